From an optimization exercise on the open Yosys and OpenROAD flow, aimed at small area, a short achievable clock period and few clock cycles; shortcuts taken in it are not production practice. Where RTL was checked, it was by simulation tests only, not by an equivalence proof against the original. Order is by start time. A run may have started before the one above it ended, and the first run may already hold edits. Some runs may be left out. An edit can pass the tests and still lose a function that they never use. The RTL of runs 2 and 3 was laid out without a check of its function. Power figures rest on the tool's default switching activity, not on a simulated workload.

==> flow/design.v <==
`timescale 1ns / 1ps
`timescale 1ns / 1ps
 `timescale 1ns / 1ps
module InstrSet(
    input [31:0] Instr,
    output Ical,
    output Rcal,
    output jal,
    output lw,
    output sw,
    output jr,
    output beq
    );
    assign Ical = (Instr[31:26] == 6'b001101) || (Instr[31:26] == 6'b001111);    
    assign Rcal = (Instr[31:26] == 6'b000000 && Instr[5:0] == 6'b100000) ||
                  (Instr[31:26] == 6'b000000 && Instr[5:0] == 6'b100010);       
    assign jal = (Instr[31:26] == 6'b000011);
    assign lw = (Instr[31:26] == 6'b100011);
    assign sw = (Instr[31:26] == 6'b101011);
    assign jr = (Instr[31:26] == 6'b000000 && Instr[5:0] == 6'b001000);
    assign beq = (Instr[31:26] == 6'b000100);
endmodule
`timescale 1ns / 1ps
 `timescale 1ns / 1ps
module control(
    input [5:0] opcode,
    input [5:0] funct,
	 input Zero,
    output [2:0] NPCOp,
    output [2:0] ALUOp,
    output [1:0] A3WRSel,
    output [1:0] WDSel,
    output EXTOp,
    output RFWr,
    output ALUBSel,
    output DMWr
    );
    wire add = (opcode == 6'b000000 && funct == 6'b100000);
    wire sub = (opcode == 6'b000000 && funct == 6'b100010);
    wire ori = (opcode == 6'b001101);
    wire lw = (opcode == 6'b100011);
    wire sw = (opcode == 6'b101011);
    wire beq = (opcode == 6'b000100);
    wire lui = (opcode == 6'b001111);
    wire nop = (opcode == 6'b000000 && funct == 6'b000000);
	 wire jal = (opcode == 6'b000011);
	 wire jr = (opcode == 6'b000000 && funct == 6'b001000);
    assign NPCOp = (beq && Zero) ? (3'b001) : 
						 (jal) ? 3'b010 :
						 (jr) ? 3'b011 :
						 2'b00;
    assign ALUOp = (sub || beq) ? 3'b001 :
                    (ori) ? 3'b010 :
                    (lui) ? 3'b011 :
                    3'b000;
    assign A3WRSel = (add || sub) ? 2'b01 : 
							(jal) ? 2'b10 :
							2'b00;
    assign WDSel = (lw) ? 2'b01 : 
						 (jal) ? 2'b10 :
						 2'b00;
    assign EXTOp = (lw || sw) ? 1'b1 : 1'b0;
    assign RFWr = (add || sub || ori || lw || lui || jal) ? 1'b1 : 1'b0;
    assign ALUBSel = (ori || lw || sw || lui) ? 1'b1 : 1'b0;
	 assign DMWr = (sw) ? 1'b1 : 1'b0;
endmodule
`timescale 1ns / 1ps
 `timescale 1ns / 1ps
module hazardUnit(
    input [31:0] D_Instr,
    input [31:0] E_Instr,
    input [31:0] M_Instr,
    input [31:0] W_Instr,
    input [4:0] E_for_GRFWriteAddr,
    input [4:0] M_for_GRFWriteAddr,
    input [4:0] W_GRFWriteAddr,
    output F_Stall,
    output D_Stall,
    output E_Flush,
    output [2:0] D_Sel_rs,
    output [2:0] D_Sel_rt,
    output [2:0] E_Sel_rs,
    output [2:0] E_Sel_rt,
    output [2:0] M_Sel_rt
    );
    wire D_Ical, D_Rcal, D_jal, D_lw, D_sw, D_jr, D_beq;
    wire [4:0] D_rs, D_rt;
    InstrSet D_InstrSet (.Instr(D_Instr), .Ical(D_Ical), .Rcal(D_Rcal), .jal(D_jal), .lw(D_lw), .sw(D_sw), .jr(D_jr), .beq(D_beq));
    assign D_rs = D_Instr[25:21];
    assign D_rt = D_Instr[20:16];
    wire E_Ical, E_Rcal, E_jal, E_lw, E_sw, E_jr, E_beq;
    wire [4:0] E_rs, E_rt, E_rd;
    InstrSet E_InstrSet (.Instr(E_Instr), .Ical(E_Ical), .Rcal(E_Rcal), .jal(E_jal), .lw(E_lw), .sw(E_sw), .jr(E_jr), .beq(E_beq));
    assign E_rs = E_Instr[25:21];
    assign E_rt = E_Instr[20:16];
    assign E_rd = E_Instr[15:11];
    wire M_Ical, M_Rcal, M_jal, M_lw, M_sw, M_jr, M_beq;
    wire [4:0] M_rs, M_rt, M_rd;
    InstrSet M_InstrSet (.Instr(M_Instr), .Ical(M_Ical), .Rcal(M_Rcal), .jal(M_jal), .lw(M_lw), .sw(M_sw), .jr(M_jr), .beq(M_beq));
    assign M_rs = M_Instr[25:21];
    assign M_rt = M_Instr[20:16];
    assign M_rd = M_Instr[15:11];
    wire W_Ical, W_Rcal, W_jal, W_lw, W_sw, W_jr, W_beq;
    wire [4:0] W_rs, W_rt, W_rd;
    InstrSet W_InstrSet (.Instr(W_Instr), .Ical(W_Ical), .Rcal(W_Rcal), .jal(W_jal), .lw(W_lw), .sw(W_sw), .jr(W_jr), .beq(W_beq));
    wire [1:0] D_Tuse_rs, D_Tuse_rt;
    assign D_Tuse_rs = (D_beq || D_jr) ? 0 :
                       (D_Rcal || D_Ical || D_lw || D_sw) ? 1 :
                                                            2;
    assign D_Tuse_rt = D_beq ? 0 :
                       D_Rcal ? 1 :
                       D_sw ? 2 :
                              3;  
    wire [1:0] E_Tnew = (E_Rcal || E_Ical) ?  1 :
                        (E_lw) ? 2 :
                                 0;
    wire [1:0] M_Tnew = (M_lw) ? 1 : 0;                                                                                            
    wire rs_Stall, rt_Stall;
    wire stallYes;
    assign stallYes = rs_Stall || rt_Stall;
    assign F_Stall = stallYes;
    assign D_Stall = stallYes;
    assign E_Flush = stallYes;
    assign rs_Stall = ((D_rs == E_for_GRFWriteAddr) && D_rs && (D_Tuse_rs < E_Tnew)) ||              
                      ((D_rs == M_for_GRFWriteAddr) && D_rs && (D_Tuse_rs < M_Tnew));                
    assign rt_Stall = ((D_rt == E_for_GRFWriteAddr) && D_rt && (D_Tuse_rt < E_Tnew)) ||              
                      ((D_rt == M_for_GRFWriteAddr) && D_rt && (D_Tuse_rt < M_Tnew));                
    assign D_Sel_rs = (E_jal && (D_rs == E_for_GRFWriteAddr)) ? 1 :                                  
                      (M_jal && (D_rs == M_for_GRFWriteAddr)) ? 2 :                                  
                      ((M_Rcal || M_Ical) && (D_rs == M_for_GRFWriteAddr) && D_rs) ? 3 :             
                                                                                     0;
    assign D_Sel_rt = (E_jal && (D_rt == E_for_GRFWriteAddr)) ? 1 :                                  
                      (M_jal && (D_rt == M_for_GRFWriteAddr)) ? 2 :                                  
                      ((M_Rcal || M_Ical) && (D_rt == M_for_GRFWriteAddr) && D_rt) ? 3 :             
                                                                                     0;
    assign E_Sel_rs = (M_jal && (E_rs == M_for_GRFWriteAddr)) ? 1 :                                  
                      ((M_Ical || M_Rcal) && (E_rs == M_for_GRFWriteAddr) && E_rs) ? 2 :             
                      (W_jal && (E_rs == W_GRFWriteAddr)) ? 3 :                                      
                      ((W_lw || W_Ical || W_Rcal) && (E_rs == W_GRFWriteAddr) && E_rs) ? 4 :         
                                                                                         0;
    assign E_Sel_rt = (M_jal && (E_rt == M_for_GRFWriteAddr)) ? 1 :                                  
                      ((M_Ical || M_Rcal) && (E_rt == M_for_GRFWriteAddr) && E_rt) ? 2 :             
                      (W_jal && (E_rt == W_GRFWriteAddr)) ? 3 :                                      
                      ((W_lw || W_Ical || W_Rcal) && (E_rt == W_GRFWriteAddr) && E_rt) ? 4 :         
                                                                                         0;
    assign M_Sel_rt = (W_jal && (M_rt == W_GRFWriteAddr)) ? 1 :                                      
                      ((W_lw || W_Ical || W_Rcal) && (M_rt == W_GRFWriteAddr) && M_rt) ? 2 :         
                                                                                         0;
endmodule
`timescale 1ns / 1ps
 `timescale 1ns / 1ps
module pc(
    input [31:0] NPC,
    input clk,
    input reset,
	 input F_Stall,
    output reg [31:0] PC
    );
    always @(posedge clk) begin
        if (reset) begin
            PC <= 32'h00003000;
        end
        else if (!F_Stall) begin
            PC <= NPC;
        end
    end
endmodule
`timescale 1ns / 1ps
 `timescale 1ns / 1ps
module npc(
    input [31:0] PC,
	 input [31:0] RA,
    input [25:0] Imm,
    input [2:0] NPCOp,	 
    output [31:0] NPC
    );
    assign NPC = (NPCOp == 3'b001) ? PC + {{14{Imm[15]}}, Imm[15:0], 2'b0} :   
                 (NPCOp == 3'b010) ? {PC[31:28], Imm, 2'b0} :                     
                 (NPCOp == 3'b011) ? RA :
                 PC + 4;                               	    						   
endmodule
`timescale 1ns / 1ps
 `timescale 1ns / 1ps
module FD_reg(
    input clk,
    input reset,
    input D_Stall,
    input [31:0] F_Instr,
    input [31:0] F_PC,
    output reg [31:0] D_Instr,
    output reg [31:0] D_PC
    );
    always @(posedge clk) begin
        if (reset) begin				 
            D_PC <= 32'h00003000;
            D_Instr <= 0;
        end
        else if (!D_Stall) begin						 
            D_PC <= F_PC;
            D_Instr <= F_Instr;
        end
    end
endmodule
`timescale 1ns / 1ps
 `timescale 1ns / 1ps
module grf(
    input clk,
    input reset,	 
    input W_RFWr,
    input [4:0] A1,
    input [4:0] A2,
    input [4:0] A3,
    input [31:0] WD,
	 input [31:0] W_PC,			  
    output [31:0] RD1,
    output [31:0] RD2
    );
    reg [31 : 0] rf [0 : 31];  
    integer i;
    always @(posedge clk) begin
        if (reset) begin
            for (i = 0; i < 32; i = i + 1) begin
                rf[i] <= 32'b0;
            end
        end
        else if (W_RFWr && A3 != 0) begin			 
            rf[A3] <= WD;
        end
    end
    assign RD1 = (W_RFWr && A1 == A3 && A3 != 0) ? WD : rf[A1];
    assign RD2 = (W_RFWr && A2 == A3 && A3 != 0) ? WD : rf[A2];
endmodule
`timescale 1ns / 1ps
 `timescale 1ns / 1ps
module ext(
    input [15:0] in,
    input D_EXTOp,
    output [31:0] out
    );
	 assign out = (D_EXTOp == 1'b1) ? {{16{in[15]}}, in} : {16'b0, in};
endmodule
`timescale 1ns / 1ps
 `timescale 1ns / 1ps
module DE_reg(
    input [31:0] D_PC,
    input [31:0] D_Imm32,
    input [31:0] D_Instr,
    input [31:0] D_RD1,
    input [31:0] D_RD2,
    input clk,
    input reset,
    output reg [31:0] E_PC,
    output reg [31:0] E_Imm32,
    output reg [31:0] E_Instr,
    output reg [31:0] E_RD1,
    output reg [31:0] E_RD2
    );
    always @(posedge clk) begin
        if (reset) begin
            E_PC <= 32'h00003000;
            E_Imm32 <= 0;
            E_Instr <= 0;
            E_RD1 <= 0;
            E_RD2 <= 0;
        end
        else begin
            E_PC <= D_PC;
            E_Imm32 <= D_Imm32;
            E_Instr <= D_Instr;
            E_RD1 <= D_RD1;
            E_RD2 <= D_RD2;
        end
    end
endmodule
`timescale 1ns / 1ps
 `timescale 1ns / 1ps
module alu(
    input [31:0] Op1,
    input [31:0] Op2,
    input [2:0] ALUOp,
    output [31:0] result
    );
    assign result = (ALUOp == 3'b000) ? Op1 + Op2 :      
                    (ALUOp == 3'b001) ? Op1 - Op2 :      
                    (ALUOp == 3'b010) ? Op1 | Op2 :      
                    (ALUOp == 3'b011) ? Op2 << 16 :  	   
                                        32'b0;
endmodule
`timescale 1ns / 1ps
 `timescale 1ns / 1ps
module EM_reg(
    input clk,
    input reset,
    input [31:0] E_PC,
    input [31:0] E_ALUResult,
    input [31:0] E_Instr,
    input [4:0] E_for_GRFWriteAddr,
    input [31:0] E_for_rt,
    output reg [31:0] M_PC,
    output reg [31:0] M_ALUResult,
    output reg [31:0] M_Instr,
    output reg [4:0] M_for_GRFWriteAddr,
    output reg [31:0] M_for_rt
    );
    always @(posedge clk) begin
        if (reset) begin
            M_PC <= 32'h00003000;
            M_ALUResult <= 0;
            M_Instr <= 0;
            M_for_GRFWriteAddr <= 0;
            M_for_rt <= 0;
        end
        else begin
            M_PC <= E_PC;
            M_ALUResult <= E_ALUResult;
            M_Instr <= E_Instr;
            M_for_GRFWriteAddr <= E_for_GRFWriteAddr;
            M_for_rt <= E_for_rt;
        end
    end
endmodule
`timescale 1ns / 1ps
 `timescale 1ns / 1ps
module MW_reg(
    input clk,
    input reset,
    input [31:0] M_PC,
    input [31:0] M_Instr,
    input [4:0] M_for_GRFWriteAddr,
    input [31:0] M_ALUResult,
    input [31:0] M_RD,
    output reg [31:0] W_PC,
    output reg [31:0] W_Instr,
    output reg [4:0] W_for_GRFWriteAddr,
    output reg [31:0] W_ALUResult,
    output reg [31:0] W_RD
    );
    always @(posedge clk) begin
        if (reset) begin
            W_PC <= 32'h00003000;
            W_Instr <= 0;   
            W_for_GRFWriteAddr <= 0;     
            W_ALUResult <= 0;
            W_RD <= 0;    
        end
        else begin
            W_PC <= M_PC;
            W_Instr <= M_Instr;
            W_for_GRFWriteAddr <= M_for_GRFWriteAddr;
            W_ALUResult <= M_ALUResult;
            W_RD <= M_RD;
        end
    end
endmodule
`timescale 1ns / 1ps
 `timescale 1ns / 1ps
module mips(
    input clk,
    input reset,
    output [31:0] i_addr,
    input  [31:0] i_data,
    output [31:0] d_addr,
    output [31:0] d_wdata,
    output        d_we,
    output [31:0] d_pc,
    input  [31:0] d_rdata,
    output        reg_we,
    output [4:0]  reg_addr,
    output [31:0] reg_wdata,
    output [31:0] reg_pc
    );
    wire [31:0] D_Instr, E_Instr, M_Instr, W_Instr;
    wire [4:0] E_for_GRFWriteAddr, M_for_GRFWriteAddr, W_GRFWriteAddr;
    wire [2:0] D_Sel_rs, D_Sel_rt, E_Sel_rs, E_Sel_rt, M_Sel_rt;
    wire F_Stall, D_Stall, E_Flush;
    hazardUnit _hazardUnit (.D_Instr(D_Instr), .E_Instr(E_Instr), .M_Instr(M_Instr), .W_Instr(W_Instr), .E_for_GRFWriteAddr(E_for_GRFWriteAddr), .M_for_GRFWriteAddr(M_for_GRFWriteAddr), .W_GRFWriteAddr(W_GRFWriteAddr), .F_Stall(F_Stall), .D_Stall(D_Stall), .E_Flush(E_Flush), .D_Sel_rs(D_Sel_rs), .D_Sel_rt(D_Sel_rt), .E_Sel_rs(E_Sel_rs), .E_Sel_rt(E_Sel_rt), .M_Sel_rt(M_Sel_rt));
    wire [31:0] F_PC, F_NPC, F_Instr, 
                D_for_rs;
    wire [2:0] F_NPCOp;
    pc _pc (.NPC(F_NPC), .clk(clk), .reset(reset), .F_Stall(F_Stall), .PC(F_PC));
    npc _npc (.PC(F_PC), .RA(D_for_rs), .Imm(D_Instr[25:0]), .NPCOp(F_NPCOp), .NPC(F_NPC));
    assign i_addr = F_PC;
    assign F_Instr = i_data;
    wire [31:0] D_PC, D_RD1, D_RD2, D_EXTResult, D_for_rt,
                E_PC, 
                M_ALUResult, M_PC, 
                W_GRFWriteData, W_PC;
    wire D_EXTOp, D_Zero,
         W_RFWr;
    assign D_for_rs = (D_Sel_rs == 1) ? E_PC + 8 :
                      (D_Sel_rs == 2) ? M_PC + 8 :
                      (D_Sel_rs == 3) ? M_ALUResult : 
                                        D_RD1;
    assign D_for_rt = (D_Sel_rt == 1) ? E_PC + 8 :
                      (D_Sel_rt == 2) ? M_PC + 8 :
                      (D_Sel_rt == 3) ? M_ALUResult : 
                                        D_RD2;
    assign D_Zero = (D_for_rs == D_for_rt) ? 1'b1 : 1'b0;
    FD_reg _fd_reg (.clk(clk), .reset(reset), .D_Stall(D_Stall), .F_Instr(F_Instr), .F_PC(F_PC), .D_Instr(D_Instr), .D_PC(D_PC));
    grf _grf (.clk(clk), .reset(reset), .W_RFWr(W_RFWr), .A1(D_Instr[25:21]), .A2(D_Instr[20:16]), .A3(W_GRFWriteAddr), .WD(W_GRFWriteData), .W_PC(W_PC), .RD1(D_RD1), .RD2(D_RD2));
    ext _ext (.in(D_Instr[15:0]), .D_EXTOp(D_EXTOp), .out(D_EXTResult));
    control D_CTRL (.opcode(D_Instr[31:26]), .funct(D_Instr[5:0]), .Zero(D_Zero), .NPCOp(F_NPCOp), .EXTOp(D_EXTOp));
    wire [31:0] E_for_rs, E_for_rt, E_EXTResult, E_RD1, E_RD2, E_ALUResult, E_ALUB;
    wire [2:0] E_ALUOp;
    wire [1:0] E_A3WRSel;
    wire E_ALUBSel;
    assign E_for_rs = (E_Sel_rs == 1) ? M_PC + 8 :
                      (E_Sel_rs == 2) ? M_ALUResult :
                      (E_Sel_rs == 3) ? W_PC + 8 :
                      (E_Sel_rs == 4) ? W_GRFWriteData :
                                        E_RD1;
    assign E_for_rt = (E_Sel_rt == 1) ? M_PC + 8 :
                      (E_Sel_rt == 2) ? M_ALUResult :
                      (E_Sel_rt == 3) ? W_PC + 8 :
                      (E_Sel_rt == 4) ? W_GRFWriteData :
                                        E_RD2;                                        
    assign E_ALUB = (E_ALUBSel == 1) ? E_EXTResult : E_for_rt;
    assign E_for_GRFWriteAddr = (E_A3WRSel == 2'b00) ? E_Instr[20:16] :
                                (E_A3WRSel == 2'b01) ? E_Instr[15:11] :
                                (E_A3WRSel == 2'b10) ? 5'd31 :
                                5'b0;
    DE_reg _de_reg (.D_PC(D_PC), .D_Imm32(D_EXTResult), .D_Instr(D_Instr), .D_RD1(D_for_rs), .D_RD2(D_for_rt), .clk(clk), .reset(reset || E_Flush), .E_PC(E_PC), .E_Imm32(E_EXTResult), .E_Instr(E_Instr), .E_RD1(E_RD1), .E_RD2(E_RD2));
    alu _alu (.Op1(E_for_rs), .Op2(E_ALUB), .ALUOp(E_ALUOp), .result(E_ALUResult));
    control E_CTRL (.opcode(E_Instr[31:26]), .funct(E_Instr[5:0]), .ALUOp(E_ALUOp), .A3WRSel(E_A3WRSel), .ALUBSel(E_ALUBSel));
    wire [31:0] M_for_rt, M_RD, M_DMWD;
    wire M_DMWr;
    assign M_DMWD = (M_Sel_rt == 1) ? W_PC + 8 :
                    (M_Sel_rt == 2) ? W_GRFWriteData : 
                                      M_for_rt; 
    EM_reg _em_reg (.clk(clk), .reset(reset), .E_PC(E_PC), .E_ALUResult(E_ALUResult), .E_Instr(E_Instr), .E_for_GRFWriteAddr(E_for_GRFWriteAddr), .E_for_rt(E_for_rt), .M_PC(M_PC), .M_ALUResult(M_ALUResult), .M_Instr(M_Instr), .M_for_GRFWriteAddr(M_for_GRFWriteAddr), .M_for_rt(M_for_rt));
    assign d_addr = M_ALUResult;
    assign d_wdata = M_DMWD;
    assign d_we = M_DMWr;
    assign d_pc = M_PC;
    assign M_RD = d_rdata;
    control M_CTRL (.opcode(M_Instr[31:26]), .funct(M_Instr[5:0]), .DMWr(M_DMWr));
    wire [31:0] W_ALUResult, W_RD;
    wire [1:0] W_WDSel;
    assign W_GRFWriteData = (W_WDSel == 2'b00) ? W_ALUResult :
                            (W_WDSel == 2'b01) ? W_RD :
                            (W_WDSel == 2'b10) ? W_PC + 8 :
                            32'b0;
    MW_reg _mw_reg (.clk(clk), .reset(reset), .M_PC(M_PC), .M_Instr(M_Instr), .M_for_GRFWriteAddr(M_for_GRFWriteAddr), .M_ALUResult(M_ALUResult), .M_RD(M_RD), .W_PC(W_PC), .W_Instr(W_Instr), .W_for_GRFWriteAddr(W_GRFWriteAddr), .W_ALUResult(W_ALUResult), .W_RD(W_RD)); 
    control W_CTRL (.opcode(W_Instr[31:26]), .funct(W_Instr[5:0]), .WDSel(W_WDSel), .RFWr(W_RFWr));
    assign reg_we = W_RFWr && (W_GRFWriteAddr != 5'd0);
    assign reg_addr = W_GRFWriteAddr;
    assign reg_wdata = W_GRFWriteData;
    assign reg_pc = W_PC;
endmodule
==> flow/run.sh <==
#!/bin/bash
# synth_recipe.tcl (not shown) runs the flow's synth.tcl, then flattens the netlist and writes it again
# the make line also repeats each setting of config.mk as NAME=value (left out here)
make -C /OpenROAD-flow-scripts/flow DESIGN_CONFIG=/design/flow/config.mk WORK_HOME=/design/flow/orfs CLKGATE_MAP_FILE= SYNTH_SCRIPT=/design/flow/synth_recipe.tcl finish
==> flow/config.mk <==
export PLATFORM = sky130hd
export DESIGN_NAME = mips
export DESIGN_NICKNAME = mips
export VERILOG_FILES = /design/flow/design.v
export SDC_FILE = /design/flow/constraint.sdc
export NUM_CORES = 4
export LEC_CHECK = 0
export CAP_MARGIN = 20
export CORE_MARGIN = 2
export CORE_UTILIZATION = 40
export SLEW_MARGIN = 20
==> flow/constraint.sdc <==
create_clock -name core_clock -period 9.0 [get_ports {clk}]
set_input_delay 1.8000 -clock core_clock [delete_from_list [all_inputs] [get_ports {clk}]]
set_output_delay 1.8000 -clock core_clock [all_outputs]
set_load 0.01 [all_outputs]
==> results of run 1 <==
-- layer usage --
layer	vias up	part of all wire [%]	global-route usage [%]
li1	27051	-	-
met1	33848	38	48.9
met2	5141	43	54.0
met3	1132	13	10.8
met4	19	7.1	21.9
met5	-	0.048	0.276
-- worst min-delay path by stage --
stage,startpoint,slack [ps],to,depth (start not counted)
2_1_floorplan,_fd_reg.D_PC[12],420,_de_reg.E_PC[12],1
3_3_place_gp,_fd_reg.D_PC[13],430,_de_reg.E_PC[13],1
3_5_place_dp,_fd_reg.D_PC[13],440,_de_reg.E_PC[13],1
4_1_cts,_fd_reg.D_PC[13],450,_de_reg.E_PC[13],1
5_1_grt,_fd_reg.D_PC[21],460,_fd_reg.D_PC[21],2
6_report,_fd_reg.D_PC[13],440,_de_reg.E_PC[13],1
-- placed cells by master, fill, tap and decap left out, types with 99 or more instances in the layout --
| cell type | count |
|---|---|
| nor2_1 | 1407 |
| edfxtp_1 | 1024 |
| mux4_2 | 576 |
| nand2_1 | 484 |
| dfxtp_1 | 453 |
| a21oi_1 | 309 |
| clkdlybuf4s50_1 | 263 |
| buf_4 | 248 |
| nor2b_1 | 182 |
| clkbuf_16 | 177 |
| inv_1 | 174 |
| o21ai_0 | 173 |
| mux2i_1 | 139 |
| xnor2_1 | 135 |
| and3_1 | 131 |
| ha_1 | 129 |
| o211ai_1 | 119 |
| xor2_1 | 110 |
| nand3_1 | 99 |
-- cell families after synthesis --
| kind of cell | share of synthesized area, % |
|---|---|
| AOI/OAI and AO/OA | 9.45 |
| xor gates and xnor gates | 2.61 |
| adders and majority gates | 2.04 |
| buffers and inverters | 4.30 |
| DFF | 48.7 |
| muxes | 18.1 |
| other | 0.00456 |
| and+or+nand+nor | 14.8 |
-- synthesized netlist by cell type (16+ instances only) --
library cell and instances:
nand2b_1 25, clkbuf_1 484, and2_1 29, mux2_2 34, o21ai_0 174, a221oi_1 34, a211oi_1 93, a21o_1 37
o31ai_1 16, a211o_1 20, mux2i_1 146, a21oi_1 312, inv_1 174, o22ai_1 48, xnor2_1 135, buf_6 30
o211ai_1 119, dfxtp_1 464, a22oi_1 32, a31oi_1 29, nor3b_1 17, buf_4 24, buf_2 62, or2_2 23
and3_1 131, or3_1 33, o21bai_1 16, nor2b_1 182, nand3_1 100, mux4_2 576, nand2_1 547, nor3_1 82
xor2_1 110, nor2_1 1413, nor4_1 20, buf_1 58, nand4_1 38, a221o_1 19, ha_1 129, edfxtp_1 1024
o21a_1 40
-- metrics by stage --
step	instances	utilization (%)
floorplan	7358	-
global placement	9910	43.1
detailed placement	9911	43.1
CTS	10219	46.0
global route	10222	46.0
finish	10243	46.1
-- area by class of cell --
cell class	count	area (sq um)	share of cell area, %
sequential	1488	40100	42.6
clock inverter	89	1230	1.31
clock buffer	219	4710	5.00
tap	2688	3360	3.57
inverter	178	673	0.715
antenna	23	57.6	0.0611
multi-input combinational	5034	39300	41.7
timing repair buffer	524	4740	5.04
-- power by group --
part	switching (mW)	internal (mW)	total (mW)
Combinational	2.39	1.27	3.66
Sequential	0.294	7.60	7.89
Clock	3.15	4.26	7.41
Total	5.83	13.1	19.0
-- critical path, cell delays in order (launching register included) --
cell       delay [ps]
dfxtp_1           360
nor3_1            240
nand4b_1          220
a211o_1           490
o311ai_1          950
buf_4             330
or2_1             280
buf_4             260
o211ai_1          100
a31oi_1           510
mux2_2            300
inv_1             110
ha_1              330
a21oi_1           230
o21bai_1          150
a2111oi_0         780
o31ai_1           260
a21oi_1           220
o21bai_1          130
a21oi_1           260
o31ai_1           130
a41oi_1           320
o31a_1            230
a21oi_1           160
a2111oi_0         480
o211ai_1          140
o311ai_0          150
==> metrics.md, run 1 <==
| Metric | Value |
|---|---|
| Hold violation count in the final report | `0` |
| Total CTS buffers | `170` |
| Post-synth top area share | `37.4%` |
| Worst rel slew slack | `18.4%` |
| Dpl hpwl | `264000 um` |
| Worst hold path type | `flop to flop` |
| RSZ-0062 raised after global routing | `no` |
| Post-CTS Hold Buffers | `0` |
| Synth area leader | `edfxtp_1` |
| CP Max Fanout | `14` |
| Predominant post-synthesis flop cell | `edfxtp_1` |
| Power Density | `201 nW/um^2` |
| Clk Latency, worst-skew pair | `900 ps` |
| Tot Pwr | `19.0 mW` |
| Post-synth EDFFs | `1024` |
| Post-Place Setup Slack | `925 ps` |
| Root Driver | `clkbuf_16` |
| Max reg flops | `1024` |
| Ranking of synthesized cells by area | `edfxtp_1 37%, mux4_2 16%, dfxtp_1 11%` |
| Via-per-instance ratio | `6.56` |
| WL/cell | `38.6 um` |
| DR iter-0 viols | `10.9k` |
| Cell Area, Synth | `82200 sq um` |
| Yosys cell types | `110` |
| Final setup violation count | `0` |
| # DRC | `0` |
| Area growth syn-to-layout | `14.6%` |
| Total wire length | `395000 um` |
| H-tree depth | `4` |
| Setup TNS | `0 ps` |
| CTS max path bufs | `3` |
| Worst reg2reg setup slack | `750 ps` |
| Sequential area share after synthesis | `48.7%` |
| Global-route wire length before repair | `537000 um` |
| #FFs+latches synth | `1488` |
| Most flop-heavy register | `_grf.rf` |
| Post-cts repair resize count | `0` |
| Critical path origin | `_em_reg.M_Instr[29]` |
| Final ANT Viol Nets | `0` |
| Required @ worst endpoint | `9740 ps` |
| Outcome | `timing/DRC/antenna clean` |
| Clock Sinks | `1488` |
| Fin crit period | `8250 ps` |
| Starting Density | `40.2%` |
| Max IR drop VDD | `212 uV` |
| Startpoint types | `flop` |
| R2R depth | `26` |
| DRT Pass-1 Iters | `7` |
| Final worst slack | `751 ps` |
| Clock Skew | `79.4 ps` |
| Clk slew on worst S/H paths | `60 ps` |
| Final Cell Area | `94200 sq um` |
| Chip Width | `457 um` |
| Post-Syn Instances | `7327` |
| LEAKAGE | `33.2 nW` |
| Syn. warnings | `6` |
| Max-cap violations | `0` |
| Via count | `67.2k` |
| Fill count | `18.7k` |
| GRT overflow | `0` |
| Aggregate global-route resource usage | `37.1%` |
| Layout cells sized above 1 | `17.6%` |
| Avg Inst Size Synth | `11.2 sq um` |
| Chip Height | `457 um` |
| Final #Nets | `7594` |
| Vias in the first global route | `64.3k` |
| Port Buffers | `264` |
| Post-DP Area | `88100 sq um` |
| Critical path class | `flop to flop` |
| Routability Congestion | `1.05` |
| FMAX | `0.121 GHz` |
| CP endpoint kind | `flop` |
| Pin count of the biggest net entering global routing | `168` |
| Worst reg2reg path endpoint | `_em_reg.M_ALUResult[31]` |
| Period utilisation layout | `91.7%` |
| Initial antenna violation count | `26` |
| Num ports | `265` |
| Worst setup endpoint | `_em_reg.M_ALUResult[31]` |
| Async S/R FF share, synth | `0%` |
| CTS tree | `done` |
| Area of the die | `209000 sq um` |
| Worst-Margin Slew | `1210 ps` |
| Slew Viols, Final | `0` |
| Post-CTS setup buffer count | `0` |
| WHS | `443 ps` |
| Row count | `166` |
| CP Data Arrival Time | `8990 ps` |
| Core ar. | `204000 sq um` |
| Worst R2R Start | `_em_reg.M_Instr[29]` |
Testbench counts, summed over its fixed seeds: cycles 29,882.
==> run 2, diff against run 1 <==
==> flow/design.v (replaced) <==
`timescale 1ns / 1ps
`timescale 1ns / 1ps
module mips(
    input clk,
    input reset,
    output [31:0] i_addr,
    input  [31:0] i_data,
    output [31:0] d_addr,
    output [31:0] d_wdata,
    output        d_we,
    output [31:0] d_pc,
    input  [31:0] d_rdata,
    output        reg_we,
    output [4:0]  reg_addr,
    output [31:0] reg_wdata,
    output [31:0] reg_pc
    );
    reg [31:0] pc;
    assign i_addr = pc;
    reg        d_v;
    reg [31:0] d_ir, dpc;
    reg [31:0] e_a, e_b, e_x, e_pc;
    reg        e_sub, e_or, e_lw, e_sw, e_beq, e_wr;
    reg [4:0]  e_dst;
    reg        e_fa, e_fb, e_fsm, e_fsl;
    reg [31:0] m_res, m_sd, m_pc;
    reg        m_lw, m_sw, m_wr;
    reg [4:0]  m_dst;
    reg [31:0] w_res, w_pc;
    reg        w_wr;
    reg [4:0]  w_dst;
    reg [31:0] rf [1:31];
    reg [31:1] rf_v;             
    always @(posedge clk) begin
        if (w_wr) rf[w_dst] <= w_res;
    end
    always @(posedge clk) begin
        if (reset) rf_v <= 31'b0;
        else if (w_wr) rf_v[w_dst] <= 1'b1;
    end
    wire [5:0] op = d_ir[31:26];
    wire [5:0] fn = d_ir[5:0];
    wire [4:0] rs = d_ir[25:21];
    wire [4:0] rt = d_ir[20:16];
    wire [4:0] rd = d_ir[15:11];
    wire [15:0] imm = d_ir[15:0];
    wire [31:0] simm = {{16{imm[15]}}, imm};
    wire rtype = (op == 6'h00);
    wire i_add = d_v & rtype & (fn == 6'h20);
    wire i_sub = d_v & rtype & (fn == 6'h22);
    wire i_jr  = d_v & rtype & (fn == 6'h08);
    wire i_ori = d_v & (op == 6'h0d);
    wire i_lui = d_v & (op == 6'h0f);
    wire i_lw  = d_v & (op == 6'h23);
    wire i_sw  = d_v & (op == 6'h2b);
    wire i_beq = d_v & (op == 6'h04);
    wire i_jal = d_v & (op == 6'h03);
    wire beq_always = i_beq & (rs == rt);      
    wire beq_cond   = i_beq & (rs != rt);
    wire [4:0] dst = (i_add | i_sub) ? rd : i_jal ? 5'd31 : rt;
    wire wr = (i_add | i_sub | i_ori | i_lui | i_lw | i_jal) & (dst != 5'd0);
    wire use_a = i_add | i_sub | i_ori | i_lw | i_sw | beq_cond;    
    wire use_b = i_add | i_sub | beq_cond;                          
    function [31:0] rdval;
        input [4:0] r;
        begin
            if (m_wr && m_dst == r) rdval = m_lw ? d_rdata : m_res;
            else if (w_wr && w_dst == r) rdval = w_res;
            else if (r != 5'd0 && rf_v[r]) rdval = rf[r];
            else rdval = 32'b0;
        end
    endfunction
    wire [31:0] rs_val = rdval(rs);
    wire [31:0] rt_val = rdval(rt);
    wire e_hit_rs = e_wr & (e_dst == rs);
    wire e_hit_rt = e_wr & (e_dst == rt);
    wire stall = (e_lw & ((use_a & e_hit_rs) | (use_b & e_hit_rt))) | (i_jr & e_hit_rs);
    wire [31:0] br_tgt = pc + {simm[29:0], 2'b00};
    wire [31:0] a = e_fa ? m_res : e_a;
    wire [31:0] b = e_fb ? m_res : e_b;
    wire [31:0] sum = a + (e_sub ? ~b : b) + {31'b0, e_sub};
    wire [31:0] res = e_or ? (a | b) : sum;
    wire taken = e_beq & (a == b);
    wire [31:0] sd = e_fsm ? m_res : e_fsl ? d_rdata : e_x;
    reg [31:0] npc;
    always @(*) begin
        if (taken) npc = e_x;
        else if (stall) npc = pc;
        else if (i_jal) npc = {pc[31:28], d_ir[25:0], 2'b00};
        else if (beq_always) npc = br_tgt;
        else if (i_jr) npc = rs_val;
        else npc = pc + 32'd4;
    end
    always @(posedge clk) begin
        if (reset) pc <= 32'h00003000;
        else pc <= npc;
    end
    always @(posedge clk) begin
        if (reset) d_v <= 1'b0;
        else if (taken) d_v <= 1'b0;
        else if (!stall) d_v <= 1'b1;
    end
    always @(posedge clk) begin
        if (!stall) begin
            d_ir <= i_data;
            dpc <= pc;
        end
    end
    wire bubble = stall;
    always @(posedge clk) begin
        if (reset | bubble) begin
            e_lw <= 1'b0; e_sw <= 1'b0; e_beq <= 1'b0; e_wr <= 1'b0;
        end else begin
            e_lw <= i_lw; e_sw <= i_sw; e_beq <= beq_cond; e_wr <= wr;
        end
    end
    always @(posedge clk) begin
        e_sub <= i_sub | beq_cond;
        e_or  <= i_ori | i_lui;
        e_dst <= dst;
        e_fa  <= use_a & e_hit_rs;
        e_fb  <= use_b & e_hit_rt;
        e_fsm <= e_hit_rt & ~e_lw;
        e_fsl <= e_hit_rt & e_lw;
        e_pc  <= dpc;
        e_a   <= i_jal ? dpc : i_lui ? 32'b0 : rs_val;
        e_b   <= (i_add | i_sub | i_beq) ? rt_val :
                 i_jal ? 32'd8 :
                 i_lui ? {imm, 16'b0} :
                 i_ori ? {16'b0, imm} : simm;
        e_x   <= i_sw ? rt_val : br_tgt;
    end
    always @(posedge clk) begin
        if (reset) begin
            m_lw <= 1'b0; m_sw <= 1'b0; m_wr <= 1'b0;
        end else begin
            m_lw <= e_lw; m_sw <= e_sw; m_wr <= e_wr;
        end
    end
    always @(posedge clk) begin
        m_res <= res;
        m_sd  <= sd;
        m_pc  <= e_pc;
        m_dst <= e_dst;
    end
    assign d_addr  = m_res;
    assign d_wdata = m_sd;
    assign d_we    = m_sw;
    assign d_pc    = m_pc;
    always @(posedge clk) begin
        if (reset) w_wr <= 1'b0;
        else w_wr <= m_wr;
    end
    always @(posedge clk) begin
        w_res <= m_lw ? d_rdata : m_res;
        w_pc  <= m_pc;
        w_dst <= m_dst;
    end
    assign reg_we    = w_wr;
    assign reg_addr  = w_dst;
    assign reg_wdata = w_res;
    assign reg_pc    = w_pc;
endmodule
==> run 2 against run 1 <==
Against the previous run: clock skew decreased by 55 ps; total power decreased by 15%; sequential power fell by 1%; maximum frequency grew 65%; combinational power fell by 48%; synthesized cell count shrank 40%; clock power shrank 14%; hold slack got worse by 120 ps; critical path depth fell by 15; critical path type unchanged; highest routed layer unchanged; count of clock-buffer cells in the layout decreased by 14.
==> metrics.md, run 2 <==
| Metric | Value |
|---|---|
| Post-synth top area share | `46.5%` |
| Final #Nets | `4853` |
| Crit-path cells | `inv_1 > ha_1 > mux4_2 > mux2_2 > a2111oi_4 > nor4_2 > a31oi_4 > nor3_2 > buf_4 > a222oi_1 > o21ai_0` |
| Placed cells | `6738` |
| Post-CTS setup buffer count | `0` |
| Clock Skew | `24.1 ps` |
| Predominant post-synthesis flop cell | `edfxtp_1` |
| Aggregate global-route resource usage | `25.8%` |
| Vias in the first global route | `42.9k` |
| Async S/R FF share, synth | `0%` |
| Most flop-heavy register | `rf` |
| Starting Density | `40.3%` |
| Worst-Margin Slew | `1180 ps` |
| Slew Viols, Final | `0` |
| Power Density | `204 nW/um^2` |
| Critical-path top delay cell | `edfxtp_1` |
| CP Max Fanout | `15` |
| FMAX | `0.200 GHz` |
| Clock Sinks | `1447` |
| Post-Syn Instances | `4432` |
| Via-per-instance ratio | `6.24` |
| Max-cap violations | `0` |
| Critical path class | `flop to flop` |
| Fin util | `46.5%` |
| Dpl hpwl | `145000 um` |
| Period utilisation layout | `55.6%` |
| Port Buffers | `264` |
| Outcome | `timing/DRC/antenna clean` |
| Max IR drop VDD | `129 uV` |
| DRT Pass-1 Iters | `8` |
| WHS | `325 ps` |
| Most common cell in the netlist | `edfxtp_1` |
| Startpoint types | `flop` |
| Post-cts repair resize count | `0` |
| Global-route wire length before repair | `321000 um` |
| Final setup violation count | `0` |
| Syn. warnings | `1` |
| Max reg flops | `992` |
| Area of the die | `174000 sq um` |
| LEAKAGE | `26.4 nW` |
| Core ar. | `169000 sq um` |
| Synth area leader | `edfxtp_1` |
| Hold violation count in the final report | `0` |
| CTS tree | `done` |
| H-tree depth | `4` |
| Critical Path Max Stage Delay | `930 ps` |
| Post-DP Area | `73700 sq um` |
| Worst hold path type | `flop to flop` |
| Final worst slack | `4000 ps` |
| CP endpoint kind | `flop` |
| Required @ worst endpoint | `9620 ps` |
| Sequential area share after synthesis | `58.0%` |
| Total CTS buffers | `157` |
| Ranking of synthesized cells by area | `edfxtp_1 47%, mux4_2 19%, dfxtp_1 11%` |
| Post-synth EDFFs | `1056` |
| Avg Inst Size Synth | `15.4 sq um` |
| Setup TNS | `0 ps` |
| Yosys cell types | `91` |
| Cell Area, Synth | `68200 sq um` |
| WL/cell | `32.3 um` |
| Worst path bufs/invs | `2` |
| Post-CTS Hold Buffers | `0` |
| Tot Pwr | `16.1 mW` |
| DR iter-0 viols | `5514` |
| Routability Congestion | `0.969` |
| Via count | `43.8k` |
| Worst reg2reg setup slack | `4000 ps` |
| Num ports | `265` |
| Most frequent cells in the layout | `1056 x edfxtp_1, 590 x mux4_2, 374 x dfxtp_1` |
| CP delay by family, top | `compound AO/OA/AOI/OAI gates` |
| Row count | `151` |
| Layout cells sized above 1 | `22.5%` |
| Total wire length | `227000 um` |
| Final cell count without fillers | `7030` |
| Root Driver | `clkbuf_16` |
| Area growth syn-to-layout | `15.5%` |
| Chip Width | `417 um` |
| Post-Place Setup Slack | `4080 ps` |
| Initial antenna violation count | `7` |
| RSZ-0062 raised after global routing | `no` |
| CTS max path bufs | `3` |
| Most common cell after layout, fill and taps aside | `edfxtp_1` |
| #FFs+latches synth | `1447` |
| Clk Latency, worst-skew pair | `800 ps` |
| Final ANT Viol Nets | `0` |
| GRT overflow | `0` |
| Chip Height | `417 um` |
| Fin crit period | `5000 ps` |
| Final Cell Area | `78700 sq um` |
| Worst rel slew slack | `20.9%` |
| # DRC | `0` |
| CP Data Arrival Time | `5630 ps` |
| Clk slew on worst S/H paths | `60 ps` |
| Pin count of the biggest net entering global routing | `99` |
| Top cells by count, synth | `1056 x edfxtp_1, 590 x mux4_2, 391 x dfxtp_1` |
run 2: metal layers:
layer  vias up  wire (um)  global-route usage [%]
met5         -         41                       0
met4         6       9840                    10.4
met3       446      18700                    4.80
met2      2249     107000                    41.1
met1     22818      91400                    35.0
li1      18320          -                       -
run 2: worst paths after layout:
check	start	end	cells past startpoint
min	e_pc[30]	m_pc[30]	0
max	d_ir[21]	e_a[14]	11
min reg2reg	e_pc[30]	m_pc[30]	0
max reg2reg	d_ir[21]	e_a[14]	11
run 2: kinds of logic (layout without fill, tap and decap cells):
| group | count (synthesis) | count (layout) | share of synthesized area (%) |
|---|---|---|---|
| and+or+nand+nor | 740 | 740 | 5.03 |
| AOI/OAI and AO/OA | 718 | 718 | 6.76 |
| DFF | 1447 | 1447 | 58.0 |
| adders and majority gates | 108 | 108 | 2.00 |
| other | 0 | 2 | 0 |
| xor gates and xnor gates | 157 | 157 | 2.03 |
| buffers and inverters | 383 | 761 | 2.35 |
| muxes | 879 | 879 | 23.8 |
run 2: power breakdown:
part           switching [mW]  leakage [nW]  total [mW]  internal (mW)
clock network            2.72          2.46        6.37           3.65
logic                    1.18          11.1        1.91          0.738
registers               0.227          12.9        7.78           7.56
run 2: area by class of cell:
cell class                      instances  area (sq um)
Fill cell                           14583         90600
Antenna cell                            2          5.00
Sequential cell                      1447         39600
Inverter                               73           275
Clock inverter                         85           807
Tap cell                             2218          2780
Multi-Input combinational cell       2602         27300
Timing Repair Buffer                  398          3730
Clock buffer                          205          4230
==> run 3, diff against run 2 <==
--- a/flow/config.mk
+++ b/flow/config.mk
@@ -5,7 +5,9 @@
 export SDC_FILE = /design/flow/constraint.sdc
 export NUM_CORES = 4
 export LEC_CHECK = 0
+export ABC_CLOCK_PERIOD_IN_PS = 3500
 export CAP_MARGIN = 20
 export CORE_MARGIN = 2
-export CORE_UTILIZATION = 40
+export CORE_UTILIZATION = 60
+export SETUP_SLACK_MARGIN = 5
 export SLEW_MARGIN = 20
==> run 3 against run 2 <==
Against the previous run: final cell count fell by 10%; hold slack improved by 0.62 ps; maximum frequency rose by 23%; count of clock-buffer cells in the layout fell by 1; cell area fell by 0.87%; clock power fell by 3.6%; worst setup slack improved by 940 ps; routed wire length rose by 0.37%; highest routed layer unchanged.
==> metrics.md, run 3 <==
| Metric | Value |
|---|---|
| Crit-path cells | `ha_1 > o21a_1 > o21ai_0 > o21ba_2 > o2111a_1 > nor4b_2 > o21ba_2 > nor3_1 > a2111oi_0 > a32o_1` |
| Max reg flops | `992` |
| DR iter-0 viols | `6825` |
| Port Buffers | `264` |
| Max-cap violations | `0` |
| Int Pwr | `11.8 mW` |
| Cell Area, Synth | `68200 sq um` |
| Layout cells sized above 1 | `23.4%` |
| Setup TNS | `0 ps` |
| Post-Syn Instances | `4432` |
| Final ANT Viol Nets | `0` |
| Worst hold path type | `flop to flop` |
| Startpoint types | `flop` |
| CTS max path bufs | `3` |
| Most flop-heavy register | `rf` |
| Post-DP Area | `72700 sq um` |
| Syn. warnings | `1` |
| RSZ-0062 raised after global routing | `yes` |
| Outcome | `timing/DRC/antenna clean` |
| Clock Skew | `23.8 ps` |
| Ranking of synthesized cells by area | `edfxtp_1 47%, mux4_2 19%, dfxtp_1 11%` |
| Dpl hpwl | `140000 um` |
| Critical-path top delay cell | `a2111oi_0` |
| Starting Density | `60.5%` |
| Psw | `4.12 mW` |
| Post-synth top area share | `46.5%` |
| Clock Sinks | `1447` |
| Final setup violation count | `0` |
| Fill count | `7541` |
| H-tree depth | `4` |
| WL/cell | `36.1 um` |
| Post-synth EDFFs | `1056` |
| FMAX | `0.246 GHz` |
| Fin crit period | `4070 ps` |
| Final #Nets | `4858` |
| Area of the multi-input gates | `27500 sq um` |
| Period utilisation layout | `45.2%` |
| CP delay by family, top | `compound AO/OA/AOI/OAI gates` |
| Root Driver | `clkbuf_16` |
| Post-Place Setup Slack | `4220 ps` |
| DRT Pass-1 Iters | `6` |
| Aggregate global-route resource usage | `39.3%` |
| Avg Inst Size Synth | `15.4 sq um` |
| Via count | `45.3k` |
| Total CTS buffers | `153` |
| Post-CTS Hold Buffers | `0` |
| Hold violation count in the final report | `0` |
| Sw Ratio | `25.9%` |
| Final Cell Area | `78000 sq um` |
| Hold depth | `0` |
| Vias in the first global route | `43.9k` |
| Synth area leader | `edfxtp_1` |
| Pin count of the biggest net entering global routing | `98` |
| Yosys cell types | `91` |
| Worst rel slew slack | `21.1%` |
| Chip Height | `341 um` |
| CP Data Arrival Time | `4780 ps` |
| # DRC | `0` |
| CTS tree | `done` |
| Num ports | `265` |
| GRT overflow | `0` |
| Final worst slack | `4930 ps` |
| Routability Congestion | `1.04` |
| Async S/R FF share, synth | `0%` |
| Via-per-instance ratio | `7.17` |
| Top cells by count, synth | `1056 x edfxtp_1, 590 x mux4_2, 391 x dfxtp_1` |
| CP Max Fanout | `6` |
| #FFs+latches synth | `1447` |
| Global-route wire length before repair | `323000 um` |
| CP endpoint kind | `flop` |
| Sequential area share after synthesis | `58.0%` |
| Worst path most repeated cell | `o21ba_2` |
| Critical path class | `flop to flop` |
| Initial antenna violation count | `10` |
| Combinational share of power | `12.3%` |
| Predominant post-synthesis flop cell | `edfxtp_1` |
| WHS | `325 ps` |
| Area growth syn-to-layout | `14.5%` |
| Most frequent cells in the layout | `1056 x edfxtp_1, 590 x mux4_2, 370 x dfxtp_1` |
| Core ar. | `113000 sq um` |
| R2R depth | `10` |
| Area of the die | `116000 sq um` |
| Most common cell in the netlist | `edfxtp_1` |
| Clk slew on worst S/H paths | `60 ps` |
| Register share of total power | `49.1%` |
| FF/Latch Area | `39600 sq um` |
| Worst path bufs/invs | `0` |
| Worst-Margin Slew | `1180 ps` |
| Chip Width | `341 um` |
| Total wire length | `228000 um` |
| Slew Viols, Final | `0` |
| Critical Path Stages | `10` |
| Row count | `123` |
| Most common cell after layout, fill and taps aside | `edfxtp_1` |
| LEAKAGE | `26.5 nW` |
| Critical Path Max Stage Delay | `860 ps` |
| Clock share of power | `38.6%` |
| Required @ worst endpoint | `9720 ps` |
| Clk Latency, worst-skew pair | `790 ps` |
| Max IR drop VDD | `203 uV` |
| Power Density | `204 nW/um^2` |
==> run 3: cell families after synthesis <==
logic type      share of synthesized area, %
simple gates                            5.03
fa+ha+maj                               2.00
flops                                   58.0
xor+xnor                                2.03
mux                                     23.8
buf+inv                                 2.35
compound gates                          6.76
==> run 3: worst register-to-register path: stages, from the launching register on <==
cell	delay (ps)
edfxtp_1	570
ha_1	400
o21a_1	200
o21ai_0	330
o21ba_2	310
o2111a_1	320
nor4b_2	480
o21ba_2	260
nor3_1	60
a2111oi_0	860
a32o_1	230
==> run 3: final cells by class <==
type | count | share of cell area [%]
Sequential cell | 1447 | 50.7
Multi-Input combinational cell | 2602 | 35.2
Clock buffer | 204 | 5.31
Timing Repair Buffer | 407 | 5.06
Tap cell | 1500 | 2.41
Clock inverter | 75 | 0.875
Inverter | 73 | 0.361
Antenna cell | 1 | 0.00321
==> run 3: repair_timing <==
action	4_1_cts	5_1_grt
endpoints found under the hold margin	0	0
pin swaps	2	0
setup endpoints to repair	184	141
gates cloned	1	1
setup buffers	13	0
gates resized for setup	39	38
==> run 3: worst paths after layout <==
check / start / to / slack (ps)
setup / recovery: d_ir[5] / pc[29] / 4930
hold / removal: e_pc[0] / m_pc[0] / 330
setup reg to reg: d_ir[5] / pc[29] / 4930
hold reg to reg: e_pc[0] / m_pc[0] / 330
==> run 3: through the flow <==
step / power, mW / utilization [%] / instances
2_1_floorplan: 8.87 / - / 4432
3_3_place_gp: 9.79 / 64.6 / 6014
3_5_place_dp: 9.80 / 64.6 / 6014
4_1_cts: 15.9 / 69.1 / 6307
5_1_grt: 16.3 / 69.3 / 6309
6_report: 15.9 / 69.3 / 6309
==> run 3: power groups by stage <==
stage | clock [mW] | combinational (mW) | sequential (mW)
3_3_place_gp | 0 | 1.85 | 7.94
3_5_place_dp | 0 | 1.87 | 7.93
4_1_cts | 6.17 | 1.90 | 7.79
6_report | 6.14 | 1.96 | 7.80
2_1_floorplan | 0 | 0.879 | 7.99
5_1_grt | 6.43 | 2.05 | 7.80
==> run 3: routing by layer <==
layer / GRT usage (%) / wire length [um] / vias up
li1: - / - / 18297
met1: 53.6 / 82600 / 22920
met2: 60.0 / 104000 / 3352
met3: 9.27 / 27500 / 676
met4: 20.1 / 13900 / 8
met5: 0 / 57 / -
==> run 4, diff against run 3 <==
--- a/flow/design.v
+++ b/flow/design.v
@@ -22,7 +22,7 @@
     reg [31:0] e_a, e_b, e_x, e_pc;
     reg        e_sub, e_or, e_lw, e_sw, e_beq, e_wr;
     reg [4:0]  e_dst;
-    reg        e_fa, e_fb, e_fsm, e_fsl;
+    reg        e_fsl;
     reg [31:0] m_res, m_sd, m_pc;
     reg        m_lw, m_sw, m_wr;
     reg [4:0]  m_dst;
@@ -31,12 +31,13 @@
     reg [4:0]  w_dst;
     reg [31:0] rf [1:31];
     reg [31:1] rf_v;             
+    wire [31:0] m_val = m_lw ? d_rdata : m_res;
     always @(posedge clk) begin
-        if (w_wr) rf[w_dst] <= w_res;
+        if (m_wr) rf[m_dst] <= m_val;
     end
     always @(posedge clk) begin
         if (reset) rf_v <= 31'b0;
-        else if (w_wr) rf_v[w_dst] <= 1'b1;
+        else if (m_wr) rf_v[m_dst] <= 1'b1;
     end
     wire [5:0] op = d_ir[31:26];
     wire [5:0] fn = d_ir[5:0];
@@ -61,27 +62,38 @@
     wire wr = (i_add | i_sub | i_ori | i_lui | i_lw | i_jal) & (dst != 5'd0);
     wire use_a = i_add | i_sub | i_ori | i_lw | i_sw | beq_cond;    
     wire use_b = i_add | i_sub | beq_cond;                          
-    function [31:0] rdval;
-        input [4:0] r;
-        begin
-            if (m_wr && m_dst == r) rdval = m_lw ? d_rdata : m_res;
-            else if (w_wr && w_dst == r) rdval = w_res;
-            else if (r != 5'd0 && rf_v[r]) rdval = rf[r];
-            else rdval = 32'b0;
-        end
-    endfunction
-    wire [31:0] rs_val = rdval(rs);
-    wire [31:0] rt_val = rdval(rt);
     wire e_hit_rs = e_wr & (e_dst == rs);
     wire e_hit_rt = e_wr & (e_dst == rt);
     wire stall = (e_lw & ((use_a & e_hit_rs) | (use_b & e_hit_rt))) | (i_jr & e_hit_rs);
+    wire [4:0] n_rs = stall ? rs : i_data[25:21];
+    wire [4:0] n_rt = stall ? rt : i_data[20:16];
+    reg  [31:1] oh_s, oh_t;
+    integer di;
+    always @(posedge clk) begin
+        for (di = 1; di < 32; di = di + 1) begin
+            oh_s[di] <= (n_rs == di);
+            oh_t[di] <= (n_rt == di);
+        end
+    end
+    wire [31:1] sel_s = oh_s & rf_v;
+    wire [31:1] sel_t = oh_t & rf_v;
+    reg  [31:0] rf_s, rf_t;
+    integer ri;
+    always @(*) begin
+        rf_s = 32'b0;
+        rf_t = 32'b0;
+        for (ri = 1; ri < 32; ri = ri + 1) begin
+            rf_s = rf_s | ({32{sel_s[ri]}} & rf[ri]);
+            rf_t = rf_t | ({32{sel_t[ri]}} & rf[ri]);
+        end
+    end
+    wire [31:0] rs_val = (m_wr && m_dst == rs) ? m_val : rf_s;
+    wire [31:0] rt_val = (m_wr && m_dst == rt) ? m_val : rf_t;
     wire [31:0] br_tgt = pc + {simm[29:0], 2'b00};
-    wire [31:0] a = e_fa ? m_res : e_a;
-    wire [31:0] b = e_fb ? m_res : e_b;
-    wire [31:0] sum = a + (e_sub ? ~b : b) + {31'b0, e_sub};
-    wire [31:0] res = e_or ? (a | b) : sum;
-    wire taken = e_beq & (a == b);
-    wire [31:0] sd = e_fsm ? m_res : e_fsl ? d_rdata : e_x;
+    wire [31:0] sum = e_a + e_b + {31'b0, e_sub};
+    wire [31:0] res = e_or ? (e_a | e_b) : sum;
+    wire taken = e_beq & (e_a == e_b);
+    wire [31:0] sd = e_fsl ? d_rdata : e_x;
     reg [31:0] npc;
     always @(*) begin
         if (taken) npc = e_x;
@@ -106,6 +118,8 @@
             dpc <= pc;
         end
     end
+    wire fwd_s = e_hit_rs & ~e_lw;
+    wire fwd_t = e_hit_rt & ~e_lw;
     wire bubble = stall;
     always @(posedge clk) begin
         if (reset | bubble) begin
@@ -115,20 +129,18 @@
         end
     end
     always @(posedge clk) begin
-        e_sub <= i_sub | beq_cond;
+        e_sub <= i_sub;
         e_or  <= i_ori | i_lui;
         e_dst <= dst;
-        e_fa  <= use_a & e_hit_rs;
-        e_fb  <= use_b & e_hit_rt;
-        e_fsm <= e_hit_rt & ~e_lw;
         e_fsl <= e_hit_rt & e_lw;
         e_pc  <= dpc;
-        e_a   <= i_jal ? dpc : i_lui ? 32'b0 : rs_val;
-        e_b   <= (i_add | i_sub | i_beq) ? rt_val :
+        e_a   <= i_jal ? dpc : i_lui ? 32'b0 : fwd_s ? res : rs_val;
+        e_b   <= (i_add | i_beq) ? (fwd_t ? res : rt_val) :
+                 i_sub ? ~(fwd_t ? res : rt_val) :
                  i_jal ? 32'd8 :
                  i_lui ? {imm, 16'b0} :
                  i_ori ? {16'b0, imm} : simm;
-        e_x   <= i_sw ? rt_val : br_tgt;
+        e_x   <= i_sw ? (fwd_t ? res : rt_val) : br_tgt;
     end
     always @(posedge clk) begin
         if (reset) begin
@@ -152,7 +164,7 @@
         else w_wr <= m_wr;
     end
     always @(posedge clk) begin
-        w_res <= m_lw ? d_rdata : m_res;
+        w_res <= m_val;
         w_pc  <= m_pc;
         w_dst <= m_dst;
     end
==> flow/flow/run.sh (new file) <==
#!/bin/bash
# The standard layout, with timing repair aiming for more setup slack
# than the clock period needs (the SDC and clock period are unchanged).
bash standard.sh SETUP_SLACK_MARGIN=6 finish > standard.log 2>&1
==> flow/standard.sh (new file) <==
#!/bin/bash
# synth_recipe.tcl (not shown) runs the flow's synth.tcl, then flattens the netlist and writes it again
# the make line also repeats each setting of config.mk as NAME=value (left out here)
make -C /OpenROAD-flow-scripts/flow DESIGN_CONFIG=/design/flow/config.mk WORK_HOME=/design/flow/orfs CLKGATE_MAP_FILE= SYNTH_SCRIPT=/design/flow/synth_recipe.tcl "${@:-finish}"
==> flow/config.mk (replaced) <==
export PLATFORM = sky130hd
export DESIGN_NAME = mips
export DESIGN_NICKNAME = mips
export VERILOG_FILES = /design/flow/design.v
export SDC_FILE = /design/flow/constraint.sdc
export NUM_CORES = 4
export LEC_CHECK = 0
export CAP_MARGIN = 20
export CORE_MARGIN = 2
export CORE_UTILIZATION = 50
export CTS_CLUSTER_DIAMETER = 80
export CTS_CLUSTER_SIZE = 24
export SLEW_MARGIN = 20
removed: flow/run.sh
==> run 4 against run 3 <==
Against the previous run: largest cell class unchanged; combinational power shrank 52%; still clean on timing, DRC and antenna; critical path depth is the same; highest routed layer unchanged; critical path type unchanged; largest power group unchanged; worst setup slack gained 520 ps; final cell count grew 19%; global-route usage grew 11 points; synthesized cell count grew 16%.
==> metrics.md, run 4 <==
| Metric | Value |
|---|---|
| Outcome | `timing/DRC/antenna clean` |
| Total wire length | `361000 um` |
| Top Usage Layer GRT | `met2` |
| CP Max Fanout | `23` |
| Fin crit period | `3550 ps` |
| Initial antenna violation count | `28` |
| Synth area leader | `edfxtp_1` |
| Top cells by count, synth | `1056 x edfxtp_1, 459 x a22oi_1, 440 x dfxtp_1` |
| Int Pwr | `9.77 mW` |
| Routability Congestion | `1.02` |
| Cell Area, Synth | `64200 sq um` |
| Hold violation count in the final report | `0` |
| Most flop-heavy register | `rf` |
| Root Driver | `clkbuf_16` |
| Predominant post-synthesis flop cell | `edfxtp_1` |
| Worst R2R Start | `rf_v[15]` |
| Routing usage on met2 | `71.9%` |
| # DRC | `0` |
| Post-Syn Instances | `5134` |
| CP endpoint kind | `flop` |
| Post-synth EDFFs | `1056` |
| Clock Sinks | `1496` |
| Required @ worst endpoint | `9690 ps` |
| Max reg flops | `992` |
| Worst-Margin Slew | `1320 ps` |
| Dpl hpwl | `194000 um` |
| Via count | `59.5k` |
| Pin count of the biggest net entering global routing | `52` |
| Clk Latency, worst-skew pair | `790 ps` |
| Total CTS buffers | `83` |
| Num ports | `265` |
| Sw Ratio | `24.8%` |
| Fill count | `9839` |
| Core ar. | `128000 sq um` |
| Final setup violation count | `0` |
| Combinational share of power | `7.2%` |
| Row count | `131` |
| DRT Pass-1 Iters | `9` |
| Slew Viols, Final | `0` |
| Post-synth top area share | `49.4%` |
| Period utilisation layout | `39.4%` |
| Critical path class | `flop to flop` |
| Ranking of synthesized cells by area | `edfxtp_1 49%, dfxtp_1 14%, a22oi_1 5.4%` |
| Async S/R FF share, synth | `0%` |
| Aggregate global-route resource usage | `50.6%` |
| Setup TNS | `0 ps` |
| CTS max path bufs | `3` |
| Starting Density | `50.3%` |
| Layout cells sized above 1 | `30.8%` |
| Port Buffers | `264` |
| Worst rel slew slack | `11.0%` |
| H-tree depth | `3` |
| WL/cell | `48.1 um` |
| Avg Inst Size Synth | `12.5 sq um` |
| CTS tree | `done` |
| Clock Skew | `41.2 ps` |
| GRT overflow | `0` |
| Max IR drop VDD | `154 uV` |
| Via-per-instance ratio | `7.92` |
| Most common cell after layout, fill and taps aside | `edfxtp_1` |
| Chip Height | `362 um` |
| CP Data Arrival Time | `4240 ps` |
| Critical path origin | `rf_v[15]` |
| Chip Width | `362 um` |
| Max-cap violations | `0` |
| WHS | `329 ps` |
| FMAX | `0.282 GHz` |
| DR iter-0 viols | `13.4k` |
| Global-route wire length before repair | `449000 um` |
| #FFs+latches synth | `1496` |
| Worst hold path type | `flop to flop` |
| Sequential area share after synthesis | `63.1%` |
| Met3 Usage GRT | `21.9%` |
| Placed cells | `6858` |
| Final cell count without fillers | `7519` |
| Clock share of power | `34.7%` |
| Vias in the first global route | `52.2k` |
| Worst hold start | `e_pc[12]` |
| Final #Nets | `5933` |
| Startpoint types | `flop` |
| Yosys cell types | `99` |
| Most frequent cells in the layout | `1056 x edfxtp_1, 455 x a22oi_1, 423 x buf_4` |
| Syn. warnings | `1` |
| Met1 usage | `60.3%` |
| Most common cell in the netlist | `edfxtp_1` |
| Area of the die | `131000 sq um` |
| Area growth syn-to-layout | `25.7%` |
| Final ANT Viol Nets | `0` |
| RSZ-0062 raised after global routing | `yes` |
| Clk slew on worst S/H paths | `100 ps` |
| Psw | `3.22 mW` |
| Register share of total power | `58.1%` |
| Power Density | `161 nW/um^2` |
| LEAKAGE | `28.8 nW` |
==> run 4: cell types whose count changed after synthesis, moves of 114 or more <==
cell	delta
mux4_2	-590
nand4_1	+114
a221oi_1	+200
nand2_1	+129
a22o_1	+200
a22oi_1	+436
mux2i_1	-180
==> run 4: path summary, 6_finish.rpt <==
path	endpoint	slack [ps]	cells past startpoint
max	e_b[28]	5450	10
min	m_pc[12]	330	0
max reg2reg	e_b[28]	5450	10
min reg2reg	m_pc[12]	330	0
==> run 4: power groups by stage <==
stage,logic (mW),clock network [mW],registers (mW)
floorplan,0.290,0,7.69
global placement,0.610,0,7.72
detailed placement,0.613,0,7.72
CTS,0.734,4.45,7.55
global route,0.950,4.70,7.55
finish,0.933,4.51,7.55
==> run 4: kinds of logic (layout without fill, tap and decap cells) <==
group,count (synthesis),count (layout),synth area share [%]
other cells,0,33,0
compound gates,1572,1572,18.5
flops,1496,1496,63.1
fa+ha+maj,107,107,2.12
buf+inv,488,1155,3.03
simple gates,1250,1257,9.80
mux,121,137,2.02
xor+xnor,100,100,1.36
==> run 4: per-stage QoR <==
step                cell area (sq um)  total power, mW  setup slack [ps]  util (%)
floorplan                       64400             7.98              5460         -
global placement                69100             8.33              4670      54.2
detailed placement              69100             8.33              4670      54.2
CTS                             76100             12.7              5740      59.7
global route                    80600             13.2              5650      63.2
finish                          80700             13.0              5450      63.3
==> run 4: cell type report <==
type                            instances  area [sq um]  area share, %
Sequential cell                      1496         40900           50.7
Multi-Input combinational cell       3173         25500           31.6
Timing Repair Buffer                  864          8750           10.8
Clock buffer                          107          2210           2.74
Tap cell                             1662          2080           2.58
Clock inverter                         42           547          0.677
Inverter                              135           543          0.673
Antenna cell                           33          82.6          0.102
Timing Repair inverter                  7          52.6         0.0651
==> run 4: repair_timing <==
action,4_1_cts,5_1_grt
cloned,14,35
pin swaps,97,179
setup endpoints to repair,678,569
hold endpoints to repair,0,0
hold buffers,0,0
resized for setup,1662,517
buffers inserted,207,219
==> run 4: metal layers <==
| layer | vias to the layer above | part of all wire (%) |
|---|---|---|
| met5 | - | 0.27 |
| li1 | 21617 | - |
| met1 | 28645 | 31 |
| met4 | 36 | 11 |
| met3 | 2274 | 18 |
| met2 | 6958 | 40 |
==> run 4: critical path: stages (launching register included) <==
cell and delay [ps]:
dfxtp_1 480, and2_4 400, buf_4 690, a22o_1 250, a221oi_1 50, nand4_1 160
nor3_2 120, a21oi_1 640, nor2_1 140, or3_1 400, nand3_1 90
Testbench counts for the RTL of run 4, summed over its fixed seeds: cycles 28,575.
==> run 5, diff against run 4 <==
--- a/flow/design.v
+++ b/flow/design.v
@@ -31,13 +31,18 @@
     reg [4:0]  w_dst;
     reg [31:0] rf [1:31];
     reg [31:1] rf_v;             
+    reg [31:1] rf_v_n;
+    integer vi;
+    always @(*) begin
+        for (vi = 1; vi < 32; vi = vi + 1)
+            rf_v_n[vi] = ~reset & (rf_v[vi] | (m_wr & (m_dst == vi)));
+    end
     wire [31:0] m_val = m_lw ? d_rdata : m_res;
     always @(posedge clk) begin
         if (m_wr) rf[m_dst] <= m_val;
     end
     always @(posedge clk) begin
-        if (reset) rf_v <= 31'b0;
-        else if (m_wr) rf_v[m_dst] <= 1'b1;
+        rf_v <= rf_v_n;
     end
     wire [5:0] op = d_ir[31:26];
     wire [5:0] fn = d_ir[5:0];
@@ -71,12 +76,12 @@
     integer di;
     always @(posedge clk) begin
         for (di = 1; di < 32; di = di + 1) begin
-            oh_s[di] <= (n_rs == di);
-            oh_t[di] <= (n_rt == di);
+            oh_s[di] <= (n_rs == di) & rf_v_n[di];
+            oh_t[di] <= (n_rt == di) & rf_v_n[di];
         end
     end
-    wire [31:1] sel_s = oh_s & rf_v;
-    wire [31:1] sel_t = oh_t & rf_v;
+    wire [31:1] sel_s = oh_s;
+    wire [31:1] sel_t = oh_t;
     reg  [31:0] rf_s, rf_t;
     integer ri;
     always @(*) begin
==> run 5 against run 4 <==
Against the previous run: flip-flop and latch count did not move; register-to-register slack improved by 270 ps; die area fell by 2.1%; synthesized area fell by 2.1%; final cell count fell by 5.2%; worst setup slack improved by 270 ps; hold slack got worse by 3.4 ps.
==> metrics.md, run 5 <==
| Metric | Value |
|---|---|
| Outcome | `timing/DRC/antenna clean` |
| Hold violation count in the final report | `0` |
| Initial antenna violation count | `28` |
| Required @ worst endpoint | `9600 ps` |
| Worst-Margin Slew | `1270 ps` |
| Setup TNS | `0 ps` |
| Top cells by count, synth | `1056 x edfxtp_1, 440 x dfxtp_1, 361 x a22oi_1` |
| Dpl hpwl | `190000 um` |
| LEAKAGE | `27.5 nW` |
| Clock Sinks | `1496` |
| Final setup violation count | `0` |
| Slew Viols, Final | `0` |
| Clk Latency, worst-skew pair | `770 ps` |
| RSZ-0062 raised after global routing | `yes` |
| Final ANT Viol Nets | `0` |
| Most common cell in the netlist | `edfxtp_1` |
| Clk slew on worst S/H paths | `100 ps` |
| Area of the multi-input gates | `23900 sq um` |
| #FFs+latches synth | `1496` |
| Max-cap violations | `0` |
| Most frequent cells in the layout | `1056 x edfxtp_1, 361 x a22oi_1, 335 x buf_4` |
| DRT Pass-1 Iters | `21` |
| CTS tree | `done` |
| Final worst slack | `5720 ps` |
| Sequential area share after synthesis | `64.5%` |
| Synth area leader | `edfxtp_1` |
| # DRC | `0` |
| Chip Width | `358 um` |
| Total CTS buffers | `79` |
| Routability Congestion | `1.02` |
| Ranking of synthesized cells by area | `edfxtp_1 50%, dfxtp_1 14%, a22oi_1 4.3%` |
| Critical path class | `flop to flop` |
| Clock Skew | `51.0 ps` |
| Pin count of the biggest net entering global routing | `55` |
| Area growth syn-to-layout | `23.4%` |
| Root Driver | `clkbuf_16` |
| Aggregate global-route resource usage | `50.0%` |
| Core ar. | `125000 sq um` |
| WL/cell | `48.3 um` |
| CP endpoint kind | `flop` |
| Vias in the first global route | `50.7k` |
| Post-Syn Instances | `4862` |
| Global-route wire length before repair | `434000 um` |
| Worst rel slew slack | `15.4%` |
| Period utilisation layout | `36.4%` |
| FF/Latch Area | `41000 sq um` |
| Startpoint types | `flop` |
| Num ports | `265` |
| Async S/R FF share, synth | `0%` |
| Layout cells sized above 1 | `28.6%` |
| Fill count | `9527` |
| Max reg flops | `992` |
| Port Buffers | `264` |
| GRT overflow | `0` |
| Final #Nets | `5544` |
| CP Max Fanout | `23` |
| Worst hold path type | `flop to flop` |
| Most common cell after layout, fill and taps aside | `edfxtp_1` |
| Post-synth top area share | `50.5%` |
| Avg Inst Size Synth | `12.9 sq um` |
| Predominant post-synthesis flop cell | `edfxtp_1` |
| Via-per-instance ratio | `8.03` |
| Syn. warnings | `1` |
| Yosys cell types | `91` |
| Post-Place Setup Slack | `4470 ps` |
| DR iter-0 viols | `15.3k` |
| Chip Height | `358 um` |
| Row count | `130` |
| CP Data Arrival Time | `3870 ps` |
| FMAX | `0.305 GHz` |
| Area of the die | `128000 sq um` |
| H-tree depth | `3` |
| Via count | `57.3k` |
| Power Density | `164 nW/um^2` |
| Cell Area, Synth | `62800 sq um` |
| Total wire length | `344000 um` |
| CTS max path bufs | `3` |
| Fin crit period | `3280 ps` |
| Starting Density | `50.2%` |
| Max IR drop VDD | `162 uV` |
| Post-synth EDFFs | `1056` |
| Most flop-heavy register | `rf` |
-- run 5: changes by cell type after synthesis, sizes merged, moves of 30 or more --
cell and change:
a21oi -42, nor2 -33, nand3 -30, a22o +54, nand2 -89, and2 -63, a22oi -98, a31oi -33
a221oi +78
-- run 5: timing repair --
action                      CTS  global route
hold buffers                  0             0
setup endpoints to repair   538           374
pin swaps                    87           142
gates resized for setup    1610           443
gates cloned                 11            26
buffers inserted            163           138
-- run 5: logic make-up after synthesis --
family                     share of synthesized area [%]
DFF                                                 64.5
buffers and inverters                               2.76
adders and majority gates                           1.93
AOI/OAI and AO/OA                                   19.4
and+or+nand+nor                                     8.11
muxes                                               2.04
xor gates and xnor gates                            1.31
-- run 5: final cells by class --
class,instances,share of cell area [%]
multi-input combinational,2944,30.8
tap,1650,2.66
sequential,1496,53.0
clock buffer,115,2.79
timing repair inverter,2,0.0161
antenna,30,0.0968
timing repair buffer,739,9.49
clock inverter,31,0.536
inverter,121,0.631
-- run 5: worst paths after layout --
check / endpoint / cells after the start / from / slack, ps
setup / recovery: e_x[10] / 11 / oh_t[26] / 5720
hold / removal: m_pc[15] / 0 / e_pc[15] / 330
setup reg to reg: e_x[10] / 11 / oh_t[26] / 5720
hold reg to reg: m_pc[15] / 0 / e_pc[15] / 330
-- run 5: metrics by stage --
stage / total power, mW / instances / hold slack, ps / utilization, % / instance area [sq um]
4_1_cts: 12.5 / 6934 / 331 / 59.4 / 74300
3_3_place_gp: 8.27 / 6614 / 311 / 54.3 / 68000
5_1_grt: 12.9 / 7099 / 336 / 61.9 / 77400
6_report: 12.7 / 7128 / 326 / 62.0 / 77500
2_1_floorplan: 7.93 / 4862 / 310 / - / 63000
3_5_place_dp: 8.27 / 6614 / 312 / 54.4 / 68000
-- run 5: where the power goes --
group / switching [mW] / internal [mW]
sequential: 0.0898 / 7.45
clock: 2.47 / 1.87
combinational: 0.522 / 0.306
total: 3.08 / 9.62
-- run 5: critical path: stages, from the launching register on --
cell and delay, ps:
dfxtp_2 520, buf_4 450, a22o_1 280, a221oi_1 330
nand4_1 170, nor3_2 540, a21oi_1 150, nor2_1 220
a31oi_4 70, buf_4 170, nand2_1 70, o21ai_0 100
-- run 5: layer usage --
metal  GRT usage, %  wire (um)  vias up
li1               -          -    20679
met1           66.6     115000    27763
met2           65.6     129000     6941
met3           23.0      65000     1871
met4           31.0      35000       18
met5              0        161        -
Testbench counts for the RTL of run 5, summed over its fixed seeds: cycles 28,575.
==> run 6, diff against run 5 <==
--- a/flow/config.mk
+++ b/flow/config.mk
@@ -7,7 +7,7 @@
 export LEC_CHECK = 0
 export CAP_MARGIN = 20
 export CORE_MARGIN = 2
-export CORE_UTILIZATION = 50
+export CORE_UTILIZATION = 45
 export CTS_CLUSTER_DIAMETER = 80
 export CTS_CLUSTER_SIZE = 24
 export SLEW_MARGIN = 20
==> run 6 against run 5 <==
Against the previous run: still clean on timing, DRC and antenna; global-route usage shrank 6.1 points; count of clock-buffer cells in the layout shrank 3; hold slack gained 1.1 ps; non-clock buffer count shrank 72; flip-flop and latch count is the same; combinational power shrank 5.6%; cell area shrank 0.52%; die area grew 11%; synthesized cell count is the same; register-to-register slack lost 180 ps; critical path type unchanged.
==> metrics.md, run 6 <==
| Metric | Value |
|---|---|
| Outcome | `timing/DRC/antenna clean` |
| Critical Path Max Stage Delay | `540 ps` |
| Async S/R FF share, synth | `0%` |
| Cell Area, Synth | `62800 sq um` |
| Sequential area share after synthesis | `64.5%` |
| Clk Latency, worst-skew pair | `780 ps` |
| Initial antenna violation count | `22` |
| Clk slew on worst S/H paths | `90 ps` |
| Worst hold path type | `flop to flop` |
| Syn. warnings | `1` |
| #FFs+latches synth | `1496` |
| GRT overflow | `0` |
| Pin count of the biggest net entering global routing | `59` |
| Setup TNS | `0 ps` |
| Max-cap violations | `0` |
| Period utilisation layout | `38.4%` |
| Ranking of synthesized cells by area | `edfxtp_1 50%, dfxtp_1 14%, a22oi_1 4.3%` |
| Predominant post-synthesis flop cell | `edfxtp_1` |
| Max reg flops | `992` |
| Required @ worst endpoint | `9560 ps` |
| DR iter-0 viols | `13.2k` |
| Chip Width | `378 um` |
| Aggregate global-route resource usage | `43.8%` |
| Core ar. | `139000 sq um` |
| Fin crit period | `3450 ps` |
| Root Driver | `clkbuf_16` |
| Via count | `56.7k` |
| CP Max Fanout | `22` |
| Total wire length | `334000 um` |
| Most common cell after layout, fill and taps aside | `edfxtp_1` |
| Combinational share of power | `6.1%` |
| CTS max path bufs | `3` |
| Chip Height | `378 um` |
| Yosys cell types | `91` |
| Avg Inst Size Synth | `12.9 sq um` |
| Worst rel slew slack | `17.8%` |
| Post-synth EDFFs | `1056` |
| Sw Ratio | `24.4%` |
| Layout cells sized above 1 | `27.6%` |
| Worst reg2reg path endpoint | `pc[4]` |
| Final ANT Viol Nets | `0` |
| Fin util | `55.5%` |
| Critical path origin | `oh_s[1]` |
| Global-route wire length before repair | `426000 um` |
| Most frequent cells in the layout | `1056 x edfxtp_1, 360 x a22oi_1, 294 x buf_4` |
| Placed cells | `6825` |
| Dpl hpwl | `180000 um` |
| Vias in the first global route | `50.4k` |
| Worst-Margin Slew | `1230 ps` |
| Final setup violation count | `0` |
| Hold violation count in the final report | `0` |
| Worst R2R Start | `oh_s[1]` |
| Total CTS buffers | `82` |
| H-tree depth | `3` |
| Starting Density | `45.2%` |
| Register share of total power | `59.1%` |
| Post-CTS Hold Buffers | `0` |
| DRT Pass-1 Iters | `14` |
| Int Pwr | `9.67 mW` |
| LEAKAGE | `27.1 nW` |
| CTS tree | `done` |
| Via-per-instance ratio | `7.79` |
| WL/cell | `46.0 um` |
| Final #Nets | `5468` |
| Crit-path cells | `buf_4 > a22o_1 > a221oi_1 > nand4_1 > nor3_4 > a21oi_1 > a221oi_1 > nand2_1 > o2111ai_1 > a21oi_1` |
| Critical path class | `flop to flop` |
| # DRC | `0` |
| Row count | `137` |
| Psw | `3.12 mW` |
| Area of the die | `143000 sq um` |
| Startpoint types | `flop` |
| CP Data Arrival Time | `4010 ps` |
| Synth area leader | `edfxtp_1` |
| Num ports | `265` |
| Routability Congestion | `1.02` |
| CP endpoint kind | `flop` |
| Clock Sinks | `1496` |
| RSZ-0062 raised after global routing | `yes` |
| Post-synth top area share | `50.5%` |
| R2R depth | `10` |
| Worst setup endpoint | `pc[4]` |
| Critical-path top delay cell | `dfxtp_2` |
| Slew Viols, Final | `0` |
| Fill count | `11.4k` |
| FMAX | `0.290 GHz` |
| Top cells by count, synth | `1056 x edfxtp_1, 440 x dfxtp_1, 361 x a22oi_1` |
| Area growth syn-to-layout | `22.8%` |
| Most common cell in the netlist | `edfxtp_1` |
| Power Density | `166 nW/um^2` |
| Port Buffers | `264` |
| Max IR drop VDD | `177 uV` |
| Clock Skew | `68.5 ps` |
| Worst reg2reg setup slack | `5550 ps` |
| Clock share of power | `34.8%` |
| Post-Syn Instances | `4862` |
| Most flop-heavy register | `rf` |
| Final cell count without fillers | `7269` |
run 6: cell counts after synthesis:
No cell type changed its count.
run 6: metal layers:
layer / global-route usage (%) / share of wire [%]
met1: 56.0 / 33
met2: 58.9 / 39
met3: 19.5 / 18
met4: 30.6 / 10
met5: 0.480 / 0.12
run 6: critical path: cells and delay by family (launching register included):
kind                   cells  cell delay, ps
DFF                        1             540
AOI/OAI and AO/OA          6            1350
buffers and inverters      1             430
and+or+nand+nor            3             860
run 6: worst min path at each step:
| stage | start | endpoint | slack, ps | depth (start not counted) |
|---|---|---|---|---|
| after floorplan | e_pc[0] | m_pc[0] | 310 | 0 |
| after global placement | e_pc[31] | m_pc[31] | 310 | 0 |
| after detailed placement | e_pc[10] | m_pc[10] | 310 | 0 |
| after CTS | e_pc[2] | m_pc[2] | 330 | 0 |
| after global routing | e_pc[18] | m_pc[18] | 330 | 0 |
| final | e_pc[27] | m_pc[27] | 330 | 0 |
run 6: area by class of cell:
cell class	count	area [sq um]	area share, %
sequential	1496	41000	53.1
multi-input combinational	2938	24000	31.1
timing repair buffer	667	6560	8.50
tap	1876	2350	3.04
clock buffer	112	2160	2.81
clock inverter	40	552	0.716
inverter	121	478	0.620
antenna	18	45.0	0.0584
timing repair inverter	1	5.00	0.00649
run 6: power by group through the flow:
| stage | Combinational (mW) | Clock (mW) | Sequential [mW] |
|---|---|---|---|
| 2_1_floorplan | 0.253 | 0 | 7.67 |
| 3_3_place_gp | 0.555 | 0 | 7.72 |
| 3_5_place_dp | 0.558 | 0 | 7.71 |
| 4_1_cts | 0.649 | 4.41 | 7.54 |
| 5_1_grt | 0.799 | 4.65 | 7.56 |
| 6_report | 0.782 | 4.45 | 7.55 |
run 6: logic make-up after synthesis:
family | count (synthesis) | synth area share [%]
multiplexers | 119 | 2.04
AND/OR/NAND/NOR | 1024 | 8.11
buffers and inverters | 446 | 2.76
flip-flops | 1496 | 64.5
adder cells (fa/ha/maj) | 95 | 1.93
XOR/XNOR | 94 | 1.31
AO/OA/AOI/OAI | 1588 | 19.4
run 6: timing repair:
action | 4_1_cts | 5_1_grt
cloned | 16 | 17
pin swaps | 73 | 148
setup buffers | 140 | 101
resized for setup | 1593 | 394
endpoints found under the setup margin | 471 | 363
hold endpoints to repair | 0 | 0
run 6: through the flow:
stage | total power, mW | area, sq um | worst slack (ps) | hold slack [ps]
detailed placement | 8.27 | 68100 | 4460 | 313
global route | 13.0 | 77100 | 5610 | 334
finish | 12.8 | 77100 | 5550 | 327
CTS | 12.6 | 74400 | 5720 | 330
global placement | 8.27 | 68100 | 4310 | 313
floorplan | 7.93 | 63000 | 5890 | 310

==> re-timing with driven ports <==
Ports are ideal in the flow. The routed layouts listed here were re-timed in OpenROAD. Step 1 sets driving cells, clkbuf_16 on the clock port and buf_2 on the other inputs (assumed; they add their load-dependent delay and slew). Step 2 adds t to the input delays and takes it off the output delays; t is the mean of the earliest and latest rising clock arrival at the registers after step 1. Input paths then give back, and output paths get back, about the clock's delay inside the block. Slacks: ideal ports / drivers / drivers and shift; pairs: ideal ports / drivers.
run | shift t [ns] | setup WS [ns] | worst setup path at the end | clock arrival spread, ns | worst data-port slew with drivers (ns)
run 1 | 0.954 | 0.751 / 0.751 / 0.751 | register to register | 0.084 / 0.084 | 0.10
run 2 | 0.859 | 3.998 / 3.998 / 3.998 | register to register | 0.030 / 0.029 | 0.09
run 3 | 0.850 | 4.934 / 4.934 / 4.741 | input to register | 0.024 / 0.024 | 0.08
run 4 | 0.858 | 5.452 / 5.452 / 4.965 | input to register | 0.046 / 0.046 | 0.07
run 5 | 0.831 | 5.725 / 5.725 / 5.023 | input to register | 0.057 / 0.058 | 0.13
run 6 | 0.836 | 5.547 / 5.547 / 4.987 | input to register | 0.076 / 0.076 | 0.12
After both steps every run listed still meets setup and hold. For run 5, which loses most, drivers alone change the setup slack by 0.000 ns; drivers and shift together by -0.702 ns.
